Source: an optimization exercise on an open RTL-to-GDS flow (aim: a short achievable clock period and few clock cycles). Production flows keep margins and buffers that such runs may drop. At most, simulation tests tie the RTL to the original design; equivalence was not proved. Order is by start time. A run may have started before the one above it ended, and the first run may already hold edits. Some runs may be left out. An edit can pass the tests and still lose a function that they never use. The RTL of runs 2 and 3 was laid out without a check of its function. Power figures rest on the tool's default switching activity, not on a simulated workload.

### flow/run.sh
#!/bin/bash
# synth_recipe.tcl (not shown) runs the flow's synth.tcl, then flattens the netlist and writes it again
# the make line also repeats each setting of config.mk as NAME=value (left out here)
make -C /OpenROAD-flow-scripts/flow DESIGN_CONFIG=/design/flow/config.mk WORK_HOME=/design/flow/orfs CLKGATE_MAP_FILE= SYNTH_SCRIPT=/design/flow/synth_recipe.tcl finish
### flow/config.mk
export PLATFORM = sky130hd
export DESIGN_NAME = Core
export DESIGN_NICKNAME = Core
export VERILOG_FILES = /design/flow/design.v
export SDC_FILE = /design/flow/constraint.sdc
export NUM_CORES = 4
export LEC_CHECK = 0
export CAP_MARGIN = 20
export CORE_AREA = 2.3 2.72 284.28 283.92
export DIE_AREA = 0 0 286.6 286.6
export SLEW_MARGIN = 20
### flow/constraint.sdc
create_clock -name core_clock -period 7.0 [get_ports {clk}]
set_input_delay 1.4000 -clock core_clock [delete_from_list [all_inputs] [get_ports {clk}]]
set_output_delay 1.4000 -clock core_clock [all_outputs]
set_load 0.01 [all_outputs]
### flow/design.v
`timescale 1ns / 1ps
module RegFile(
	input 		  clk,
	input 		  write_enable,
	input   [3:0] read_index_1,
	input   [3:0] read_index_2,
	input   [3:0] write_index,
	input  [23:0] write_data,
	output reg [23:0] read_data_1,
	output reg [23:0] read_data_2
    );
	reg [23:0] sp;
	reg [23:0] fp;
	reg [23:0] ra;
	reg [23:0] a0;
	reg [23:0] a1;
	reg [23:0] m0;
	reg [23:0] m1;
	reg [23:0] rv;
	reg [23:0] v0;
	reg [23:0] v1;
	reg [23:0] p0;
	reg [23:0] p1;
	reg [23:0] p2;
	reg [23:0] p3;
	reg [23:0] p4;
	always@(*) 
	begin
		case(read_index_1)
			0: read_data_1 = 0;
			1: read_data_1 = sp;
			2: read_data_1 = fp;
			3: read_data_1 = ra;
			4: read_data_1 = a0;
			5: read_data_1 = a1;
			6: read_data_1 = m0;
			7: read_data_1 = m1;
			8: read_data_1 = rv;
			9: read_data_1 = v0;
			10: read_data_1 = v1;
			11: read_data_1 = p0;
			12: read_data_1 = p1;
			13: read_data_1 = p2;
			14: read_data_1 = p3;
			15: read_data_1 = p4;
		endcase
	end
	always@(*) 
	begin
		case(read_index_2)
			0: read_data_2 = 0;
			1: read_data_2 = sp;
			2: read_data_2 = fp;
			3: read_data_2 = ra;
			4: read_data_2 = a0;
			5: read_data_2 = a1;
			6: read_data_2 = m0;
			7: read_data_2 = m1;
			8: read_data_2 = rv;
			9: read_data_2 = v0;
			10: read_data_2 = v1;
			11: read_data_2 = p0;
			12: read_data_2 = p1;
			13: read_data_2 = p2;
			14: read_data_2 = p3;
			15: read_data_2 = p4;
		endcase
	end
	always@(posedge clk)begin
		if(write_enable) begin
			case(write_index)
				1: sp <= write_data;
				2: fp <= write_data;
				3: ra <= write_data;
				4: a0 <= write_data;
				5: a1 <= write_data;
				6: m0 <= write_data;
				7: m1 <= write_data;
				8: rv <= write_data;
				9: v0 <= write_data;
				10: v1 <= write_data;
				11: p0 <= write_data;
				12: p1 <= write_data;
				13: p2 <= write_data;
				14: p3 <= write_data;
				15: p4 <= write_data;
		endcase
	end
	end
endmodule
`timescale 1ns / 1ps
module Core(
	input clk,
	input rst,  
	input core_hold,
	output reg[23:0] addr,  
	input [15:0] read_data,  
	output reg[15:0] write_data,
	output reg write_enable,  
	output reg req,
	input sw
    );
	reg		   reg_write_enable;
	reg  [3:0] reg_read_index_1;
	reg  [3:0] reg_read_index_2;
	reg  [3:0] reg_write_index;
	reg [23:0] reg_write_data;
	wire [23:0] reg_read_data_1;
	wire [23:0] reg_read_data_2;
	RegFile _RegFile(.clk(clk),
						  .write_enable(reg_write_enable),
						  .read_index_1(reg_read_index_1),
						  .read_index_2(reg_read_index_2),
						  .write_index(reg_write_index),
						  .write_data(reg_write_data),
						  .read_data_1(reg_read_data_1),
						  .read_data_2(reg_read_data_2));
	parameter ADD = 5'b00000;
	parameter SUB = 5'b00001;
	parameter CMP = 5'b00010;
	parameter AND = 5'b00011;
	parameter OR = 5'b00100;
	parameter XOR = 5'b00101;
	parameter MOV = 5'b00110;
	parameter BLT = 5'b00111;
	parameter BLTE = 5'b01000;
	parameter LOAD = 5'b01001;
	parameter STORE = 5'b01010;
	parameter JR = 5'b01011;
	parameter BE = 5'b01100;
	parameter BNE = 5'b01101;
	parameter SHIFTLI = 5'b01110;
	parameter SHIFTRI = 5'b01111;
	parameter INC = 5'b11111;
	parameter ADDI = 5'b10000;
	parameter SUBI = 5'b10001;
	parameter CMPI = 5'b10010;
	parameter ANDI = 5'b10011;
	parameter ORI = 5'b10100;
	parameter XORI = 5'b10101;
	parameter MOVI = 5'b10110;
	parameter LOADI = 5'b10111;
	parameter STOREI = 5'b11000;
	parameter JA = 5'b11001;
	parameter BEI = 5'b11010;
	parameter BNEI = 5'b11011;
	parameter BLTI = 5'b11100;
	parameter BLTEI = 5'b11101;
	parameter JS = 5'b11110;	
	parameter FETCH = 0;
	parameter FETCH2 = 1;
	parameter FETCH3 = 2;
	parameter FETCH4 = 3;
	parameter OPERATION = 4;
	parameter BRANCH = 5;
	parameter LOADSTATE = 6;
	parameter STORESTATE = 7;
	parameter I_OPERATION = 8;
	parameter I_BRANCH = 9;
	parameter I_LOAD = 10;
	parameter I_STORE = 11;
	parameter LOADSTATE2 = 12;
	parameter I_LOAD2 = 13;
	parameter STORESTATE2 = 14;
	reg[4:0] state;
	reg[23:0] PC;
	reg neg_flag;
	reg zero_flag;
	reg[4:0] OPCODE;  
	reg[22:0] immd;
	always @ (*) begin
		addr = 0;
		req = 1'b0;
		write_enable = 0;
		reg_write_data = 0;
		write_data = 0;
		reg_write_enable = 0;
		if(!core_hold)
			if(state == FETCH) begin
				req = 1'b1;
				addr = {2'd0, PC};
			end
			else if(state == FETCH2) begin
			end
			else if(state == FETCH3) begin
				req = 1'b1;
				addr = {2'd0, PC};
			end
			else if(state == FETCH4) begin
			end
			else if(state == OPERATION) begin
				reg_write_enable = 1'b1;
				case(OPCODE)
					ADD: begin
							reg_write_data = reg_read_data_1 + reg_read_data_2;
					end
					SUB: begin
							reg_write_data = reg_read_data_1 - reg_read_data_2;
					end
					CMP: begin
							reg_write_data = reg_read_data_1 - reg_read_data_2;
					end
					AND: begin
							reg_write_data = reg_read_data_1 & reg_read_data_2;
					end
					OR: begin
							reg_write_data = reg_read_data_1 | reg_read_data_2;
					end
					XOR: begin
							reg_write_data = reg_read_data_1 ^ reg_read_data_2;
					end
					MOV: begin
							reg_write_data = reg_read_data_2;
					end
					SHIFTLI: begin
							reg_write_data = reg_read_data_1 << reg_read_index_2;
					end
					SHIFTRI: begin
							reg_write_data = reg_read_data_1 >> reg_read_index_2;
					end
					INC: begin
							reg_write_data = reg_read_data_1 + 1'b1;
					end
				endcase
				if(OPCODE == CMP) begin
					reg_write_enable = 1'b0;
				end
			end
			else if(state == I_BRANCH) begin
				if(OPCODE == JS) begin
						reg_write_data = PC;  
						reg_write_enable = 1;
				end
			end
			else if(state == LOADSTATE) begin
				req = 1'b1;
				addr = {2'b00, reg_read_data_2};  
			end
			else if(state == LOADSTATE2) begin
				reg_write_data = read_data;  
				reg_write_enable = 1;
			end
			else if(state == I_LOAD) begin
				req = 1'b1;
				addr = {3'b000, immd};
			end
			else if(state == I_LOAD2) begin
				reg_write_data = read_data;
				reg_write_enable = 1;
			end
			else if(state == STORESTATE) begin
				req = 1'b1;
				write_enable = 1;
				addr = {2'b00, reg_read_data_2};
				write_data = reg_read_data_1[15:0];
			end 
			else if(state == STORESTATE2) begin
			end
			else if(state == I_STORE) begin
				req = 1'b1;
				addr = {3'b00, immd};
				write_data = reg_read_data_1[15:0];
				write_enable = 1;
			end
			else if(state == I_OPERATION) begin
				reg_write_enable = 1'b1;
				case(OPCODE)
					ADDI: begin
							reg_write_data = reg_read_data_1 + immd;
					end
					SUBI:begin
							reg_write_data = reg_read_data_1 - immd;
					end
					CMPI: begin
							reg_write_data = reg_read_data_1 - immd;
					end
					ANDI: begin
							reg_write_data = reg_read_data_1 & immd;
					end
					ORI: begin
							reg_write_data = reg_read_data_1 | immd;
					end
					XORI: begin
							reg_write_data = reg_read_data_1 ^ immd;
					end
					MOVI: begin
							reg_write_data = immd;
					end
				endcase
				if(OPCODE == CMPI) begin
					reg_write_enable = 1'b0;
				end
			end
	end
	always @ (posedge clk) begin
		if(rst) begin
			state <= FETCH;
			PC <= 24'h8000;
			neg_flag <= 0;
			zero_flag <= 0;
		end
		else if(!core_hold)
			if(state == FETCH && sw) begin
				state <= FETCH2;
				PC <= PC + 1'b1;
			end
			else if(state == FETCH2) begin
					OPCODE = read_data[15:11];
					reg_read_index_1 <= read_data[10:7];
					reg_read_index_2 <= read_data[6:3];
					reg_write_index <= read_data[10:7];
					immd[22:16] <= read_data[6:0];
					if(OPCODE == INC || OPCODE <= MOV || OPCODE == SHIFTLI || OPCODE == SHIFTRI) begin
						state <= OPERATION;
					end
					else if(OPCODE[4] == 1'b1) begin  
						state <= FETCH3;
					end
					else if(OPCODE == LOAD) begin
						state <= LOADSTATE;
					end
					else if(OPCODE == STORE) begin
						state <= STORESTATE;
					end
					else begin
						state <= BRANCH;
					end
			end
			else if(state == OPERATION || state == I_OPERATION) begin
				if(reg_write_data == 0) begin
					zero_flag <= 1; 
				end
				else begin
					zero_flag <= 0;
				end
				if(reg_write_data[23] == 1'b1) begin
					neg_flag <= 1;
				end
				else begin
					neg_flag <= 0;
				end
				state <= FETCH;
			end
			else if(state == BRANCH) begin
				case(OPCODE)
					BLT: begin
						if(neg_flag) 
							PC <= reg_read_data_1;
					end
					BLTE: begin
						if(neg_flag || zero_flag) 
							PC <= reg_read_data_1;
					end
					JR: begin
						PC <= reg_read_data_1;
					end
					BE: begin
						if(zero_flag)
							PC <= reg_read_data_1;
					end
					BNE: begin
						if(!zero_flag) 
							PC <= reg_read_data_1;
					end
				endcase
				state <= FETCH;
			end 
			else if(state == I_BRANCH) begin
				case(OPCODE)
					BLTI: begin
						if(neg_flag) 
							PC <= immd;
					end
					BLTEI: begin
						if(neg_flag || zero_flag) 
							PC <= immd;
					end
					JA: begin
						PC <= immd;
					end
					JS: begin
						PC <= immd;
					end
					BEI: begin
						if(zero_flag)
							PC <= immd;
					end
					BNEI: begin
						if(!zero_flag) 
							PC <= immd;
					end
				endcase
				state <= FETCH;
			end
			else if(state == STORESTATE) begin
				state <= STORESTATE2;
			end
			else if(state == STORESTATE2) begin
				state <= FETCH;
			end
			else if(state == I_STORE) begin
				state <= FETCH;
			end
			else if(state == LOADSTATE) begin
				state <= LOADSTATE2;
			end
			else if(state == LOADSTATE2) begin
				state <= FETCH;
			end
			else if(state == I_LOAD) begin
				state <= I_LOAD2;
			end
			else if(state == I_LOAD2) begin
				state <= FETCH;
			end
			else if(state == FETCH3) begin
				state <= FETCH4;
				PC <= PC + 1'b1;
			end
			else if(state == FETCH4) begin
				immd[15:0] <= read_data;
				if(OPCODE <= MOVI) 
					state <= I_OPERATION;
				else if(OPCODE == LOADI)
					state <= I_LOAD;
				else if(OPCODE == STOREI)
					state <= I_STORE;
				else begin
					if(OPCODE == JS) 
						reg_write_index <= 4'd3;
					state <= I_BRANCH; 
				end
			end
	end
endmodule
==> results of run 1 <==
==> per-stage QoR <==
stage,setup WS (ns),cells,utilization [%],power (uW),instance area [sq um]
floorplan,0.7431,3250,-,3165,31290
global route,0.07022,4471,46.18,6393,36480
CTS,0.3190,4471,46.16,6241,36470
detailed placement,0.3587,4379,43.94,3442,34710
finish,0.1981,4472,46.18,6262,36490
global placement,0.3567,4379,43.94,3444,34710
==> cells in the final DEF, fill, tap and decap left out, types with 17 or more instances in the layout <==
master / n
mux2i_1: 155
a222oi_1: 36
a21o_1: 19
nand3_1: 89
nor2b_1: 34
o22ai_1: 80
a21oi_1: 205
clkbuf_16: 49
nor4_1: 32
mux2_2: 35
edfxtp_1: 396
dfxtp_1: 30
o21ai_0: 179
buf_4: 280
ha_1: 144
a31oi_1: 36
a22o_1: 28
and3_1: 30
a221oi_1: 59
nand3b_1: 32
nor3_1: 55
clkdlybuf4s50_1: 61
a2111oi_0: 19
nand2_1: 190
nor2_1: 233
nand4_1: 22
inv_1: 99
a221o_1: 17
o211ai_1: 40
nand2b_1: 34
a211oi_1: 60
and2_1: 26
xnor2_1: 64
a22oi_1: 101
==> worst min-delay path, cell delays in order, from the launching register on <==
cell,delay [ns]
dfxtp_1,0.35
o21ai_0,0.09
a21oi_1,0.06
==> layout make-up <==
cell class / instances / share of cell area, %
Inverter: 108 / 1.111
Antenna cell: 1 / 0.006859
Multi-Input combinational cell: 2438 / 47.92
Clock inverter: 35 / 1.372
Sequential cell: 426 / 34.24
Timing Repair Buffer: 357 / 8.313
Tap cell: 1050 / 3.601
Clock buffer: 57 / 3.443
==> metal layers <==
| layer | vias up | share of wire (%) |
|---|---|---|
| li1 | 13026 | - |
| met1 | 15306 | 37 |
| met2 | 2632 | 42 |
| met3 | 679 | 13 |
| met4 | 0 | 7.8 |
| met5 | - | 0 |
==> repair_timing <==
action                                  in CTS  in global routing
buffers inserted                             0                  0
resized for setup                            0                  4
endpoints found under the setup margin       0                 45
==> state kept, by name, indices dropped and copies added, names as in the netlist, 4 cells and up <==
| signal | cells |
|---|---|
| _RegFile.ra | 24 |
| _RegFile.rv | 24 |
| reg_read_index_1 | 4 |
| _RegFile.p0 | 24 |
| OPCODE | 5 |
| _RegFile.v1 | 24 |
| PC | 24 |
| _RegFile.p4 | 24 |
| immd | 23 |
| _RegFile.fp | 24 |
| _RegFile.p2 | 24 |
| _RegFile.a0 | 24 |
| reg_write_index | 4 |
| _RegFile.p1 | 24 |
| _RegFile.v0 | 24 |
| _RegFile.m1 | 24 |
| _RegFile.sp | 24 |
| _RegFile.p3 | 24 |
| _RegFile.a1 | 24 |
| state | 4 |
| _RegFile.m0 | 24 |
==> cells by family (layout without fill, tap and decap cells) <==
group                    after synthesis  count (layout)  synth area share (%)
adder cells (fa/ha/maj)              146             146                 5.886
buffers and inverters                386             557                 5.098
XOR/XNOR                              75              75                 2.099
AND/OR/NAND/NOR                      932             932                 15.63
multiplexers                         208             208                 7.441
AO/OA/AOI/OAI                       1077            1077                 23.93
other                                  0               1                     0
flip-flops                           426             426                 39.92
==> power by group through the flow <==
stage               Combinational, uW  Clock (uW)  Sequential, uW
global placement                  620           0            2820
CTS                               621        2850            2770
floorplan                         352           0            2810
detailed placement                618           0            2820
finish                            652        2840            2770
global route                      676        2950            2770
==> path summary, 6_finish.rpt <==
kind / from / endpoint / slack (ns)
min reg2reg: PC[22]$_SDFFE_PP0P_ / PC[22]$_SDFFE_PP0P_ / 0.55
min: PC[22]$_SDFFE_PP0P_ / PC[22]$_SDFFE_PP0P_ / 0.55
max: immd[21]$_DFFE_PP_ / _RegFile.p0[23]$_DFFE_PP_ / 0.20
max reg2reg: immd[21]$_DFFE_PP_ / _RegFile.p0[23]$_DFFE_PP_ / 0.20
==> results.ini, run 1 <==
[worst_setup_path]
path_max_fanout = 44
crit_chain = buf_12, buf_4, nor2_1, a22oi_1, o211ai_1, inv_1, nand4_1, o21ai_0, xnor2_1, nor2_1, ha_1, and3_1, o31ai_1, o211ai_1, a41oi_1, a21oi_1, nor4_1, o21bai_1, xnor2_1, xnor2_1, o221ai_2, nand3_1, inv_1, buf_12
start_kind = flop
cp_data_arrival_time_ns = 7.19
critPathTopFamily = compound AO/OA/AOI/OAI gates
cp.depth = 24
cp.required_ns = 7.39
crit_type = flop to flop
endpoint_kind = flop
critPathBufInv = 5
reg2regPathDepth = 24
critPathMaxStageDelay_ns = 0.74
cp_slowest_cell = nor2_1
crit_top_cell = xnor2_1

[sta]
maxSlewHeadroom_pct = 21.11
fin_skew_ns = 0.02394
setup_tns_ns = 0
maxSlewViolCount = 0
rsz0062_at_grt = no
fmax_mhz = 147.0
hold_viol_final = 0
whs_ns = 0.5452
finalCritPeriodShare_pct = 97.17
tightest_slew_ns = 1.171
finalSetupViolCount = 0
fin_crit_ns = 6.802

[route]
first_pass_iters = 7
postRouteWirelength_um = 166600
postRouteAntennaNets = 0
num_vias = 31643
drc = 0
wl_per_cell_um = 37.26
viasPerCell = 7.076
first_iter_violations = 5190

[floorplanning]
rows = 103
core_sq_mm = 0.07900
start_util_pct = 39.61
ioPinCount = 62
die_h_um = 286.6
die_x_um = 286.6
die-area_sq_mm = 0.08214

[finish]
num-fill-cells = 7501
multi_input_area_sq_mm = 0.01748
seq_area_sq_mm = 0.01249
drive_gt1_share_pct = 15.17
nets = 3546
syn2layout_area_growth_pct = 16.59

[synth]
synth.most_common_cell = edfxtp_1
synthCells = 3250
ys_seq_area_share_pct = 39.92
post-synth-top-area-cell = edfxtp_1
syn_avg_cell_area_sq_um = 9.628
ys_seq_elements = 426
synthFlopType = edfxtp_1
synth_cell_types = 89
synth_area_leaders = edfxtp_1 (38%), ha_1 (5.8%), mux2i_1 (5.0%)
synth_edf_count = 396
syn_nets = 3416
yosysTopAreaCellShare_pct = 38.00
synth_common_cells = edfxtp_1 (396), nor2_1 (245), a21oi_1 (206)
postSynth.asyncResetShare_pct = 0
syn-cell-area_sq_mm = 0.03129
ys_warn_count = 2

[power]
vdd_ir_drop_max_uv = 196.0
power.internal_uw = 4619
p_per_area_mw_per_mm2 = 171.6
power.switching_uw = 1643
seq_power_share_pct = 44.2
pwr-share-comb_pct = 10.4
p_clk_share_pct = 45.3
sw_frac_of_total_pct = 26.24
p_leak_uw = 0.01297

[cts]
numClockSinks = 426
clkLatencyLatePin_ns = 0.64
clk_pin_slew_ns = 0.07
cts_tree = done
numCtsBuffers = 49
htree_levels = 2
cts_root_buffer = clkbuf_16
hold_buffers = 0
clockBufferDepth = 3

[global_route]
overflow = 0
first_global_vias = 29721
grt_max_degree = 71
met1_usage_pct = 50.40
antenna_found_initial = 3
met3_usage_pct = 10.85
grt.met2_usage_pct = 59.00
grt_pass1_wl_um = 231100
grt_usage_pct = 39.45
grt-busiest-layer = met2

[min_path]
hp-class = flop to flop
min_delay_path_depth = 2

[outcome]
status = complete, no violations

[placement]
gp_congestion = 1.068
io_buffers = 61
dp_hpwl_um = 120500

[job]
max_cap_violations = 0

Testbench counts, summed over its fixed seeds: cycles 155,259.
==> run 2, diff against run 1 <==
==> flow/design.v (replaced) <==
`timescale 1ns / 1ps
module RegFile(
	input          clk,
	input          en,
	input          we_a,
	input    [3:0] wi_a,
	input   [23:0] wd_a,
	input          we_l,
	input    [3:0] wi_l,
	input   [23:0] wd_l,
	output [383:0] regs
    );
	reg [23:0] r [1:15];
	assign regs[23:0] = 24'd0;
	genvar g;
	generate
		for (g = 1; g < 16; g = g + 1) begin : out
			assign regs[24*g +: 24] = r[g];
		end
	endgenerate
	integer i;
	always @(posedge clk) begin
		if (en) begin
			for (i = 1; i < 16; i = i + 1) begin
				if (we_l && wi_l == i)
					r[i] <= wd_l;
				else if (we_a && wi_a == i)
					r[i] <= wd_a;
			end
		end
	end
endmodule
`timescale 1ns / 1ps
module Core(
	input clk,
	input rst,  
	input core_hold,
	output reg[23:0] addr,
	input [15:0] read_data,
	output reg[15:0] write_data,
	output reg write_enable,
	output reg req,
	input sw
    );
	parameter FRESH = 1;
	localparam [4:0] CMP = 5'd2, BLT = 5'd7, BLTE = 5'd8, LOAD = 5'd9, STORE = 5'd10,
		JR = 5'd11, BE = 5'd12, BNE = 5'd13, SHIFTLI = 5'd14, SHIFTRI = 5'd15,
		CMPI = 5'd18, LOADI = 5'd23, STOREI = 5'd24, JA = 5'd25, BEI = 5'd26,
		BNEI = 5'd27, BLTI = 5'd28, BLTEI = 5'd29, JS = 5'd30, INC = 5'd31;
	reg [15:0] q0, q1, q2, q3;
	reg  [2:0] cnt;
	reg        opv;      
	reg [23:0] opa, opb;
	reg        cur_f;    
	reg        arr_f;    
	reg [23:0] npc;      
	reg [23:0] hpc;      
	reg        zf, nf;
	reg        ld1, ld2;        
	reg  [3:0] ld1_r, ld2_r;
	wire go_en = !core_hold;
	wire [4:0] op = q0[15:11];
	wire [3:0] ra = q0[10:7];
	wire [3:0] rb = q0[6:3];
	wire is_inc = (op == INC);
	wire two = op[4] & ~is_inc;
	wire ibr = two && (op >= JA) && (op <= JS);
	wire rbr = (op == BLT) || (op == BLTE) || (op == JR) || (op == BE) || (op == BNE);
	wire is_ld = (op == LOAD) || (op == LOADI);
	wire is_st = (op == STORE) || (op == STOREI);
	wire is_alu = !ibr && !rbr && !is_ld && !is_st;
	wire byp = ibr && (cnt == 3'd1) && arr_f;
	wire complete = (cnt != 3'd0) && (!two || cnt >= 3'd2 || byp);
	wire [3:0] wdst = (op == JS) ? 4'd3 : ra;
	wire hz1 = ld1 && (ld1_r != 4'd0) &&
		(ld1_r == ra || (!two && ld1_r == rb) || (op == JS && ld1_r == 4'd3));
	wire hz2 = ld2 && (ld2_r != 4'd0) &&
		(ld2_r == ra || (!two && ld2_r == rb) || (op == JS && ld2_r == 4'd3));
	wire go = complete && opv && sw && !hz1 && !hz2;
	wire [23:0] imm = {1'b0, q0[6:0], q1};
	wire [23:0] bimm = {1'b0, q0[6:0], byp ? read_data : q1};
	wire [23:0] opx = is_inc ? 24'd1 : (two ? imm : opb);
	wire        sub = (op[3:0] == 4'd1) || (op[3:0] == 4'd2);
	wire [23:0] sum = opa + (sub ? ~opx : opx) + sub;
	reg  [23:0] res;
	always @(*) begin
		case (op[3:0])
			4'd3: res = opa & opx;
			4'd4: res = opa | opx;
			4'd5: res = opa ^ opx;
			4'd6: res = opx;
			4'd14: res = opa << rb;
			4'd15: res = is_inc ? sum : (opa >> rb);
			default: res = sum;
		endcase
	end
	reg cond;
	always @(*) begin
		case (op)
			BLT, BLTI: cond = nf;
			BLTE, BLTEI: cond = nf | zf;
			BE, BEI: cond = zf;
			BNE, BNEI: cond = !zf;
			default: cond = 1'b1;  
		endcase
	end
	wire redirect = go && (ibr || rbr) && cond;
	wire [23:0] target = rbr ? opa : bimm;
	wire alu_we = go && is_alu && op != CMP && op != CMPI;
	wire js_we = go && op == JS;
	wire we_a = (alu_we | js_we) && wdst != 4'd0;
	wire [23:0] wd_a = (op == JS) ? hpc + 24'd2 : res;
	wire [23:0] wd_l = {8'd0, read_data};
	wire [383:0] regs;
	RegFile _RegFile(.clk(clk), .en(go_en),
		.we_a(we_a), .wi_a(wdst), .wd_a(wd_a),
		.we_l(ld2), .wi_l(ld2_r), .wd_l(wd_l),
		.regs(regs));
	wire [1:0] pop = go ? (two ? (byp ? 2'd1 : 2'd2) : 2'd1) : 2'd0;
	wire push = arr_f && !(go && byp);
	wire [2:0] left = cnt - pop;
	wire data_req = go && (is_ld || is_st);
	wire fetch_ok = ({1'b0, left} + push + cur_f) < 4'd4;
	function [23:0] rdreg;
		input [383:0] rf;
		input [3:0] i;
		input wa;
		input [3:0] ia;
		input [23:0] da;
		input wl;
		input [3:0] il;
		input [23:0] dl;
		begin
			if (wl && il == i)
				rdreg = dl;
			else if (wa && ia == i)
				rdreg = da;
			else
				rdreg = rf[24*i +: 24];
		end
	endfunction
	wire [15:0] nh = (left == 3'd0) ? read_data : (pop == 2'd0) ? q0 : (pop == 2'd1) ? q1 : q2;
	wire nh_fresh = (left == 3'd0);
	wire [23:0] na_q0 = rdreg(regs, q0[10:7], we_a, wdst, wd_a, ld2, ld2_r, wd_l);
	wire [23:0] na_q1 = rdreg(regs, q1[10:7], we_a, wdst, wd_a, ld2, ld2_r, wd_l);
	wire [23:0] na_q2 = rdreg(regs, q2[10:7], we_a, wdst, wd_a, ld2, ld2_r, wd_l);
	wire [23:0] na_rd = rdreg(regs, read_data[10:7], we_a, wdst, wd_a, ld2, ld2_r, wd_l);
	wire [23:0] nb_q0 = rdreg(regs, q0[6:3], we_a, wdst, wd_a, ld2, ld2_r, wd_l);
	wire [23:0] nb_q1 = rdreg(regs, q1[6:3], we_a, wdst, wd_a, ld2, ld2_r, wd_l);
	wire [23:0] nb_q2 = rdreg(regs, q2[6:3], we_a, wdst, wd_a, ld2, ld2_r, wd_l);
	wire [23:0] nb_rd = rdreg(regs, read_data[6:3], we_a, wdst, wd_a, ld2, ld2_r, wd_l);
	wire [23:0] na = nh_fresh ? na_rd : (pop == 2'd0) ? na_q0 : (pop == 2'd1) ? na_q1 : na_q2;
	wire [23:0] nb = nh_fresh ? nb_rd : (pop == 2'd0) ? nb_q0 : (pop == 2'd1) ? nb_q1 : nb_q2;
	always @(posedge clk) begin
		if (rst) begin
			cnt <= 3'd0;
			opv <= 1'b0;
			cur_f <= 1'b1;
			arr_f <= 1'b0;
			npc <= 24'h008000;
			hpc <= 24'h008000;
			addr <= 24'h008000;
			req <= 1'b1;
			write_enable <= 1'b0;
			write_data <= 16'd0;
			zf <= 1'b0;
			nf <= 1'b0;
			ld1 <= 1'b0;
			ld2 <= 1'b0;
		end else if (go_en) begin
			if (go && is_alu) begin
				zf <= (res == 24'd0);
				nf <= res[23];
			end
			ld1 <= data_req && is_ld;
			ld1_r <= ra;
			ld2 <= ld1;
			ld2_r <= ld1_r;
			opa <= na;
			opb <= nb;
			opv <= FRESH ? 1'b1 : !nh_fresh;
			if (redirect) begin
				cnt <= 3'd0;
				hpc <= target;
			end else begin
				cnt <= left + push;
				hpc <= hpc + (go ? (two ? 24'd2 : 24'd1) : 24'd0);
				case (pop)
					2'd0: begin
						if (push && cnt == 3'd0) q0 <= read_data;
						if (push && cnt == 3'd1) q1 <= read_data;
						if (push && cnt == 3'd2) q2 <= read_data;
						if (push && cnt == 3'd3) q3 <= read_data;
					end
					2'd1: begin
						q0 <= (push && cnt == 3'd1) ? read_data : q1;
						q1 <= (push && cnt == 3'd2) ? read_data : q2;
						q2 <= (push && cnt == 3'd3) ? read_data : q3;
						if (push && cnt == 3'd4) q3 <= read_data;
					end
					default: begin
						q0 <= (push && cnt == 3'd2) ? read_data : q2;
						q1 <= (push && cnt == 3'd3) ? read_data : q3;
						if (push && cnt == 3'd4) q2 <= read_data;
					end
				endcase
			end
			arr_f <= cur_f && !redirect;
			if (data_req) begin
				addr <= two ? imm : opb;
				req <= 1'b1;
				write_enable <= is_st;
				write_data <= opa[15:0];
				cur_f <= 1'b0;
			end else if (redirect) begin
				addr <= target;
				req <= 1'b1;
				write_enable <= 1'b0;
				cur_f <= 1'b1;
				npc <= target;
			end else if (fetch_ok) begin
				addr <= npc + 24'd1;
				req <= 1'b1;
				write_enable <= 1'b0;
				cur_f <= 1'b1;
				npc <= npc + 24'd1;
			end else begin
				req <= 1'b0;
				write_enable <= 1'b0;
				cur_f <= 1'b0;
			end
		end
	end
endmodule
--- a/flow/config.mk
+++ b/flow/config.mk
@@ -6,6 +6,9 @@
 export NUM_CORES = 4
 export LEC_CHECK = 0
+export ABC_CLOCK_PERIOD_IN_PS = 3000
 export CAP_MARGIN = 20
-export CORE_AREA = 2.3 2.72 284.28 283.92
-export DIE_AREA = 0 0 286.6 286.6
+export CORE_MARGIN = 2
+export CORE_UTILIZATION = 45
+export SETUP_SLACK_MARGIN = 3.5
 export SLEW_MARGIN = 20
+export TNS_END_PERCENT = 100
==> run 2 against run 1 <==
Register-to-register slack better by 2.0 ns. First-iteration DRC count is 110% higher. Synthesized cell count is 76% higher. Maximum frequency is 42% higher. Setup slack better by 2.0 ns. Now fails the layout checks on max-capacitance violations, max-slew violations. Highest routed layer is now met5. Combinational power grew to 6.4 times the previous value. Utilization is 10 points higher.
==> results.ini, run 2 <==
[power]
p_per_area_mw_per_mm2 = 162.9
total_power_uw = 12060
vdd_ir_drop_max_uv = 185.7
p_leak_uw = 0.02532

[cts]
cts_tree = done
clockBufferDepth = 3
cts_root_buffer = clkbuf_16
numClockSinks = 580
clk_pin_slew_ns = 0.06
hold_buffers = 0
clkLatencyLatePin_ns = 0.72
numCtsBuffers = 74
htree_levels = 3

[floorplanning]
core_sq_mm = 0.1316
die_h_um = 368.5
start_util_pct = 45.43
die-area_sq_mm = 0.1358
rows = 133
ioPinCount = 62
die_x_um = 368.5

[route]
drc = 0
first_pass_iters = 8
num_vias = 60342
first_iter_violations = 11141
postRouteWirelength_um = 318700
postRouteAntennaNets = 0
viasPerCell = 7.904
wl_per_cell_um = 41.75

[placement]
place_ws_ns = 0.7212
gp_congestion = 1.068
dp_hpwl_um = 191100
place_area_sq_mm = 0.06251
io_buffers = 61

[worst_setup_path]
cp.required_ns = 7.62
endpoint_kind = flop
crit_type = flop to flop
critPathTopFamily = simple AND/OR/NAND/NOR gates
crit_chain = buf_4, buf_4, mux2i_1, or2_2, inv_1, xnor2_1, ha_1, a21oi_1, nor2_1, nor3_1, nand3_4, buf_6, nor3_2, nand4_1, o21ai_1
cp.depth = 15
cp_data_arrival_time_ns = 5.43
endpoint = zf$_SDFFE_PP0P_
reg2reg_from = q0[6]$_DFFE_PP_
critPathBufInv = 4
cp_slowest_cell = buf_4
start_kind = flop
critPathMaxStageDelay_ns = 0.64
reg2reg_to = zf$_SDFFE_PP0P_
reg2regPathDepth = 15
path_max_fanout = 36
reg2reg_slack_ns = 2.19
startpoint = q0[6]$_DFFE_PP_
crit_top_cell = buf_4

[synth]
ys_seq_elements = 580
synth_cell_types = 115
synth.most_common_cell = mux4_2
syn_nets = 5821
post-synth-top-area-cell = mux4_2
synthCells = 5720
syn-cell-area_sq_mm = 0.05980
synth_area_leaders = mux4_2 (30%), edfxtp_1 (24%), mux2i_1 (4.7%)
postSynth.asyncResetShare_pct = 0
ys_seq_area_share_pct = 27.45
synth_common_cells = mux4_2 (799), nand2_1 (560), nor2_1 (554)
syn_avg_cell_area_sq_um = 10.45
synthFlopType = edfxtp_1
ys_warn_count = 3
synth_edf_count = 480
yosysTopAreaCellShare_pct = 30.09

[sta]
finalSetupViolCount = 0
tightest_slew_ns = 2.495
maxSlewHeadroom_pct = -67.52
setup_tns_ns = 0
fin_skew_ns = 0.04110
fmax_mhz = 208.0
finalCritPeriodShare_pct = 68.67
fin_crit_ns = 4.807
rsz0062_at_grt = yes
hold_viol_final = 0
worst_slack_ns = 2.193
maxSlewViolCount = 15

[finish]
drive_gt1_share_pct = 40.06
regMostFlops = _RegFile.r
nets = 5902
final_cell_mix = mux4_2 (799), nand2_1 (521), edfxtp_1 (480), nor2_1 (426), buf_4 (382)
final_area_sq_mm = 0.07402
layout_commonest_cell = mux4_2
syn2layout_area_growth_pct = 23.78
largest_reg_flops = 360

[outcome]
status = finished with violations
so_faults = max-capacitance violations, max-slew violations

[job]
max_cap_violations = 3

[global_route]
grt_pass1_wl_um = 430900
overflow = 0
grt_max_degree = 87
first_global_vias = 54876
grt_usage_pct = 44.78
antenna_found_initial = 19

[min_path]
min_delay_path_depth = 1
hp-class = flop to flop
min_from = opv$_SDFFE_PP0N_

==> run 2: changes by cell type after synthesis, sizes merged, moves of 53 or more <==
cell    change
edfxtp     +84
o21ai     +274
nand2     +371
buf       +147
a22oi      -67
mux4      +793
clkbuf    +263
nor2      +312
ha         -66
mux2i     +127
a21oi     +207
xor2       +55
mux2       +53
dfxtp      +70
==> run 2: timing repair <==
action	in CTS	in global routing
setup buffers	253	90
gates resized for setup	578	507
pin swaps	170	170
endpoints found under the setup margin	992	874
cloned	35	28
==> run 2: per-layer routing <==
| metal | wire length [um] | share of wire [%] | track usage, % |
|---|---|---|---|
| met4 | 30140 | 9.5 | 30.01 |
| met1 | 103500 | 32 | 55.48 |
| met3 | 55930 | 18 | 20.00 |
| met5 | 715 | 0.22 | 1.246 |
| met2 | 128400 | 40 | 62.56 |
==> run 2: worst register-to-register path, cell delays in order, from the launching register on <==
cell	delay, ns
edfxtp_1	0.38
buf_4	0.48
buf_4	0.68
mux2i_1	0.53
or2_2	0.47
inv_1	0.10
xnor2_1	0.12
ha_1	0.31
a21oi_1	0.21
nor2_1	0.09
nor3_1	0.28
nand3_4	0.17
buf_6	0.16
nor3_2	0.20
nand4_1	0.38
o21ai_1	0.19
==> run 2: per-stage QoR <==
step	cells	util, %	hold WS, ns
floorplan	5720	-	0.4206
global placement	7073	47.49	0.4481
detailed placement	7073	47.49	0.4431
CTS	7489	53.57	0.4577
global route	7614	56.20	0.4730
finish	7634	56.23	0.4596
==> run 2: area by class of cell <==
| type | instances | area, sq um |
|---|---|---|
| antenna | 26 | 65.06 |
| clock buffer | 89 | 1968 |
| clock inverter | 39 | 334.1 |
| fill | 10968 | 57610 |
| inverter | 94 | 377.9 |
| multi-input combinational | 4377 | 44900 |
| sequential | 580 | 16420 |
| tap | 1755 | 2196 |
| timing repair buffer | 674 | 7762 |
==> run 2: power breakdown <==
part,total (uW),internal [uW],switching [uW],leakage (uW)
combinational,4160,1820,2340,0.0190
sequential,4060,3920,133,0.00518
clock,3850,2150,1700,0.00113
total,12100,7890,4170,0.0253
==> run 2: cell families (layout without fill, tap and decap cells) <==
family                   after synthesis  after routing  share of synthesized area, %
AND/OR/NAND/NOR                     1548           1557                         11.48
flip-flops                           580            580                         27.45
AO/OA/AOI/OAI                       1416           1419                         14.93
buffers and inverters                783            896                         5.545
multiplexers                        1181           1189                         36.95
other                                  0             26                             0
adder cells (fa/ha/maj)               81             81                         1.732
XOR/XNOR                             131            131                         1.919
==> run 2: how the worst min path moves through the flow <==
stage | end | slack [ns]
final | opv$_SDFFE_PP0N_ | 0.46
after global routing | opv$_SDFFE_PP0N_ | 0.47
after CTS | opv$_SDFFE_PP0N_ | 0.46
after detailed placement | opv$_SDFFE_PP0N_ | 0.44
after global placement | opv$_SDFFE_PP0N_ | 0.45
after floorplan | ld1_r[0]$_DFFE_PP_ | 0.42
==> run 3, diff against run 2 <==
==> flow/design.v (replaced) <==
`timescale 1ns / 1ps
module RegFile;
endmodule
`timescale 1ns / 1ps
module Core(
	input clk,
	input rst,  
	input core_hold,
	output reg[23:0] addr,
	input [15:0] read_data,
	output reg[15:0] write_data,
	output reg write_enable,
	output reg req,
	input sw
    );
	localparam [4:0] CMP = 5'd2, BLT = 5'd7, BLTE = 5'd8, LOAD = 5'd9, STORE = 5'd10,
		JR = 5'd11, BE = 5'd12, BNE = 5'd13, SHIFTLI = 5'd14, SHIFTRI = 5'd15,
		CMPI = 5'd18, LOADI = 5'd23, STOREI = 5'd24, JA = 5'd25, BEI = 5'd26,
		BNEI = 5'd27, BLTI = 5'd28, BLTEI = 5'd29, JS = 5'd30, INC = 5'd31;
	reg [15:0] q0, q1, q2, q3;
	reg  [2:0] cnt;
	reg [23:0] opa, opb;   
	reg        cur_f;    
	reg        arr_f;    
	reg [23:0] npc;      
	reg [23:0] hpc;      
	reg [23:0] zres;     
	reg        nf;
	reg        ld1, ld2;        
	reg  [3:0] ld1_r, ld2_r;
	wire go_en = !core_hold;
	wire [4:0] op = q0[15:11];
	wire [3:0] ra = q0[10:7];
	wire [3:0] rb = q0[6:3];
	wire is_inc = (op == INC);
	wire is_js = (op == JS);
	wire two = op[4] & ~is_inc;
	wire ibr = two && (op >= JA) && (op <= JS);
	wire rbr = (op == BLT) || (op == BLTE) || (op == JR) || (op == BE) || (op == BNE);
	wire is_ld = (op == LOAD) || (op == LOADI);
	wire is_st = (op == STORE) || (op == STOREI);
	wire is_alu = !ibr && !rbr && !is_ld && !is_st;
	wire byp = ibr && (cnt == 3'd1) && arr_f;
	wire complete = (cnt != 3'd0) && (!two || cnt >= 3'd2 || byp);
	wire hz1 = ld1 && (ld1_r == ra || (!two && ld1_r == rb) || (is_js && ld1_r == 4'd3));
	wire hz2 = ld2 && (ld2_r == ra || (!two && ld2_r == rb) || (is_js && ld2_r == 4'd3));
	wire go1 = complete && !hz1 && !hz2;
	wire go = go1 && sw;
	wire [23:0] imm = {1'b0, q0[6:0], q1};
	wire [23:0] bimm = {1'b0, q0[6:0], byp ? read_data : q1};
	wire [23:0] opx = is_inc ? 24'd1 : (two ? imm : opb);
	wire        sub = (op[3:0] == 4'd1) || (op[3:0] == 4'd2);
	wire [23:0] opy = sub ? ~opx : opx;
	wire [23:0] pg_p = opa ^ opy;
	wire [23:0] pg_g = opa & opy;
	reg  [23:0] cg, cp;
	integer k, l;
	always @(*) begin
		cg = pg_g;
		cp = pg_p;
		cg[0] = pg_g[0] | (pg_p[0] & sub);
		for (l = 0; l < 5; l = l + 1)
			for (k = 0; k < 24; k = k + 1)
				if (k[l]) begin
					cg[k] = cg[k] | (cp[k] & cg[((k >> l) << l) - 1]);
					cp[k] = cp[k] & cp[((k >> l) << l) - 1];
				end
	end
	wire [23:0] sum = pg_p ^ {cg[22:0], sub};
	reg  [23:0] res;
	always @(*) begin
		case (op[3:0])
			4'd3: res = opa & opx;
			4'd4: res = opa | opx;
			4'd5: res = opa ^ opx;
			4'd6: res = opx;
			4'd14: res = opa << rb;
			4'd15: res = is_inc ? sum : (opa >> rb);
			default: res = sum;
		endcase
	end
	wire zf = (zres == 24'd0);
	reg cond;
	always @(*) begin
		case (op)
			BLT, BLTI: cond = nf;
			BLTE, BLTEI: cond = nf | zf;
			BE, BEI: cond = zf;
			BNE, BNEI: cond = !zf;
			default: cond = 1'b1;  
		endcase
	end
	wire redirect = go && (ibr || rbr) && cond;
	wire [23:0] target = rbr ? opa : bimm;
	wire alu_we = go && is_alu && op != CMP && op != CMPI && ra != 4'd0;
	wire js_we = go && is_js;
	wire [23:0] link = hpc + 24'd2;
	wire [23:0] wd_l = {8'd0, read_data};
	reg [23:0] r [1:15];
	integer i;
	always @(posedge clk) begin
		if (go_en) begin
			for (i = 1; i < 16; i = i + 1) begin
				if (alu_we && ra == i)
					r[i] <= res;
				else if (ld2 && ld2_r == i)
					r[i] <= wd_l;
				else if (js_we && i == 3)
					r[i] <= link;
			end
		end
	end
	wire [1:0] pop = go ? (two ? (byp ? 2'd1 : 2'd2) : 2'd1) : 2'd0;
	wire push = arr_f && !(go && byp);
	wire [2:0] left = cnt - pop;
	wire data_req = go && (is_ld || is_st);
	wire fetch_ok = ({1'b0, left} + push + cur_f) < 4'd4;
	function [23:0] rdreg;
		input [3:0] idx;
		begin
			rdreg = (idx == 4'd0) ? 24'd0 : r[idx];
		end
	endfunction
	wire nh_fresh = (left == 3'd0);
	wire [15:0] nh = nh_fresh ? read_data : (pop == 2'd0) ? q0 : (pop == 2'd1) ? q1 : q2;
	wire [3:0] na_i = nh[10:7];
	wire [3:0] nb_i = nh[6:3];
	wire [23:0] ca = nh_fresh ? rdreg(read_data[10:7]) :
		(pop == 2'd0) ? rdreg(q0[10:7]) : (pop == 2'd1) ? rdreg(q1[10:7]) : rdreg(q2[10:7]);
	wire [23:0] cb = nh_fresh ? rdreg(read_data[6:3]) :
		(pop == 2'd0) ? rdreg(q0[6:3]) : (pop == 2'd1) ? rdreg(q1[6:3]) : rdreg(q2[6:3]);
	wire [23:0] na = (alu_we && ra == na_i) ? res :
		(ld2 && ld2_r == na_i) ? wd_l : (js_we && na_i == 4'd3) ? link : ca;
	wire [23:0] nb = (alu_we && ra == nb_i) ? res :
		(ld2 && ld2_r == nb_i) ? wd_l : (js_we && nb_i == 4'd3) ? link : cb;
	always @(posedge clk) begin
		if (rst) begin
			cnt <= 3'd0;
			cur_f <= 1'b1;
			arr_f <= 1'b0;
			npc <= 24'h008000;
			hpc <= 24'h008000;
			addr <= 24'h008000;
			req <= 1'b1;
			write_enable <= 1'b0;
			write_data <= 16'd0;
			zres <= 24'd1;  
			nf <= 1'b0;
			ld1 <= 1'b0;
			ld2 <= 1'b0;
		end else if (go_en) begin
			if (go && is_alu) begin
				zres <= res;
				nf <= res[23];
			end
			ld1 <= data_req && is_ld && ra != 4'd0;
			ld1_r <= ra;
			ld2 <= ld1;
			ld2_r <= ld1_r;
			opa <= na;
			opb <= nb;
			if (redirect) begin
				cnt <= 3'd0;
				hpc <= target;
			end else begin
				cnt <= left + push;
				hpc <= hpc + (go ? (two ? 24'd2 : 24'd1) : 24'd0);
				case (pop)
					2'd0: begin
						if (push && cnt == 3'd0) q0 <= read_data;
						if (push && cnt == 3'd1) q1 <= read_data;
						if (push && cnt == 3'd2) q2 <= read_data;
						if (push && cnt == 3'd3) q3 <= read_data;
					end
					2'd1: begin
						q0 <= (push && cnt == 3'd1) ? read_data : q1;
						q1 <= (push && cnt == 3'd2) ? read_data : q2;
						q2 <= (push && cnt == 3'd3) ? read_data : q3;
						if (push && cnt == 3'd4) q3 <= read_data;
					end
					default: begin
						q0 <= (push && cnt == 3'd2) ? read_data : q2;
						q1 <= (push && cnt == 3'd3) ? read_data : q3;
						if (push && cnt == 3'd4) q2 <= read_data;
					end
				endcase
			end
			arr_f <= cur_f && !redirect;
			if (data_req) begin
				addr <= two ? imm : opb;
				req <= 1'b1;
				write_enable <= is_st;
				write_data <= opa[15:0];
				cur_f <= 1'b0;
			end else if (redirect) begin
				addr <= target;
				req <= 1'b1;
				write_enable <= 1'b0;
				cur_f <= 1'b1;
				npc <= target;
			end else if (fetch_ok) begin
				addr <= npc + 24'd1;
				req <= 1'b1;
				write_enable <= 1'b0;
				cur_f <= 1'b1;
				npc <= npc + 24'd1;
			end else begin
				req <= 1'b0;
				write_enable <= 1'b0;
				cur_f <= 1'b0;
			end
		end
	end
endmodule
==> run 3 against run 2 <==
The run now fails in 5_1_grt. Synthesized area down 9.7%. Synthesized cell count up 18%.
==> results.ini, run 3 <==
[outcome]
status = aborted with a tool error
stop_stage = 5_1_grt
error_line = [ERROR GRT-0232] Routing congestion too high. Check the congestion heatmap in the GUI.

[placement]
place_ws_ns = 0.6955
placedCellCount = 7648
dp_hpwl_um = 246200
io_buffers = 61
gp_congestion = 1.147

[synth]
synth_cell_types = 99
ys_seq_area_share_pct = 31.19
postSynth.asyncResetShare_pct = 0
ys_warn_count = 26
synthCells = 6731
post-synth-top-area-cell = edfxtp_1
synthFlopType = edfxtp_1
syn-cell-area_sq_mm = 0.05398
syn_nets = 6835
synth.most_common_cell = a22oi_1
synth_area_leaders = edfxtp_1 (27%), a22oi_1 (12%), a21oi_1 (5.6%)
synth_common_cells = a22oi_1 (863), clkbuf_1 (751), nor2_1 (632)
synth_edf_count = 480
yosysTopAreaCellShare_pct = 26.70
ys_seq_elements = 601
syn_avg_cell_area_sq_um = 8.020

[cts]
clockBufferDepth = 3
cts_root_buffer = clkbuf_16
numCtsBuffers = 77
numClockSinks = 601
hold_buffers = 0
htree_levels = 3

[floorplanning]
die_x_um = 350.4
start_util_pct = 45.18
die_h_um = 350.4
rows = 127
ioPinCount = 62

[global_route]
grt_max_degree = 74
overflow = 1
grt_usage_pct = 75.10

## run 3: cells by family after synthesis
group                    after synthesis  synth area share [%]
adder cells (fa/ha/maj)               84                 2.044
buffers and inverters               1199                 8.798
AO/OA/AOI/OAI                       2648                 34.10
multiplexers                         260                 5.477
XOR/XNOR                             111                 1.829
flip-flops                           601                 31.19
AND/OR/NAND/NOR                     1828                 16.56
## run 3: timing repair
action	in CTS
gates cloned	84
resized for setup	601
pin swaps	132
endpoints found under the setup margin	998
buffers inserted	282
## run 3: per-stage QoR
| stage | hold WS, ns | cell area, sq um |
|---|---|---|
| CTS | 0.4599 | 66560 |
| detailed placement | 0.4520 | 56880 |
| global placement | 0.4436 | 56880 |
| floorplan | 0.4358 | 55410 |
## run 3: metal layers
layer	GRT usage (%)	overflow
met2	84.03	0
met4	62.95	0
met5	52.39	0
met3	66.38	1
met1	79.77	0
## run 3: worst min path at each step
stage                                        to  slack (ns)
after floorplan            zres[0]$_SDFFE_PP1P_        0.44
after global placement     zres[1]$_SDFFE_PP0P_        0.44
after CTS                 zres[15]$_SDFFE_PP0P_        0.46
after detailed placement   zres[1]$_SDFFE_PP0P_        0.45
## run 3: power groups by stage
stage / clock, uW / sequential (uW) / combinational [uW]
2_1_floorplan: 0 / 4080 / 1890
4_1_cts: 4170 / 4080 / 4200
3_5_place_dp: 0 / 4160 / 3140
3_3_place_gp: 0 / 4160 / 3120
==> run 4, diff against run 3 <==
==> flow/design.v (replaced) <==
`timescale 1ns / 1ps
module RegFile;
endmodule
`timescale 1ns / 1ps
module Core(
	input clk,
	input rst,  
	input core_hold,
	output reg[23:0] addr,
	input [15:0] read_data,
	output reg[15:0] write_data,
	output reg write_enable,
	output reg req,
	input sw
    );
	localparam D_TWO = 0;    
	localparam D_IBR = 1;    
	localparam D_RBR = 2;    
	localparam D_LD  = 3;    
	localparam D_ST  = 4;    
	localparam D_ALU = 5;    
	localparam D_WR  = 6;    
	localparam D_SUB = 7;    
	localparam D_INC = 8;    
	localparam D_JS  = 9;
	localparam D_SUM = 10;   
	localparam D_AND = 11;
	localparam D_OR  = 12;
	localparam D_XOR = 13;
	localparam D_MOV = 14;
	localparam D_SHL = 15;
	localparam D_SHR = 16;
	localparam D_CN  = 17;   
	localparam D_CZ  = 18;
	localparam D_CNZ = 19;
	localparam D_CAL = 20;   
	localparam DW = 21;
	function [DW-1:0] dec;
		input [15:0] w;
		reg [4:0] o;
		reg t;
		begin
			o = w[15:11];
			t = o[4] && o != 5'd31;
			dec = {DW{1'b0}};
			dec[D_TWO] = t;
			dec[D_IBR] = o >= 5'd25 && o <= 5'd30;
			dec[D_RBR] = o == 5'd7 || o == 5'd8 || o == 5'd11 || o == 5'd12 || o == 5'd13;
			dec[D_LD] = o == 5'd9 || o == 5'd23;
			dec[D_ST] = o == 5'd10 || o == 5'd24;
			dec[D_ALU] = o <= 5'd6 || o == 5'd14 || o == 5'd15 || (o >= 5'd16 && o <= 5'd22) || o == 5'd31;
			dec[D_WR] = dec[D_ALU] && o != 5'd2 && o != 5'd18;
			dec[D_SUB] = (o[3:0] == 4'd1 || o[3:0] == 4'd2) && (o <= 5'd2 || (o >= 5'd17 && o <= 5'd18));
			dec[D_INC] = o == 5'd31;
			dec[D_JS] = o == 5'd30;
			dec[D_SUM] = o <= 5'd2 || (o >= 5'd16 && o <= 5'd18) || o == 5'd31;
			dec[D_AND] = o == 5'd3 || o == 5'd19;
			dec[D_OR] = o == 5'd4 || o == 5'd20;
			dec[D_XOR] = o == 5'd5 || o == 5'd21;
			dec[D_MOV] = o == 5'd6 || o == 5'd22;
			dec[D_SHL] = o == 5'd14;
			dec[D_SHR] = o == 5'd15;
			dec[D_CN] = o == 5'd7 || o == 5'd28;
			dec[D_CZ] = o == 5'd12 || o == 5'd26;
			dec[D_CNZ] = o == 5'd13 || o == 5'd27;
			dec[D_CAL] = o == 5'd11 || o == 5'd25 || o == 5'd30;
			if (o == 5'd8 || o == 5'd29) begin
				dec[D_CN] = 1'b1;
				dec[D_CZ] = 1'b1;
			end
		end
	endfunction
	reg [15:0] w0, w1, w2, w3;   
	reg [15:0] m0, m1, m2, m3;   
	reg  [3:0] qv;       
	reg  [3:0] mv;       
	reg        ni;       
	reg [DW-1:0] dh;     
	reg [23:0] opa;      
	reg [23:0] opb;      
	reg        cur_f;    
	reg        arr_f;    
	reg [23:0] npc;      
	reg [23:0] hpc;      
	reg [23:0] zres;     
	reg        nf;
	reg        ld1, ld2;        
	reg  [3:0] ld1_r, ld2_r;
	reg  [1:0] hzc;      
	reg [23:0] res_q;    
	reg        wb_we;    
	reg  [3:0] wb_r;
	reg        fa, fb;   
	wire go_en = !core_hold;
	wire [3:0] ra = w0[10:7];
	wire [3:0] rb = w0[6:3];
	wire two = dh[D_TWO];
	wire byp = dh[D_IBR] && !mv[0] && arr_f;
	wire complete = qv[0] && (!two || mv[0] || byp);
	wire gpre = complete && hzc == 2'd0;
	wire [23:0] link = hpc + 24'd2;
	wire [23:0] A = fa ? res_q : opa;
	wire [23:0] B = fb ? res_q : opb;
	wire [23:0] opy = B ^ {24{dh[D_SUB]}};
	wire [23:0] sum = A + opy + dh[D_SUB];
	wire [23:0] res_o =
		({24{dh[D_AND]}} & (A & B)) |
		({24{dh[D_OR]}} & (A | B)) |
		({24{dh[D_XOR]}} & (A ^ B)) |
		({24{dh[D_MOV]}} & B) |
		({24{dh[D_SHL]}} & (A << rb)) |
		({24{dh[D_SHR]}} & (A >> rb)) |
		({24{dh[D_JS]}} & link);
	wire [23:0] res = dh[D_SUM] ? sum : res_o;
	reg [23:0] r [1:15];
	function [23:0] rdreg;
		input [3:0] idx;
		begin
			rdreg = (idx == 4'd0) ? 24'd0 : r[idx];
		end
	endfunction
	wire [23:0] wd_l = {8'd0, read_data};
	wire [15:0] s1_w0, s1_w1, s1_w2, s1_w3, s0_w0, s0_w1, s0_w2, s0_w3;
	wire [15:0] s1_m0, s1_m1, s1_m2, s1_m3, s0_m0, s0_m1, s0_m2, s0_m3;
	wire [3:0] s1_qv, s0_qv, s1_mv, s0_mv;
	wire s1_ni, s0_ni;
	wire [DW-1:0] s1_dh, s0_dh;
	wire [23:0] s1_opa, s1_opb, s0_opa, s0_opb;
	wire [1:0] s1_hzc, s0_hzc;
	wire s1_cur_f, s1_arr_f, s0_cur_f, s0_arr_f;
	wire [23:0] s1_npc, s1_hpc, s0_npc, s0_hpc;
	wire s1_flags, s0_flags;
	wire s1_ld1, s0_ld1;
	wire [23:0] s1_addr, s0_addr;
	wire s1_req, s1_we, s0_req, s0_we;
	wire [15:0] s1_wd, s0_wd;
	wire s1_alu_we, s1_js_we, s0_alu_we, s0_js_we;
	wire s1_fa, s1_fb, s0_fa, s0_fb;
	wire [DW-1:0] dec_rd = dec(read_data);
	wire [DW-1:0] dec_w1 = dec(w1);
	wire [23:0] fr_a = rdreg(read_data[10:7]);
	wire [23:0] fr_b = rdreg(read_data[6:3]);
	wire [23:0] w1_a = rdreg(w1[10:7]);
	wire [23:0] w1_b = rdreg(w1[6:3]);
	CoreStep s1(.go(gpre),
		.w0(w0), .w1(w1), .w2(w2), .w3(w3), .m0(m0), .m1(m1), .m2(m2), .m3(m3),
		.qv(qv), .mv(mv), .ni(ni), .dh(dh), .opa(opa), .opb(opb),
		.cur_f(cur_f), .arr_f(arr_f), .npc(npc), .hpc(hpc), .zres(zres), .nf(nf),
		.ld1(ld1), .ld2(ld2), .ld1_r(ld1_r), .ld2_r(ld2_r), .hzc(hzc),
		.read_data(read_data), .A(A), .B(B), .res_q(res_q), .wb_we(wb_we), .wb_r(wb_r),
		.fa(fa), .fb(fb),
		.dec_rd(dec_rd), .dec_w1(dec_w1), .fr_a(fr_a), .fr_b(fr_b), .w1_a(w1_a), .w1_b(w1_b),
		.n_w0(s1_w0), .n_w1(s1_w1), .n_w2(s1_w2), .n_w3(s1_w3),
		.n_m0(s1_m0), .n_m1(s1_m1), .n_m2(s1_m2), .n_m3(s1_m3),
		.n_qv(s1_qv), .n_mv(s1_mv), .n_ni(s1_ni), .n_dh(s1_dh),
		.n_opa(s1_opa), .n_opb(s1_opb), .n_hzc(s1_hzc), .n_cur_f(s1_cur_f), .n_arr_f(s1_arr_f),
		.n_npc(s1_npc), .n_hpc(s1_hpc), .set_flags(s1_flags), .n_ld1(s1_ld1),
		.n_addr(s1_addr), .n_req(s1_req), .n_we(s1_we), .n_wd(s1_wd),
		.alu_we(s1_alu_we), .js_we(s1_js_we), .n_fa(s1_fa), .n_fb(s1_fb));
	CoreStep s0(.go(1'b0),
		.w0(w0), .w1(w1), .w2(w2), .w3(w3), .m0(m0), .m1(m1), .m2(m2), .m3(m3),
		.qv(qv), .mv(mv), .ni(ni), .dh(dh), .opa(opa), .opb(opb),
		.cur_f(cur_f), .arr_f(arr_f), .npc(npc), .hpc(hpc), .zres(zres), .nf(nf),
		.ld1(ld1), .ld2(ld2), .ld1_r(ld1_r), .ld2_r(ld2_r), .hzc(hzc),
		.read_data(read_data), .A(A), .B(B), .res_q(res_q), .wb_we(wb_we), .wb_r(wb_r),
		.fa(fa), .fb(fb),
		.dec_rd(dec_rd), .dec_w1(dec_w1), .fr_a(fr_a), .fr_b(fr_b), .w1_a(w1_a), .w1_b(w1_b),
		.n_w0(s0_w0), .n_w1(s0_w1), .n_w2(s0_w2), .n_w3(s0_w3),
		.n_m0(s0_m0), .n_m1(s0_m1), .n_m2(s0_m2), .n_m3(s0_m3),
		.n_qv(s0_qv), .n_mv(s0_mv), .n_ni(s0_ni), .n_dh(s0_dh),
		.n_opa(s0_opa), .n_opb(s0_opb), .n_hzc(s0_hzc), .n_cur_f(s0_cur_f), .n_arr_f(s0_arr_f),
		.n_npc(s0_npc), .n_hpc(s0_hpc), .set_flags(s0_flags), .n_ld1(s0_ld1),
		.n_addr(s0_addr), .n_req(s0_req), .n_we(s0_we), .n_wd(s0_wd),
		.alu_we(s0_alu_we), .js_we(s0_js_we), .n_fa(s0_fa), .n_fb(s0_fb));
	integer i;
	always @(posedge clk) begin
		if (go_en) begin
			for (i = 1; i < 16; i = i + 1) begin
				if (ld2 && ld2_r == i)
					r[i] <= wd_l;
				else if (wb_we && wb_r == i)
					r[i] <= res_q;
			end
		end
	end
	always @(posedge clk) begin
		if (rst) begin
			qv <= 4'd0;
			ni <= 1'b0;
			cur_f <= 1'b1;
			arr_f <= 1'b0;
			npc <= 24'h008000;
			hpc <= 24'h008000;
			addr <= 24'h008000;
			req <= 1'b1;
			write_enable <= 1'b0;
			write_data <= 16'd0;
			zres <= 24'd1;  
			nf <= 1'b0;
			ld1 <= 1'b0;
			ld2 <= 1'b0;
			hzc <= 2'd0;
			wb_we <= 1'b0;
			fa <= 1'b0;
			fb <= 1'b0;
		end else if (go_en) begin
			if (sw ? (s1_alu_we || s1_js_we) : 1'b0) begin
				res_q <= res;
				wb_r <= s1_js_we ? 4'd3 : ra;
			end
			wb_we <= sw ? (s1_alu_we || s1_js_we) : 1'b0;
			fa <= sw ? s1_fa : s0_fa;
			fb <= sw ? s1_fb : s0_fb;
			if (sw ? s1_flags : s0_flags) begin
				zres <= res;
				nf <= res[23];
			end
			ld1 <= sw ? s1_ld1 : s0_ld1;
			ld1_r <= ra;
			ld2 <= ld1;
			ld2_r <= ld1_r;
			w0 <= sw ? s1_w0 : s0_w0;
			w1 <= sw ? s1_w1 : s0_w1;
			w2 <= sw ? s1_w2 : s0_w2;
			w3 <= sw ? s1_w3 : s0_w3;
			m0 <= sw ? s1_m0 : s0_m0;
			m1 <= sw ? s1_m1 : s0_m1;
			m2 <= sw ? s1_m2 : s0_m2;
			m3 <= sw ? s1_m3 : s0_m3;
			qv <= sw ? s1_qv : s0_qv;
			mv <= sw ? s1_mv : s0_mv;
			ni <= sw ? s1_ni : s0_ni;
			dh <= sw ? s1_dh : s0_dh;
			opa <= sw ? s1_opa : s0_opa;
			opb <= sw ? s1_opb : s0_opb;
			hzc <= sw ? s1_hzc : s0_hzc;
			cur_f <= sw ? s1_cur_f : s0_cur_f;
			arr_f <= sw ? s1_arr_f : s0_arr_f;
			npc <= sw ? s1_npc : s0_npc;
			hpc <= sw ? s1_hpc : s0_hpc;
			addr <= sw ? s1_addr : s0_addr;
			req <= sw ? s1_req : s0_req;
			write_enable <= sw ? s1_we : s0_we;
			write_data <= sw ? s1_wd : s0_wd;
		end
	end
endmodule
module CoreStep #(parameter DW = 21) (
	input go,
	input [15:0] w0, w1, w2, w3, m0, m1, m2, m3,
	input [3:0] qv, mv,
	input ni,
	input [DW-1:0] dh,
	input [23:0] opa, opb,
	input cur_f, arr_f,
	input [23:0] npc, hpc, zres,
	input nf, ld1, ld2,
	input [3:0] ld1_r, ld2_r,
	input [1:0] hzc,
	input [15:0] read_data,
	input [23:0] A, B, res_q,
	input wb_we,
	input [3:0] wb_r,
	input fa, fb,
	input [DW-1:0] dec_rd, dec_w1,
	input [23:0] fr_a, fr_b, w1_a, w1_b,
	output [15:0] n_w0, n_w1, n_w2, n_w3, n_m0, n_m1, n_m2, n_m3,
	output [3:0] n_qv, n_mv,
	output n_ni,
	output [DW-1:0] n_dh,
	output [23:0] n_opa, n_opb,
	output [1:0] n_hzc,
	output n_cur_f, n_arr_f,
	output [23:0] n_npc, n_hpc,
	output set_flags, n_ld1,
	output [23:0] n_addr,
	output n_req, n_we,
	output [15:0] n_wd,
	output alu_we, js_we,
	output n_fa, n_fb
    );
	localparam D_TWO = 0;    
	localparam D_IBR = 1;    
	localparam D_RBR = 2;    
	localparam D_LD  = 3;    
	localparam D_ST  = 4;    
	localparam D_ALU = 5;    
	localparam D_WR  = 6;    
	localparam D_SUB = 7;    
	localparam D_INC = 8;    
	localparam D_JS  = 9;
	localparam D_SUM = 10;   
	localparam D_AND = 11;
	localparam D_OR  = 12;
	localparam D_XOR = 13;
	localparam D_MOV = 14;
	localparam D_SHL = 15;
	localparam D_SHR = 16;
	localparam D_CN  = 17;   
	localparam D_CZ  = 18;
	localparam D_CNZ = 19;
	localparam D_CAL = 20;   
	wire [3:0] ra = w0[10:7];
	wire two = dh[D_TWO];
	wire q_empty = !qv[0];
	wire byp = dh[D_IBR] && !mv[0] && arr_f;
	wire [23:0] imm = {1'b0, w0[6:0], m0};
	wire [23:0] bimm = {1'b0, w0[6:0], byp ? read_data : m0};
	wire zf = (zres == 24'd0);
	wire cond = dh[D_CAL] | (dh[D_CN] & nf) | (dh[D_CZ] & zf) | (dh[D_CNZ] & !zf);
	wire redirect = go && (dh[D_IBR] || dh[D_RBR]) && cond;
	wire [23:0] target = dh[D_RBR] ? A : bimm;
	assign alu_we = go && dh[D_WR] && ra != 4'd0;
	assign js_we = go && dh[D_JS];
	assign set_flags = go && dh[D_ALU];
	wire [23:0] wd_l = {8'd0, read_data};
	wire [3:0] vs = go ? {1'b0, qv[3:1]} : qv;    
	wire [3:0] ms = go ? {1'b0, mv[3:1]} : mv;
	wire push = arr_f && !(go && byp);
	wire data_req = go && (dh[D_LD] || dh[D_ST]);
	wire fetch_ok = (push && cur_f) ? !vs[1] : (push || cur_f) ? !vs[2] : !vs[3];
	wire [3:0] ins = {4{push && !ni}} & ~vs & {vs[2:0], 1'b1};
	wire [3:0] imi = {4{push && ni}} & vs & {1'b1, ~vs[3:1]};
	wire [15:0] s_w0 = go ? w1 : w0;
	wire [15:0] s_w1 = go ? w2 : w1;
	wire [15:0] s_w2 = go ? w3 : w2;
	wire [15:0] s_m0 = go ? m1 : m0;
	wire [15:0] s_m1 = go ? m2 : m1;
	wire [15:0] s_m2 = go ? m3 : m2;
	assign n_w0 = ins[0] ? read_data : s_w0;
	assign n_w1 = ins[1] ? read_data : s_w1;
	assign n_w2 = ins[2] ? read_data : s_w2;
	assign n_w3 = ins[3] ? read_data : w3;
	assign n_m0 = imi[0] ? read_data : s_m0;
	assign n_m1 = imi[1] ? read_data : s_m1;
	assign n_m2 = imi[2] ? read_data : s_m2;
	assign n_m3 = imi[3] ? read_data : m3;
	assign n_qv = redirect ? 4'd0 : (vs | ins);
	assign n_mv = (ms & ~ins) | imi;
	assign n_ni = (redirect || (go && byp)) ? 1'b0 : !push ? ni : ni ? 1'b0 : dec_rd[D_TWO];
	assign n_hpc = redirect ? target : !go ? hpc : hpc + (two ? 24'd2 : 24'd1);
	wire fresh = go ? !qv[1] : q_empty;
	wire hold = !go && !q_empty;
	wire [15:0] nh = fresh ? read_data : go ? w1 : w0;
	wire [DW-1:0] nd = fresh ? dec_rd : go ? dec_w1 : dh;
	wire [3:0] na_i = nh[10:7];
	wire [3:0] nb_i = nh[6:3];
	wire n_inc = nd[D_INC];
	wire n_two = nd[D_TWO];
	assign n_dh = nd;
	wire [15:0] nm = go ? (mv[1] ? m1 : read_data) : (mv[0] ? m0 : read_data);
	wire [23:0] nbi = {1'b0, nh[6:0], nm};
	wire e_we = alu_we || js_we;
	wire [3:0] e_r = js_we ? 4'd3 : ra;
	wire [23:0] ca = fresh ? fr_a : w1_a;
	wire [23:0] cb = fresh ? fr_b : w1_b;
	assign n_fa = e_we && e_r == na_i;
	assign n_fb = e_we && e_r == nb_i && !n_inc && !n_two;
	assign n_opa = hold ? (fa ? res_q : (ld2 && ld2_r == ra) ? wd_l : opa) :
		(wb_we && wb_r == na_i) ? res_q :
		(ld2 && ld2_r == na_i) ? wd_l : ca;
	assign n_opb = n_two ? nbi : n_inc ? 24'd1 :
		hold ? (fb ? res_q : (ld2 && ld2_r == nb_i) ? wd_l : opb) :
		(wb_we && wb_r == nb_i) ? res_q :
		(ld2 && ld2_r == nb_i) ? wd_l : cb;
	function uses;
		input [15:0] w;
		input [DW-1:0] d;
		input [3:0] rr;
		begin
			uses = (!d[D_IBR] && w[10:7] == rr) || (!d[D_TWO] && w[6:3] == rr) ||
				(d[D_JS] && rr == 4'd3);
		end
	endfunction
	wire ld_now = dh[D_LD] && ra != 4'd0;
	wire [1:0] hz_g = (ld_now && uses(nh, nd, ra)) ? 2'd2 : (ld1 && uses(nh, nd, ld1_r)) ? 2'd1 : 2'd0;
	wire [1:0] hz_f = (ld1 && uses(read_data, dec_rd, ld1_r)) ? 2'd1 : 2'd0;
	wire [1:0] hz_n = q_empty ? hz_f : (hzc == 2'd0) ? 2'd0 : hzc - 2'd1;
	assign n_hzc = go ? hz_g : hz_n;
	assign n_ld1 = data_req && dh[D_LD] && ra != 4'd0;
	assign n_arr_f = cur_f && !redirect;
	assign n_addr = data_req ? (two ? imm : B) : redirect ? target : npc + 24'd1;
	assign n_req = data_req || redirect || fetch_ok;
	assign n_we = data_req && dh[D_ST];
	assign n_wd = A[15:0];
	assign n_cur_f = !data_req && (redirect || fetch_ok);
	assign n_npc = data_req ? npc : redirect ? target : fetch_ok ? npc + 24'd1 : npc;
endmodule
==> flow/config.mk (replaced) <==
export PLATFORM = sky130hd
export DESIGN_NAME = Core
export DESIGN_NICKNAME = Core
export VERILOG_FILES = /design/flow/design.v
export SDC_FILE = /design/flow/constraint.sdc
export NUM_CORES = 4
export LEC_CHECK = 0
export ABC_CLOCK_PERIOD_IN_PS = 2000
export CAP_MARGIN = 35
export CORE_MARGIN = 2
export CORE_UTILIZATION = 30
export PLACE_DENSITY = 0.45
export SETUP_SLACK_MARGIN = 4.0
export SLEW_MARGIN = 35
export TNS_END_PERCENT = 100
==> run 4 against run 3 <==
Now clean on timing, DRC and antenna. Synthesized area decreased by 2.2%. Synthesized cell count decreased by 13%.
==> results.ini, run 4 <==
[outcome]
status = complete, no violations

[floorplanning]
die-area_sq_mm = 0.1794
die_h_um = 423.6
rows = 153
ioPinCount = 62
die_x_um = 423.6
start_util_pct = 30.28
core_sq_mm = 0.1744

[sta]
worst_slack_ns = 3.461
fin_skew_ns = 0.07028
setup_tns_ns = 0
hold_viol_final = 0
maxSlewViolCount = 0
finalSetupViolCount = 0
fmax_mhz = 282.5
fin_crit_ns = 3.539
tightest_slew_ns = 1.038
rsz0062_at_grt = yes
finalCritPeriodShare_pct = 50.56
whs_ns = 0.4454
maxSlewHeadroom_pct = 30.79

[global_route]
grt_pass1_wl_um = 473200
first_global_vias = 53240
grt_max_degree = 60
antenna_found_initial = 27
overflow = 0
grt_usage_pct = 37.86

[synth]
postSynth.asyncResetShare_pct = 0
ys_seq_area_share_pct = 38.51
synth_common_cells = edfxtp_1 (592), nand2_1 (545), clkbuf_1 (511)
yosysTopAreaCellShare_pct = 33.66
syn-cell-area_sq_mm = 0.05282
synth_cell_types = 92
synth.most_common_cell = edfxtp_1
ys_seq_elements = 720
synth_edf_count = 592
synthCells = 5825
syn_avg_cell_area_sq_um = 9.067
syn_nets = 5921
post-synth-top-area-cell = edfxtp_1
synthFlopType = edfxtp_1
ys_warn_count = 27
synth_area_leaders = edfxtp_1 (34%), mux2_2 (7.2%), dfxtp_1 (4.9%)

[placement]
gp_congestion = 1.052
dp_hpwl_um = 229500
place_area_sq_mm = 0.05744
io_buffers = 61
place_ws_ns = 2.002

[finish]
final_cell_mix = edfxtp_1 (592), nand2_1 (528), a21oi_1 (447), buf_4 (415), nor2_1 (401)
nets = 6106
syn2layout_area_growth_pct = 28.36
largest_reg_flops = 360
layout_commonest_cell = edfxtp_1
drive_gt1_share_pct = 27.38
regMostFlops = r
final_area_sq_mm = 0.06780

[worst_setup_path]
start_kind = flop
path_max_fanout = 3
critPathBufInv = 1
cp_slowest_cell = edfxtp_1
crit_chain = mux2i_4, inv_2, a211oi_4, nor2_2, fa_2, a21oi_4, or3_4, a311oi_4, or2_4, o41ai_4, xor2_1, a32oi_2, a22o_1
critPathTopFamily = compound AO/OA/AOI/OAI gates
critPathMaxStageDelay_ns = 0.57
cp_data_arrival_time_ns = 4.19
crit_type = flop to flop
endpoint_kind = flop
cp.required_ns = 7.65

[cts]
hold_buffers = 0
cts_root_buffer = clkbuf_16
htree_levels = 3
cts_tree = done
clk_pin_slew_ns = 0.07
clockBufferDepth = 3
clkLatencyLatePin_ns = 0.79
numCtsBuffers = 91
numClockSinks = 720

[route]
first_iter_violations = 11429
num_vias = 57989
first_pass_iters = 12
postRouteWirelength_um = 356200
wl_per_cell_um = 42.26
viasPerCell = 6.880
drc = 0
postRouteAntennaNets = 0

[min_path]
hp-class = flop to flop

[power]
p_per_area_mw_per_mm2 = 183.1
total_power_uw = 12410
vdd_ir_drop_max_uv = 299.1
p_leak_uw = 0.02368

[job]
max_cap_violations = 0

==> run 4: per-layer routing <==
layer / GRT usage, % / up-vias / part of all wire [%]
met4: 22.09 / 20 / 7.3
li1: - / 22830 / -
met3: 14.05 / 1314 / 14
met2: 53.06 / 5052 / 40
met1: 49.37 / 28773 / 39
met5: 0.5914 / - / 0.11
==> run 4: where the power goes <==
| group | internal [uW] | switching, uW | leakage [uW] |
|---|---|---|---|
| Sequential | 4670 | 87.5 | 0.00641 |
| Combinational | 952 | 1580 | 0.0158 |
| Clock | 2940 | 2180 | 0.00150 |
| Total | 8570 | 3840 | 0.0237 |
==> run 4: timing repair <==
item                                    in CTS  in global routing
setup buffers                              211                 84
endpoints found under the setup margin     656                288
cloned                                      35                  8
gates resized for setup                    632                185
pin swaps                                  126                 86
==> run 4: cell type report <==
cell class / instances / area (sq um)
well taps: 2325 / 2909
inverters: 125 / 540.5
fillers: 17187 / 106600
diodes: 16 / 40.04
clock buffers: 107 / 2390
clock inverters: 64 / 740.7
flip-flops and latches: 720 / 20350
repair buffers: 684 / 7735
multi-input cells: 4388 / 33090
==> run 4: kinds of logic (layout without fill, tap and decap cells) <==
family	after synthesis	after routing	synth area share (%)
compound gates	1894	1894	24.38
simple gates	1684	1686	15.09
flops	720	720	38.51
buf+inv	719	980	5.198
mux	589	589	12.63
xor+xnor	143	143	2.371
fa+ha+maj	76	76	1.829
other cells	0	16	0
==> run 4: worst paths after layout <==
| path | from | end | slack (ns) | depth (start not counted) |
|---|---|---|---|---|
| worst min register to register | addr[6]$_SDFFE_PP0N_ | addr[6]$_SDFFE_PP0N_ | 0.45 | 2 |
| worst max register to register | opa[0]$_DFFE_PP_ | zres[16]$_SDFFE_PP0P_ | 3.46 | 13 |
| worst min-delay path | addr[6]$_SDFFE_PP0N_ | addr[6]$_SDFFE_PP0N_ | 0.45 | 2 |
| worst max-delay path | opa[0]$_DFFE_PP_ | zres[16]$_SDFFE_PP0P_ | 3.46 | 13 |
==> run 4: worst min-delay path: stages (launching register included) <==
cell and delay [ns]:
dfxtp_1 0.31, nand2_1 0.05, nand2_1 0.04
==> run 4: per-stage QoR <==
stage	cells	util [%]
floorplan	5825	-
global placement	7889	32.76
detailed placement	7902	32.94
CTS	8319	37.81
global route	8414	38.85
finish	8429	38.87
Testbench counts for the RTL of run 4, summed over its fixed seeds: cycles 68,900.
==> run 5, diff against run 4 <==
--- a/flow/design.v
+++ b/flow/design.v
@@ -84,5 +84,6 @@
 	reg [23:0] hpc;      
 	reg [23:0] zres;     
-	reg        nf;
+	reg        nf;       
+	reg        zclr;     
 	reg        ld1, ld2;        
 	reg  [3:0] ld1_r, ld2_r;
@@ -146,5 +147,5 @@
 		.w0(w0), .w1(w1), .w2(w2), .w3(w3), .m0(m0), .m1(m1), .m2(m2), .m3(m3),
 		.qv(qv), .mv(mv), .ni(ni), .dh(dh), .opa(opa), .opb(opb),
-		.cur_f(cur_f), .arr_f(arr_f), .npc(npc), .hpc(hpc), .zres(zres), .nf(nf),
+		.cur_f(cur_f), .arr_f(arr_f), .npc(npc), .hpc(hpc), .zres(zres), .nf(nf), .zclr(zclr),
 		.ld1(ld1), .ld2(ld2), .ld1_r(ld1_r), .ld2_r(ld2_r), .hzc(hzc),
 		.read_data(read_data), .A(A), .B(B), .res_q(res_q), .wb_we(wb_we), .wb_r(wb_r),
@@ -161,5 +162,5 @@
 		.w0(w0), .w1(w1), .w2(w2), .w3(w3), .m0(m0), .m1(m1), .m2(m2), .m3(m3),
 		.qv(qv), .mv(mv), .ni(ni), .dh(dh), .opa(opa), .opb(opb),
-		.cur_f(cur_f), .arr_f(arr_f), .npc(npc), .hpc(hpc), .zres(zres), .nf(nf),
+		.cur_f(cur_f), .arr_f(arr_f), .npc(npc), .hpc(hpc), .zres(zres), .nf(nf), .zclr(zclr),
 		.ld1(ld1), .ld2(ld2), .ld1_r(ld1_r), .ld2_r(ld2_r), .hzc(hzc),
 		.read_data(read_data), .A(A), .B(B), .res_q(res_q), .wb_we(wb_we), .wb_r(wb_r),
@@ -173,4 +174,10 @@
 		.n_addr(s0_addr), .n_req(s0_req), .n_we(s0_we), .n_wd(s0_wd),
 		.alu_we(s0_alu_we), .js_we(s0_js_we), .n_fa(s0_fa), .n_fb(s0_fb));
+	always @(posedge clk) begin
+		if (go_en && (sw ? s1_flags : s0_flags)) begin
+			zres <= res;
+			nf <= res[23];
+		end
+	end
 	integer i;
 	always @(posedge clk) begin
@@ -196,6 +203,5 @@
 			write_enable <= 1'b0;
 			write_data <= 16'd0;
-			zres <= 24'd1;  
-			nf <= 1'b0;
+			zclr <= 1'b1;
 			ld1 <= 1'b0;
 			ld2 <= 1'b0;
@@ -212,8 +218,6 @@
 			fa <= sw ? s1_fa : s0_fa;
 			fb <= sw ? s1_fb : s0_fb;
-			if (sw ? s1_flags : s0_flags) begin
-				zres <= res;
-				nf <= res[23];
-			end
+			if (sw ? s1_flags : s0_flags)
+				zclr <= 1'b0;
 			ld1 <= sw ? s1_ld1 : s0_ld1;
 			ld1_r <= ra;
@@ -255,5 +259,5 @@
 	input cur_f, arr_f,
 	input [23:0] npc, hpc, zres,
-	input nf, ld1, ld2,
+	input nf, zclr, ld1, ld2,
 	input [3:0] ld1_r, ld2_r,
 	input [1:0] hzc,
@@ -307,6 +311,7 @@
 	wire [23:0] imm = {1'b0, w0[6:0], m0};
 	wire [23:0] bimm = {1'b0, w0[6:0], byp ? read_data : m0};
-	wire zf = (zres == 24'd0);
-	wire cond = dh[D_CAL] | (dh[D_CN] & nf) | (dh[D_CZ] & zf) | (dh[D_CNZ] & !zf);
+	wire zf = !zclr && (zres == 24'd0);
+	wire nfl = !zclr && nf;
+	wire cond = dh[D_CAL] | (dh[D_CN] & nfl) | (dh[D_CZ] & zf) | (dh[D_CNZ] & !zf);
 	wire redirect = go && (dh[D_IBR] || dh[D_RBR]) && cond;
 	wire [23:0] target = dh[D_RBR] ? A : bimm;
==> run 5 against run 4 <==
Still clean on timing, DRC and antenna. Setup slack improved by 0.16 ns. Largest cell class unchanged. Die area is 1.5% lower. Worst hold slack about the same. Via count decreased by 2.6%. Flip-flop and latch count rose by 1. Largest power group unchanged. Clock skew is 0.030 ns lower. Combinational power shrank 3%. Synthesized area fell by 1.5%. Final area down 1.5%. Register-to-register slack improved by 0.16 ns.
==> results.ini, run 5 <==
[outcome]
status = complete, no violations

[global_route]
first_global_vias = 51848
grt_usage_pct = 35.67
overflow = 0
grt_pass1_wl_um = 440800
antenna_found_initial = 12
grt_max_degree = 77

[sta]
rsz0062_at_grt = yes
fmax_mhz = 295.6
worst_slack_ns = 3.617
finalSetupViolCount = 0
fin_skew_ns = 0.04038
maxSlewHeadroom_pct = 33.54
tightest_slew_ns = 0.9865
hold_viol_final = 0
finalCritPeriodShare_pct = 48.33
fin_crit_ns = 3.383
setup_tns_ns = 0
maxSlewViolCount = 0

[route]
wl_per_cell_um = 39.02
drc = 0
first_pass_iters = 13
postRouteAntennaNets = 0
postRouteWirelength_um = 327400
num_vias = 56455
first_iter_violations = 10284
viasPerCell = 6.729

[finish]
drive_gt1_share_pct = 27.18
syn2layout_area_growth_pct = 28.43
regMostFlops = r
fin_cells = 8390
final_area_sq_mm = 0.06681
nets = 6100
multi_input_area_sq_mm = 0.03205
layout_commonest_cell = edfxtp_1
final_cell_mix = edfxtp_1 (616), nand2_1 (528), a22oi_1 (436), buf_4 (415), a21oi_1 (411)
largest_reg_flops = 360
seq_area_sq_mm = 0.02061
num-fill-cells = 17102

[cts]
clockBufferDepth = 3
cts_tree = done
numCtsBuffers = 91
hold_buffers = 0
cts_root_buffer = clkbuf_16
htree_levels = 3
clk_pin_slew_ns = 0.06
clkLatencyLatePin_ns = 0.74
numClockSinks = 721

[worst_setup_path]
cp.required_ns = 7.46
crit_type = flop to flop
path_max_fanout = 4
endpoint_kind = flop
reg2regPathDepth = 21
start_kind = flop
cp_data_arrival_time_ns = 3.84

[power]
p_leak_uw = 0.02345
seq_power_share_pct = 39.1
sw_frac_of_total_pct = 30.73
power.internal_uw = 8471
p_clk_share_pct = 40.9
power.switching_uw = 3758
p_per_area_mw_per_mm2 = 183.0
vdd_ir_drop_max_uv = 194.5
pwr-share-comb_pct = 20.0

[synth]
synth_common_cells = edfxtp_1 (616), nand2_1 (562), clkbuf_1 (512)
synth_cell_types = 97
synthCells = 5793
synth_area_leaders = edfxtp_1 (36%), a22oi_1 (6.4%), mux2_2 (6.2%)
syn_nets = 5889
syn_avg_cell_area_sq_um = 8.980
post-synth-top-area-cell = edfxtp_1
synth_edf_count = 616
syn-cell-area_sq_mm = 0.05202
ys_seq_elements = 721
ys_seq_area_share_pct = 39.60
yosysTopAreaCellShare_pct = 35.56
synth.most_common_cell = edfxtp_1
ys_warn_count = 27
postSynth.asyncResetShare_pct = 0
synthFlopType = edfxtp_1

[placement]
gp_congestion = 1.030
place_area_sq_mm = 0.05629
io_buffers = 61
dp_hpwl_um = 207500
place_ws_ns = 1.907
placedCellCount = 7829

[floorplanning]
core_sq_mm = 0.1719
die_h_um = 420.4
die_x_um = 420.4
die-area_sq_mm = 0.1767
rows = 152
ioPinCount = 62
start_util_pct = 30.26

[min_path]
min_delay_path_depth = 1
hp-class = flop to flop

[job]
max_cap_violations = 0

-- run 5: changes by cell type in the layout (fill, tap and decap cells not counted), sizes merged, moves of 46 or more --
cell and change:
nor2 -122, a22oi +121, a21o +46, a221oi -61
nor2b +74, mux2 -51, a22o -59, o21ai +139
-- run 5: repair_timing --
action                                  in CTS  in global routing
resized for setup                          598                265
buffers inserted                           273                 76
cloned                                      38                  4
pin swaps                                  124                102
endpoints found under the setup margin     786                405
-- run 5: power groups by stage --
| stage | clock network (uW) | registers, uW | logic (uW) |
|---|---|---|---|
| after detailed placement | 0 | 4870 | 1840 |
| final | 5000 | 4780 | 2450 |
| after global routing | 5190 | 4780 | 2530 |
| after CTS | 5030 | 4770 | 2210 |
| after global placement | 0 | 4870 | 1830 |
| after floorplan | 0 | 4830 | 1170 |
-- run 5: metrics by stage --
| step | total power [uW] | hold WS [ns] | util (%) |
|---|---|---|---|
| final | 12230 | 0.4457 | 38.86 |
| after global routing | 12500 | 0.4674 | 38.86 |
| after CTS | 12010 | 0.4528 | 37.79 |
| after detailed placement | 6711 | 0.4432 | 32.74 |
| after global placement | 6706 | 0.4367 | 32.65 |
| after floorplan | 6007 | 0.4244 | - |
-- run 5: layout make-up --
type / instances / area share [%]
inverter: 133 / 0.8783
multi-input combinational: 4356 / 47.97
clock inverter: 60 / 0.9027
clock buffer: 107 / 3.607
sequential: 721 / 30.85
antenna: 2 / 0.007491
timing repair buffer: 701 / 11.45
tap: 2310 / 4.326
-- run 5: cells by family after synthesis --
kind of cell / count (synthesis) / share of synthesized area (%)
AO/OA/AOI/OAI: 2029 / 25.81
multiplexers: 481 / 10.16
XOR/XNOR: 149 / 2.509
adder cells (fa/ha/maj): 76 / 1.857
buffers and inverters: 719 / 5.279
flip-flops: 721 / 39.60
AND/OR/NAND/NOR: 1618 / 14.78
-- run 5: routing by layer --
layer	GRT usage, %	vias to the layer above	part of all wire [%]
li1	-	22602	-
met1	48.98	27995	40
met2	48.66	4774	39
met3	13.15	1078	14
met4	17.35	6	6.2
met5	0.08336	-	0.012
-- run 5: critical path: stages (launching register included) --
cell and delay [ns]:
edfxtp_1 0.44, buf_12 0.16, nand2b_4 0.14, o21ai_4 0.12, inv_4 0.08, a211oi_4 0.23
nor2_2 0.08, fa_2 0.38, a21oi_4 0.19, buf_4 0.13, buf_6 0.08, buf_4 0.09
buf_4 0.09, buf_4 0.10, buf_4 0.10, buf_6 0.08, buf_6 0.08, buf_6 0.08
nor2b_2 0.03, nor2_1 0.12, xor2_1 0.17, a21oi_2 0.10
-- run 5: final timing paths --
kind	start	to	slack [ns]
min reg2reg	addr[9]$_SDFFE_PP0N_	addr[9]$_SDFFE_PP0N_	0.45
max	res_q[0]$_DFFE_PP_	res_q[4]$_DFFE_PP_	3.62
max reg2reg	res_q[0]$_DFFE_PP_	res_q[4]$_DFFE_PP_	3.62
min	addr[9]$_SDFFE_PP0N_	addr[9]$_SDFFE_PP0N_	0.45
Testbench counts for the RTL of run 5, summed over its fixed seeds: cycles 68,900.
==> run 6, diff against run 5 <==
--- a/flow/config.mk
+++ b/flow/config.mk
@@ -9,6 +9,6 @@
 export CAP_MARGIN = 35
 export CORE_MARGIN = 2
-export CORE_UTILIZATION = 30
-export PLACE_DENSITY = 0.45
+export CORE_UTILIZATION = 28
+export PLACE_DENSITY = 0.4
 export SETUP_SLACK_MARGIN = 4.0
 export SLEW_MARGIN = 35
==> run 6 against run 5 <==
Utilization decreased by 1.6 points. Synthesized area unchanged. First-iteration DRC count decreased by 0.77%. Maximum frequency decreased by 1.4%. Critical path type unchanged.
==> results.ini, run 6 <==
[floorplanning]
die_h_um = 435.0
ioPinCount = 62
die-area_sq_mm = 0.1893
rows = 158
die_x_um = 435.0
start_util_pct = 28.11
core_sq_mm = 0.1850

[global_route]
overflow = 0
grt_usage_pct = 33.94
first_global_vias = 52451
grt_max_degree = 81
grt_pass1_wl_um = 454000
antenna_found_initial = 9

[cts]
clockBufferDepth = 3
hold_buffers = 0
clk_pin_slew_ns = 0.07
cts_tree = done
numClockSinks = 721
numCtsBuffers = 93
cts_root_buffer = clkbuf_16
htree_levels = 3
clkLatencyLatePin_ns = 0.77

[sta]
finalCritPeriodShare_pct = 49.02
fin_crit_ns = 3.432
maxSlewHeadroom_pct = 32.79
setup_tns_ns = 0
tightest_slew_ns = 1.004
rsz0062_at_grt = yes
finalSetupViolCount = 0
worst_slack_ns = 3.568
fin_skew_ns = 0.05504
hold_viol_final = 0
fmax_mhz = 291.4
maxSlewViolCount = 0

[finish]
num-fill-cells = 18680
fin_cells = 8664
largest_reg_flops = 360
layout_commonest_cell = edfxtp_1
drive_gt1_share_pct = 29.55
final_cell_mix = edfxtp_1 (616), nand2_1 (529), buf_4 (464), a22oi_1 (439), a21oi_1 (391)
syn2layout_area_growth_pct = 32.67
final_area_sq_mm = 0.06901
nets = 6204
regMostFlops = r

[synth]
ys_warn_count = 27
synth_common_cells = edfxtp_1 (616), nand2_1 (562), clkbuf_1 (512)
ys_seq_area_share_pct = 39.60
synthFlopType = edfxtp_1
syn_avg_cell_area_sq_um = 8.980
ys_seq_elements = 721
synth_cell_types = 97
syn_nets = 5889
synth_area_leaders = edfxtp_1 (36%), a22oi_1 (6.4%), mux2_2 (6.2%)
synthCells = 5793
synth_edf_count = 616
postSynth.asyncResetShare_pct = 0
synth.most_common_cell = edfxtp_1
syn-cell-area_sq_mm = 0.05202
post-synth-top-area-cell = edfxtp_1
yosysTopAreaCellShare_pct = 35.56

[route]
wl_per_cell_um = 39.29
postRouteWirelength_um = 340400
postRouteAntennaNets = 0
first_iter_violations = 10205
drc = 0
num_vias = 56836
first_pass_iters = 10
viasPerCell = 6.560

[placement]
gp_congestion = 1.047
placedCellCount = 8025
dp_hpwl_um = 213900
place_area_sq_mm = 0.05672
place_ws_ns = 1.652
io_buffers = 61

[job]
max_cap_violations = 0

[worst_setup_path]
cp.required_ns = 7.46
crit_type = flop to flop
reg2reg_slack_ns = 3.57
start_kind = flop
path_max_fanout = 5
cp_data_arrival_time_ns = 3.89
endpoint_kind = flop

[power]
total_power_uw = 12490
p_leak_uw = 0.02423
p_per_area_mw_per_mm2 = 180.9
vdd_ir_drop_max_uv = 166.1

[outcome]
status = complete, no violations

[min_path]
hp-class = flop to flop

## run 6: cell counts after synthesis
Identical to the previous run, type by type.
## run 6: area by class of cell
class	instances	area, sq um	area share [%]
Antenna cell	2	5.005	0.007252
Tap cell	2480	3103	4.496
Clock buffer	112	2471	3.581
Clock inverter	57	649.4	0.9410
Inverter	133	576.8	0.8358
Sequential cell	721	20620	29.88
Timing Repair Buffer	798	8966	12.99
Multi-Input combinational cell	4361	32620	47.27
## run 6: through the flow
| step | hold WS (ns) | utilization [%] |
|---|---|---|
| finish | 0.4445 | 37.30 |
| global route | 0.4707 | 37.29 |
| floorplan | 0.4244 | - |
| global placement | 0.4374 | 30.52 |
| detailed placement | 0.4450 | 30.65 |
| CTS | 0.4542 | 35.66 |
## run 6: cells by family (layout without fill, tap and decap cells)
family	after synthesis	count (layout)	synth area share (%)
AOI/OAI and AO/OA	2029	2030	25.81
adders and majority gates	76	76	1.857
muxes	481	481	10.16
xor gates and xnor gates	149	149	2.509
buffers and inverters	719	1100	5.279
other	0	2	0
DFF	721	721	39.60
and+or+nand+nor	1618	1625	14.78
## run 6: what timing repair did
| action | in CTS | in global routing |
|---|---|---|
| setup endpoints to repair | 805 | 301 |
| pin swaps | 170 | 205 |
| gates resized for setup | 667 | 372 |
| cloned | 41 | 14 |
| setup buffers | 281 | 132 |
## run 6: final timing paths
kind / from / endpoint / depth (start not counted)
max: fa$_SDFFE_PP0N_ / res_q[0]$_DFFE_PP_ / 19
min: write_data[10]$_SDFFE_PP0N_ / write_data[10]$_SDFFE_PP0N_ / 2
max reg2reg: fa$_SDFFE_PP0N_ / res_q[0]$_DFFE_PP_ / 19
min reg2reg: write_data[10]$_SDFFE_PP0N_ / write_data[10]$_SDFFE_PP0N_ / 2
## run 6: power by group
group          internal, uW  total, uW  switching (uW)
combinational           989       2570            1590
sequential             4710       4790            72.6
clock                  2960       5130            2160
## run 6: metal layers
metal  wire (um)  track usage, %
met1      139700           47.47
met2      135800           47.48
met3       45970           10.91
met4       18810           14.44
met5         103               0
## run 6: worst max-delay path, cell delays in order, from the launching register on
cell and delay (ns):
dfxtp_4 0.37, buf_12 0.14, buf_16 0.13, o21ai_4 0.17
inv_2 0.07, buf_4 0.13, buf_4 0.12, buf_4 0.12
buf_4 0.12, buf_4 0.12, buf_4 0.13, buf_4 0.13
buf_4 0.12, buf_4 0.13, buf_6 0.12, ha_4 0.15
a222oi_1 0.32, o211ai_1 0.15, a211oi_2 0.28, a21oi_2 0.10
==> run 7, diff against run 6 <==
--- a/flow/config.mk
+++ b/flow/config.mk
@@ -6,9 +6,9 @@
 export NUM_CORES = 4
 export LEC_CHECK = 0
-export ABC_CLOCK_PERIOD_IN_PS = 2000
+export ABC_CLOCK_PERIOD_IN_PS = 1000
 export CAP_MARGIN = 35
 export CORE_MARGIN = 2
-export CORE_UTILIZATION = 28
-export PLACE_DENSITY = 0.4
+export CORE_UTILIZATION = 30
+export PLACE_DENSITY = 0.45
 export SETUP_SLACK_MARGIN = 4.0
 export SLEW_MARGIN = 35
==> run 7 against run 6 <==
Still clean on timing, DRC and antenna. Setup slack improved by 0.049 ns. Critical path depth increased by 2. Sequential share of layout area increased by 0.98 points. Synthesized area unchanged. First-iteration DRC count increased by 0.77%. Critical endpoint is now res_q[4]$_DFFE_PP_. Largest cell class unchanged. Largest power group unchanged.
==> results.ini, run 7 <==
[sta]
rsz0062_at_grt = yes
maxSlewViolCount = 0
setup_tns_ns = 0
fmax_mhz = 295.6
fin_crit_ns = 3.383
hold_viol_final = 0
finalSetupViolCount = 0
tightest_slew_ns = 0.9865
finalCritPeriodShare_pct = 48.33
maxSlewHeadroom_pct = 33.54
fin_skew_ns = 0.04038

[worst_setup_path]
path_max_fanout = 4
critPathMaxStageDelay_ns = 0.44
crit_top_cell = buf_4
endpoint_kind = flop
start_kind = flop
reg2regPathDepth = 21
crit_type = flop to flop
crit_chain = buf_12, nand2b_4, o21ai_4, inv_4, a211oi_4, nor2_2, fa_2, a21oi_4, buf_4, buf_6, buf_4, buf_4, buf_4, buf_4, buf_6, buf_6, buf_6, nor2b_2, nor2_1, xor2_1, a21oi_2
cp_data_arrival_time_ns = 3.84
cp_slowest_cell = edfxtp_1
cp.required_ns = 7.46

[synth]
ys_warn_count = 27
synth_edf_count = 616
syn_avg_cell_area_sq_um = 8.980
post-synth-top-area-cell = edfxtp_1
synth_common_cells = edfxtp_1 (616), nand2_1 (562), clkbuf_1 (512)
postSynth.asyncResetShare_pct = 0
synthCells = 5793
syn_nets = 5889
yosysTopAreaCellShare_pct = 35.56
synthFlopType = edfxtp_1
synth_cell_types = 97
synth_area_leaders = edfxtp_1 (36%), a22oi_1 (6.4%), mux2_2 (6.2%)
syn-cell-area_sq_mm = 0.05202
ys_seq_area_share_pct = 39.60
synth.most_common_cell = edfxtp_1
ys_seq_elements = 721

[floorplanning]
rows = 152
die_h_um = 420.4
die_x_um = 420.4
start_util_pct = 30.26
die-area_sq_mm = 0.1767
core_sq_mm = 0.1719
ioPinCount = 62

[global_route]
grt_max_degree = 77
grt-busiest-layer = met1
grt.met2_usage_pct = 48.66
grt_pass1_wl_um = 440800
first_global_vias = 51848
antenna_found_initial = 12
grt_usage_pct = 35.67
met1_usage_pct = 48.98
met3_usage_pct = 13.15
overflow = 0

[min_path]
hp-class = flop to flop
min_delay_path_depth = 1

[route]
first_pass_iters = 13
drc = 0
num_vias = 56455
postRouteAntennaNets = 0
viasPerCell = 6.729
first_iter_violations = 10284
postRouteWirelength_um = 327400
wl_per_cell_um = 39.02

[power]
vdd_ir_drop_max_uv = 194.5
p_leak_uw = 0.02345
total_power_uw = 12230
p_per_area_mw_per_mm2 = 183.0

[finish]
final_cell_mix = edfxtp_1 (616), nand2_1 (528), a22oi_1 (436), buf_4 (415), a21oi_1 (411)
drive_gt1_share_pct = 27.18
seq_area_sq_mm = 0.02061
syn2layout_area_growth_pct = 28.43
largest_reg_flops = 360
regMostFlops = r
layout_commonest_cell = edfxtp_1
num-fill-cells = 17102
multi_input_area_sq_mm = 0.03205
nets = 6100

[cts]
cts_root_buffer = clkbuf_16
htree_levels = 3
numCtsBuffers = 91
numClockSinks = 721
clk_pin_slew_ns = 0.06
cts_tree = done
clockBufferDepth = 3
clkLatencyLatePin_ns = 0.74

[placement]
io_buffers = 61
dp_hpwl_um = 207500
gp_congestion = 1.030

[outcome]
status = complete, no violations

[job]
max_cap_violations = 0

[run 7: metal layers]
metal | vias to the layer above | share of wire [%]
met5 | - | 0.012
met4 | 6 | 6.2
met3 | 1078 | 14
met2 | 4774 | 39
met1 | 27995 | 40
li1 | 22602 | -
[run 7: final cells by class]
class                      count  share of cell area (%)
timing repair buffer         701                   11.45
multi-input combinational   4356                   47.97
sequential                   721                   30.85
antenna                        2                0.007491
clock buffer                 107                   3.607
inverter                     133                  0.8783
tap                         2310                   4.326
clock inverter                60                  0.9027
[run 7: timing repair]
item	4_1_cts	5_1_grt
setup endpoints to repair	786	405
pin swaps	124	102
hold buffers	0	0
buffers inserted	273	76
resized for setup	598	265
cloned	38	4
[run 7: stage by stage]
step           utilization, %  hold slack, ns  instance area [sq um]  std cells  worst slack [ns]
6_report                38.86          0.4457                  66810       8390             3.617
5_1_grt                 38.86          0.4674                  66800       8388             3.522
4_1_cts                 37.79          0.4528                  64970       8307             3.638
3_5_place_dp            32.74          0.4432                  56290       7829             1.907
3_3_place_gp            32.65          0.4367                  56130       7820             1.842
2_1_floorplan               -          0.4244                  53300       5793             3.453
[run 7: report_power, final]
group          internal (uW)  switching [uW]  total, uW
combinational            925            1520       2450
clock                   2830            2170       5000
sequential              4710            66.6       4780
[run 7: worst max-delay path: cells and delay by family, from the launching register on]
kind	cells	cell delay, ns
xor gates and xnor gates	1	0.17
AOI/OAI and AO/OA	4	0.64
and+or+nand+nor	4	0.37
buffers and inverters	11	1.07
adders and majority gates	1	0.38
DFF	1	0.44
[run 7: path summary, 6_finish.rpt]
path	slack, ns	startpoint	endpoint
worst min register to register	0.45	addr[9]$_SDFFE_PP0N_	addr[9]$_SDFFE_PP0N_
worst max register to register	3.62	res_q[0]$_DFFE_PP_	res_q[4]$_DFFE_PP_
worst min-delay path	0.45	addr[9]$_SDFFE_PP0N_	addr[9]$_SDFFE_PP0N_
worst max-delay path	3.62	res_q[0]$_DFFE_PP_	res_q[4]$_DFFE_PP_
[run 7: logic make-up after synthesis]
| kind of cell | synth area share [%] |
|---|---|
| AOI/OAI and AO/OA | 25.81 |
| xor gates and xnor gates | 2.509 |
| adders and majority gates | 1.857 |
| buffers and inverters | 5.279 |
| DFF | 39.60 |
| muxes | 10.16 |
| and+or+nand+nor | 14.78 |
==> run 8, diff against run 7 <==
--- a/flow/config.mk
+++ b/flow/config.mk
@@ -6,10 +6,10 @@
 export NUM_CORES = 4
 export LEC_CHECK = 0
-export ABC_CLOCK_PERIOD_IN_PS = 1000
+export ABC_CLOCK_PERIOD_IN_PS = 2000
 export CAP_MARGIN = 35
 export CORE_MARGIN = 2
 export CORE_UTILIZATION = 30
 export PLACE_DENSITY = 0.45
-export SETUP_SLACK_MARGIN = 4.0
+export SETUP_SLACK_MARGIN = 4.6
 export SLEW_MARGIN = 35
 export TNS_END_PERCENT = 100
==> run 8 against run 7 <==
Register-to-register slack better by 0.05 ns. Clock power down 3%. Synthesized cell count did not move. Synthesized area did not move. Still clean on timing, DRC and antenna. Total power up 3.1%. Flip-flop and latch count unchanged. Global-route usage up 1.6 points. Utilization up 5.0 points.
==> results.ini, run 8 <==
[power]
sw_frac_of_total_pct = 31.32
seq_power_share_pct = 38.0
p_per_area_mw_per_mm2 = 167.1
p_leak_uw = 0.02699
power.internal_uw = 8657
pwr-share-comb_pct = 23.4
power.switching_uw = 3947
p_clk_share_pct = 38.6
vdd_ir_drop_max_uv = 190.6

[synth]
post-synth-top-area-cell = edfxtp_1
synthSimpleGateAreaFrac_pct = 14.78
ys_warn_count = 27
synth_common_cells = edfxtp_1 (616), nand2_1 (562), clkbuf_1 (512)
synth_top_family_by_area = compound AO/OA/AOI/OAI gates
ys_seq_elements = 721
postSynth.asyncResetShare_pct = 0
synth_edf_count = 616
synth.most_common_cell = edfxtp_1
synthMuxAreaShare_pct = 10.16
synth-xor-area-share_pct = 2.509
ys_seq_area_share_pct = 39.60
yosysTopAreaCellShare_pct = 35.56
synthCells = 5793
synthFlopType = edfxtp_1
synth_area_leaders = edfxtp_1 (36%), a22oi_1 (6.4%), mux2_2 (6.2%)
synth_cell_types = 97
syn_nets = 5889
synth_compound_area_share_pct = 25.81
syn_avg_cell_area_sq_um = 8.980
syn-cell-area_sq_mm = 0.05202
synth_fa_ha_area_share_pct = 1.857

[global_route]
antenna_found_initial = 29
overflow = 0
first_global_vias = 53473
grt_max_degree = 79
grt_pass1_wl_um = 459300
grt_usage_pct = 37.29

[sta]
hold_viol_final = 0
maxSlewHeadroom_pct = 33.22
fin_crit_ns = 3.329
tightest_slew_ns = 1.002
maxSlewViolCount = 0
fmax_mhz = 300.4
finalSetupViolCount = 0
rsz0062_at_grt = yes
worst_slack_ns = 3.671
setup_tns_ns = 0
whs_ns = 0.4532
fin_skew_ns = 0.04935
finalCritPeriodShare_pct = 47.55

[job]
max_cap_violations = 0

[finish]
layout_commonest_cell = edfxtp_1
syn2layout_area_growth_pct = 45.00
drive_gt1_share_pct = 37.79
largest_reg_flops = 360
regMostFlops = r
fin_cells = 8722
final_cell_mix = edfxtp_1 (616), buf_4 (488), nand2_1 (487), a22oi_1 (425), a21oi_1 (355)
nets = 6430
num-fill-cells = 16228

[worst_setup_path]
start_kind = flop
crit_type = flop to flop
reg2regPathDepth = 11
path_max_fanout = 5
cp.required_ns = 7.46
cp_data_arrival_time_ns = 3.79
endpoint_kind = flop

[cts]
clk_pin_slew_ns = 0.06
clockBufferDepth = 3
numCtsBuffers = 89
cts_tree = done
hold_buffers = 0
htree_levels = 3
numClockSinks = 721
clkLatencyLatePin_ns = 0.74
cts_root_buffer = clkbuf_16

[route]
postRouteWirelength_um = 357300
first_pass_iters = 17
first_iter_violations = 12326
wl_per_cell_um = 40.96
drc = 0
viasPerCell = 6.862
postRouteAntennaNets = 0
num_vias = 59851

[min_path]
min_delay_path_depth = 1
hp-class = flop to flop

[placement]
place_ws_ns = 1.942
placedCellCount = 7816
gp_congestion = 1.065
io_buffers = 61
dp_hpwl_um = 207800

[outcome]
status = complete, no violations

[floorplanning]
die-area_sq_mm = 0.1767
rows = 152
ioPinCount = 62
start_util_pct = 30.26
core_sq_mm = 0.1719
die_h_um = 420.4
die_x_um = 420.4

==> run 8: cell types whose count changed in the layout (fill, tap and decap cells not counted), moves of 40 or more <==
cell           change
a21oi_1           -56
a21oi_2           +45
buf_12            +84
buf_4             +73
buf_6            +120
dfxtp_1           -45
dlygate4sd2_1     -43
mux2_2           -124
mux2_4           +124
nand2_1           -41
o21ai_0           -76
o21ai_1           +40
==> run 8: layout make-up <==
type                       instances  area [sq um]  area share (%)
multi-input combinational       4363         35200           46.67
sequential                       721         20690           27.43
timing repair buffer            1025         13020           17.26
tap                             2310          2890           3.832
clock buffer                     111          2455           3.254
inverter                         133         668.1          0.8858
clock inverter                    48         469.2          0.6220
antenna                           10         25.02         0.03318
timing repair inverter             1         11.26         0.01493
==> run 8: through the flow <==
stage	utilization, %	cell area (sq um)	power (uW)
floorplan	-	55070	6106
global placement	33.10	56910	6768
detailed placement	33.26	57180	6779
CTS	40.90	70320	12200
global route	43.86	75410	12820
finish	43.87	75430	12600
==> run 8: path summary, 6_finish.rpt <==
path	from	to	slack (ns)
worst max-delay path	opa[11]$_DFFE_PP_	res_q[22]$_DFFE_PP_	3.67
worst min-delay path	addr[7]$_SDFFE_PP0N_	addr[7]$_SDFFE_PP0N_	0.45
worst max register to register	opa[11]$_DFFE_PP_	res_q[22]$_DFFE_PP_	3.67
worst min register to register	addr[7]$_SDFFE_PP0N_	addr[7]$_SDFFE_PP0N_	0.45
==> run 8: cell families (layout without fill, tap and decap cells) <==
group | count (synthesis) | after routing
other cells | 0 | 10
flops | 721 | 721
compound gates | 2029 | 2029
fa+ha+maj | 76 | 76
buf+inv | 719 | 1318
simple gates | 1618 | 1628
xor+xnor | 149 | 149
mux | 481 | 481
==> run 8: worst max-delay path: stages (launching register included) <==
cell and delay, ns:
edfxtp_1 0.65, mux2i_4 0.39, inv_2 0.18, ha_4 0.30
a21o_1 0.19, a211oi_2 0.26, o22ai_2 0.16, o21ai_4 0.22
o221ai_2 0.15, a31oi_1 0.20, mux2i_1 0.26, nor4_2 0.07
==> run 8: power groups by stage <==
stage               Combinational [uW]  Clock [uW]  Sequential [uW]
floorplan                         1270           0             4840
global placement                  1880           0             4880
detailed placement                1900           0             4880
CTS                               2510        4900             4780
global route                      3000        5030             4790
finish                            2950        4860             4790
==> run 8: per-layer routing <==
metal | wire [um] | share of wire, % | GRT usage [%]
met1 | 136500 | 38 | 50.44
met2 | 137300 | 38 | 50.45
met3 | 56900 | 16 | 14.43
met4 | 25960 | 7.3 | 19.91
met5 | 624 | 0.17 | 0.1389
==> run 8: timing repair <==
item / in CTS / in global routing
setup endpoints to repair: 1252 / 697
resized for setup: 1320 / 609
buffers inserted: 428 / 195
pin swaps: 256 / 280
gates cloned: 77 / 37

## re-timing with driven ports
Ports are ideal in the flow. The routed layouts listed here were re-timed in OpenROAD.
Step 1 sets driving cells, clkbuf_16 on the clock port and buf_2 on the other inputs (assumed; they add their load-dependent delay and slew).
Step 2 moves the port delays by t, midway between the first and last clock arrival at a register: inputs arrive t later, outputs are due t later. That takes back most of the time a late clock gives input paths.
a / b / c = no drivers / after step 1 / after step 2; a / b = the first two.
run | shift t [ns] | setup slack, ns | clock arrival spread, ns | worst register clock-pin slew, ns | cell pins on the clock port's net
run 1 | 0.699 | 0.198 / 0.198 / 0.198 | 0.024 / 0.024 | 0.07 / 0.07 | 1
run 2 | 0.782 | 2.193 / 2.193 / 2.062 | 0.042 / 0.041 | 0.07 / 0.07 | 1
run 4 | 0.857 | 3.461 / 3.402 / 2.545 | 0.071 / 0.070 | 0.07 / 0.07 | 1
run 5 | 0.809 | 3.617 / 3.390 / 2.580 | 0.041 / 0.041 | 0.07 / 0.07 | 1
run 6 | 0.829 | 3.568 / 3.568 / 2.755 | 0.058 / 0.057 | 0.08 / 0.08 | 1
run 7 | 0.809 | 3.617 / 3.390 / 2.580 | 0.041 / 0.041 | 0.07 / 0.07 | 1
run 8 | 0.815 | 3.671 / 3.486 / 2.671 | 0.062 / 0.061 | 0.07 / 0.07 | 1
